This design comes from an exercise in tuning for small area and a short achievable clock period on the open sky130 flow, not from production work.
At most, simulation tests tie the RTL to the original design; equivalence was not proved.
The runs stand in the order in which they began. Some may have run side by side, so a run need not build on the results above it, and the first need not be the original design.
The series may have gaps, and a smaller design here may also do less where the tests do not look.
Function not checked in run 2: the RTL went through the layout flow alone.
Power is estimated from default activity; no workload was simulated.

==> design/flow/design.v <==
`timescale 1ns / 1ps
module alu(
    input [2:0] funct3_in,    
    input [6:0] opcode_in, funct7_in,
    input [31:0] rs1_value_in, mux_result_in,    
    output reg [31:0] alu_result_out, raw_output
);
    localparam  reg_reg     = 7'b0110011,
                immediate   = 7'b0010011;
    always @(*) begin
        alu_result_out = 32'b0;
        case (opcode_in)
            immediate: begin
                case (funct3_in)
                    3'b000: alu_result_out = rs1_value_in + mux_result_in;
                    3'b001: alu_result_out = rs1_value_in << mux_result_in[4:0];
                    3'b010: alu_result_out = ($signed(rs1_value_in) < $signed(mux_result_in)) ? 1 : 0;
                    3'b011: alu_result_out = (rs1_value_in < mux_result_in) ? 1 : 0;
                    3'b100: alu_result_out = rs1_value_in ^ mux_result_in;
                    3'b101: begin
                        if (mux_result_in[11:5] == 0) alu_result_out = rs1_value_in >> mux_result_in[4:0];
                        else alu_result_out = $signed(rs1_value_in) >>> mux_result_in[4:0];
                    end
                    3'b110: alu_result_out = rs1_value_in | mux_result_in;
                    3'b111: alu_result_out = rs1_value_in & mux_result_in;          
                endcase
            end
            reg_reg: begin
                case (funct3_in)
                    3'b000: begin
                        if (funct7_in == 0) alu_result_out = rs1_value_in + mux_result_in;
                        else alu_result_out = rs1_value_in - mux_result_in;
                    end
                    3'b001: alu_result_out = rs1_value_in << mux_result_in[4:0];
                    3'b010: alu_result_out = ($signed(rs1_value_in) < $signed(mux_result_in)) ? 1 : 0;
                    3'b011: alu_result_out = (rs1_value_in < mux_result_in) ? 1 : 0;
                    3'b100: alu_result_out = rs1_value_in ^ mux_result_in;
                    3'b101: begin
                        if (funct7_in == 0) alu_result_out = rs1_value_in >> mux_result_in[4:0];
                        else alu_result_out = $signed(rs1_value_in) >>> mux_result_in[4:0];
                    end
                    3'b110: alu_result_out = rs1_value_in | mux_result_in;
                    3'b111: alu_result_out = rs1_value_in & mux_result_in;
                endcase             
            end
            default: begin
                alu_result_out = 32'b0;
            end
        endcase
        raw_output = alu_result_out;
    end        
endmodule
`timescale 1ns / 1ps
module decoder(
    input [31:0] instruction,
    output reg imm_sel_out, write_enable_out,
    output reg [2:0] funct3_out,
    output reg [4:0] rd_sel_out, rs1_sel_out, rs2_sel_out,
    output reg [6:0] funct7_out, opcode_out,
    output reg [11:0] imm_value_out
);
    localparam  reg_reg         = 7'b0110011,
                immediate       = 7'b0010011,
                upper_immediate = 7'b0110111,
                store           = 7'b0100011,
                branch          = 7'b1100011,
                jump            = 7'b1101111;
   always @(*) begin
        opcode_out = instruction[6:0];
        funct7_out = instruction[31:25];
        rs2_sel_out = instruction[24:20];
        rs1_sel_out = instruction[19:15];
        funct3_out = instruction[14:12];
        rd_sel_out = instruction[11:7];
        imm_value_out = instruction[31:20];
        imm_sel_out = 0;
        write_enable_out = 0;
        case (opcode_out)
            immediate: begin
                imm_sel_out = 1;
                write_enable_out = 1;             
            end
            reg_reg: begin
                imm_sel_out = 0;
                write_enable_out = 1;
            end
            default: begin
                imm_sel_out = 0;
                write_enable_out = 0;
            end
        endcase
   end
endmodule
`timescale 1ns / 1ps
module mux_alu(
    input imm_sel_in,
    input [11:0] imm_value_in,
    input [31:0] rs2_value_in,
    output [31:0] mux_result_out,
    output [11:0] trace_imm    
);
    assign mux_result_out = (imm_sel_in) ? {{20{imm_value_in[11]}}, imm_value_in} : rs2_value_in;
    assign trace_imm = imm_value_in;
endmodule
`timescale 1ns / 1ps
module raw_handler(
    input clk,
    input write_enable_in, write_enable_in_2,
    input [4:0] rs1_sel_in, rs2_sel_in, rd_write_back_in, rd_write_back_in_2,
    input [31:0] rs1_value_in, rs2_value_in, rd_value_in, rd_wb_value_2,
    output reg [4:0] get_rs1, get_rs2,
    output reg [31:0] rs1_value_out, rs2_value_out    
);
    always @(*) begin
        get_rs1 = rs1_sel_in;
        get_rs2 = rs2_sel_in;
        if (write_enable_in && rd_write_back_in != 5'b00000 && rs1_sel_in == rd_write_back_in) begin
            rs1_value_out = rd_value_in;
        end
        else if (write_enable_in_2 && rd_write_back_in_2 != 5'b00000 && rs1_sel_in == rd_write_back_in_2) begin
            rs1_value_out = rd_wb_value_2;
        end
        else begin
            rs1_value_out = rs1_value_in;
        end
        if (write_enable_in && rd_write_back_in != 5'b00000 && rs2_sel_in == rd_write_back_in) begin
            rs2_value_out = rd_value_in;
        end
        else if (write_enable_in_2 && rd_write_back_in_2 != 5'b00000 && rs2_sel_in == rd_write_back_in_2) begin
            rs2_value_out = rd_wb_value_2;
        end        
        else begin
            rs2_value_out = rs2_value_in;
        end
    end
endmodule
`timescale 1ns / 1ps
module register_file(
    input clk, write_enable_in,
    input [4:0] rd_sel_in, rs1_sel_in, rs2_sel_in,
    input [31:0] write_data_in,
    output reg [31:0] rs1_value_out, rs2_value_out,
    output reg [4:0] trace_rd, trace_rs1, trace_rs2,
    output reg [31:0] trace_write_in
);
    reg [31:0] registers [0:31];
    always @(*) begin
        rs1_value_out = (rs1_sel_in == 5'b00000) ? 32'b0 : registers[rs1_sel_in];
        rs2_value_out = (rs2_sel_in == 5'b00000) ? 32'b0 : registers[rs2_sel_in];
    end
    always @(posedge clk) begin
        if (write_enable_in && rd_sel_in != 5'b00000) begin
            registers[rd_sel_in] <= write_data_in;
        end   
        trace_rd <= rd_sel_in;
        trace_rs1 <= rs1_sel_in;
        trace_rs2 <= rs2_sel_in;
        trace_write_in <= write_data_in;   
    end
endmodule
`timescale 1ns / 1ps
module pipeline_reg_alu(
    input clk,
    input write_enable_in,
    input [4:0] rd_sel_in,
    input [31:0] alu_result_in,
    output reg write_enable_out,
    output reg [4:0] rd_sel_out, rd_write_back_2,
    output reg [31:0] alu_result_out, rd_wb_value_2
);
    always @(posedge clk) begin
        rd_sel_out <= rd_sel_in;
        alu_result_out <= alu_result_in;
        write_enable_out <= write_enable_in;
        rd_write_back_2 <= rd_sel_in;
        rd_wb_value_2 <= alu_result_in;                        
    end
endmodule
`timescale 1ns / 1ps
module pipeline_reg_decoder(
    input clk,
    input write_enable_in,
    input [31:0] mux_result_in, rs1_value_in,
    input [6:0] opcode_in, funct7_in,
    input [4:0] rd_sel_in,
    input [2:0] funct3_in,
    output reg write_enable_out,
    output reg [31:0] mux_result_out, rs1_value_out,
    output reg [6:0] opcode_out, funct7_out,
    output reg [4:0] rd_sel_out, raw_rd,
    output reg [2:0] funct3_out
);
    always @(posedge clk) begin
        write_enable_out <= write_enable_in;
        mux_result_out <= mux_result_in;
        rs1_value_out <= rs1_value_in;
        opcode_out <= opcode_in;
        funct7_out <= funct7_in;
        rd_sel_out <= rd_sel_in;
        funct3_out <= funct3_in;
        raw_rd <= rd_sel_in;  
    end
endmodule
`timescale 1ns / 1ps
module pipeline_reg_instruction(
    input clk,
    input [31:0] instruction_in,
    output reg [31:0] instruction_out,
    output reg [31:0] trace_instruction
);
    always @(posedge clk) begin
        instruction_out <= instruction_in;
        trace_instruction <= instruction_in;
    end
endmodule
`timescale 1ns / 1ps
module program_counter(
    input clk, rst_n,
    output reg [31:0] program_count
);
    always @(posedge clk) begin
        if (!rst_n) begin
            program_count <= 0;
        end
        else begin
            program_count <= program_count + 4;
        end
    end
endmodule
`timescale 1ns / 1ps
module cpu(
    input rst_n, clk,
    input [31:0] imem_insn,
    output [31:0] imem_addr,
    output [31:0] trace_instruction, trace_rd_value,
    output [11:0] trace_imm,
    output [4:0] trace_rd, trace_rs1, trace_rs2
);
    wire        imm_sel,
                write_enable,
                write_enable_reg,
                write_enable_alu;
    wire [31:0] instruction_reg,
                mux_result,
                mux_result_reg,
                rs1_value,
                rs1_value_reg,
                rs2_value,
                rs2_value_reg,
                alu_result,
                alu_result_reg,
                rd_wb_value,
                rd_wb_value_2,
                raw_rs1_value,
                raw_rs2_value;
    wire [11:0] imm_value;
    wire [6:0]  funct7,
                funct7_reg,
                opcode,
                opcode_reg;
    wire [4:0]  rd_sel,
                rd_sel_reg,
                rd_sel_wb,
                rd_write_back,
                rd_write_back_2,
                rs1_sel,
                rs1_sel_reg,
                rs2_sel,
                rs2_sel_reg,
                get_rs1,
                get_rs2;                
    wire [2:0]  funct3,
                funct3_reg;    
    pipeline_reg_instruction pri(
        .clk(clk),
        .instruction_in(imem_insn),
        .instruction_out(instruction_reg),
        .trace_instruction(trace_instruction)
    );
    pipeline_reg_decoder prd(
        .clk(clk),
        .write_enable_in(write_enable),
        .mux_result_in(mux_result),
        .rs1_value_in(raw_rs1_value),
        .opcode_in(opcode),
        .funct7_in(funct7),
        .rd_sel_in(rd_sel),
        .funct3_in(funct3),
        .write_enable_out(write_enable_reg),
        .mux_result_out(mux_result_reg),
        .rs1_value_out(rs1_value_reg),
        .opcode_out(opcode_reg),
        .funct7_out(funct7_reg),
        .rd_sel_out(rd_sel_reg),
        .funct3_out(funct3_reg),
        .raw_rd(rd_write_back)
    );
    pipeline_reg_alu pra(
        .clk(clk),
        .write_enable_in(write_enable_reg),
        .rd_sel_in(rd_sel_reg),
        .alu_result_in(alu_result),
        .write_enable_out(write_enable_alu),
        .rd_sel_out(rd_sel_wb),
        .alu_result_out(alu_result_reg),
        .rd_write_back_2(rd_write_back_2),
        .rd_wb_value_2(rd_wb_value_2)
    );
    program_counter pc(
        .clk(clk),
        .rst_n(rst_n),
        .program_count(imem_addr)
    );
    decoder dcr(
        .instruction(instruction_reg),
        .funct3_out(funct3),
        .funct7_out(funct7),
        .rd_sel_out(rd_sel),
        .rs1_sel_out(rs1_sel),
        .rs2_sel_out(rs2_sel),
        .imm_value_out(imm_value),
        .opcode_out(opcode),
        .imm_sel_out(imm_sel),
        .write_enable_out(write_enable)
    );
    mux_alu mux(
        .imm_sel_in(imm_sel),
        .imm_value_in(imm_value),
        .rs2_value_in(raw_rs2_value),
        .mux_result_out(mux_result),
        .trace_imm(trace_imm)
    );
    alu alu(
        .opcode_in(opcode_reg),
        .funct3_in(funct3_reg),
        .funct7_in(funct7_reg),
        .rs1_value_in(rs1_value_reg),
        .mux_result_in(mux_result_reg),
        .alu_result_out(alu_result),
        .raw_output(rd_wb_value)
    );
    raw_handler rwh(
        .clk(clk),
        .write_enable_in(write_enable_reg),
        .write_enable_in_2(write_enable_alu),
        .rs1_sel_in(rs1_sel),
        .rs2_sel_in(rs2_sel),
        .rd_write_back_in(rd_write_back),
        .rd_write_back_in_2(rd_write_back_2),
        .rs1_value_in(rs1_value),
        .rs2_value_in(rs2_value),
        .rd_value_in(rd_wb_value),
        .rd_wb_value_2(rd_wb_value_2),
        .get_rs1(get_rs1),
        .get_rs2(get_rs2),
        .rs1_value_out(raw_rs1_value),
        .rs2_value_out(raw_rs2_value)
    );
    register_file rgf(
        .clk(clk),
        .write_enable_in(write_enable_alu),
        .rd_sel_in(rd_sel_wb),
        .rs1_sel_in(get_rs1),
        .rs2_sel_in(get_rs2),
        .write_data_in(alu_result_reg),
        .rs1_value_out(rs1_value),
        .rs2_value_out(rs2_value),
        .trace_rd(trace_rd),
        .trace_rs1(trace_rs1),
        .trace_rs2(trace_rs2),
        .trace_write_in(trace_rd_value) 
    );
endmodule
==> design/flow/run.sh <==
#!/bin/bash
# synth_recipe.tcl (not shown) runs the flow's synth.tcl, then flattens the netlist and writes it again
# the make line also repeats each setting of config.mk as NAME=value (left out here)
make -C /OpenROAD-flow-scripts/flow DESIGN_CONFIG=/design/flow/config.mk WORK_HOME=/design/flow/orfs CLKGATE_MAP_FILE= SYNTH_SCRIPT=/design/flow/synth_recipe.tcl finish
==> design/flow/config.mk <==
export PLATFORM = sky130hd
export DESIGN_NAME = cpu
export DESIGN_NICKNAME = cpu
export VERILOG_FILES = /design/flow/design.v
export SDC_FILE = /design/flow/constraint.sdc
export NUM_CORES = 4
export LEC_CHECK = 0
export CAP_MARGIN = 20
export CORE_MARGIN = 2
export CORE_UTILIZATION = 50
export SLEW_MARGIN = 20
==> design/flow/constraint.sdc <==
create_clock -name core_clock -period 5.0 [get_ports {clk}]
set_input_delay 1.0000 -clock core_clock [delete_from_list [all_inputs] [get_ports {clk}]]
set_output_delay 1.0000 -clock core_clock [all_outputs]
set_load 0.01 [all_outputs]
==> results of run 1 <==
report_power, final:
| part | total (mW) | switching (mW) | internal (mW) |
|---|---|---|---|
| logic | 3.76 | 2.40 | 1.36 |
| clock network | 10.2 | 4.39 | 5.80 |
| registers | 11.6 | 0.257 | 11.3 |
cell type report:
cell class                      instances  area share, %
Inverter                              121         0.6272
Clock buffer                          187          5.123
Antenna cell                            3        0.01025
Sequential cell                      1258          48.47
Tap cell                             1662          2.840
Clock inverter                         65          1.019
Multi-Input combinational cell       3006          36.88
Timing Repair Buffer                  373          5.028
stage by stage:
| step | utilization (%) | cells | hold slack, ps | cell area [µm²] |
|---|---|---|---|---|
| global placement | 53.91 | 6419 | 349.0 | 68660 |
| detailed placement | 53.94 | 6420 | 336.7 | 68700 |
| finish | 57.49 | 6675 | 350.1 | 73210 |
| CTS | 57.47 | 6672 | 352.3 | 73200 |
| global route | 57.48 | 6672 | 360.9 | 73210 |
| floorplan | - | 4758 | 324.9 | 64230 |
cell usage in the layout (no fill, tap or decap), types with 99 or more instances in the layout:
cell type           n
a21oi_1           244
a221oi_1          171
a22oi_1            99
buf_4             180
clkbuf_16         141
clkdlybuf4s50_1   154
dfxtp_1           208
edfxtp_1         1024
inv_1             111
mux2i_1           431
mux4_2            376
nand2_1           233
nor2_1            294
o21ai_0           236
per-layer routing:
layer / routed length [µm] / track usage [%] / part of all wire [%]
met4: 10210 / 14.20 / 4.3
met5: 71 / 0 / 0.030
met3: 26560 / 8.229 / 11
met2: 106200 / 54.11 / 45
met1: 92110 / 49.64 / 39
kinds of logic (layout without fill, tap and decap cells):
logic type	after synthesis	in the layout
AO/OA/AOI/OAI	1104	1104
AND/OR/NAND/NOR	830	830
other	1	37
adder cells (fa/ha/maj)	100	100
flip-flops	1258	1258
buffers and inverters	494	746
multiplexers	876	876
XOR/XNOR	62	62
registers in the layout, summed over array words and instances (netlist names):
| register | cells |
|---|---|
| prd.rd_sel_out | 5 |
| pra.write_enable_out | 1 |
| rgf.trace_rs1 | 5 |
| rgf.trace_rs2 | 5 |
| prd.funct3_out | 3 |
| pri.instruction_out | 32 |
| prd.write_enable_out | 1 |
| pra.alu_result_out | 32 |
| prd.opcode_out | 7 |
| pc.program_count | 30 |
| prd.funct7_out | 7 |
| rgf.registers | 1024 |
| rgf.trace_write_in | 32 |
| rgf.trace_rd | 5 |
| pra.rd_write_back_2 | 5 |
| prd.rs1_value_out | 32 |
| prd.mux_result_out | 32 |
worst min path at each step:
stage / startpoint / depth (start not counted) / end
after global placement: pri.instruction_out[10] / 0 / prd.rd_sel_out[3]
after floorplan: prd.write_enable_out / 0 / pra.write_enable_out
final: pri.instruction_out[10] / 0 / prd.rd_sel_out[3]
after global routing: pri.instruction_out[10] / 0 / prd.rd_sel_out[3]
after detailed placement: pri.instruction_out[10] / 0 / prd.rd_sel_out[3]
after CTS: pri.instruction_out[10] / 0 / prd.rd_sel_out[3]
critical path: cells and delay by family (launching register included):
kind / cells / cell delay, ps
adders and majority gates: 1 / 440
buffers and inverters: 2 / 410
DFF: 1 / 640
and+or+nand+nor: 3 / 450
AOI/OAI and AO/OA: 7 / 2580
==> summary.txt, run 1 <==
total track usage -> 35.58%
CP required -> 5680 ps
PortBufs -> 154
WL per Instance -> 35.23 µm
Pwr per Cell Area -> 348.9 nW/µm²
Post-synth top cells -> edfxtp_1, mux2i_1, mux4_2
Setup crit start -> prd.mux_result_out[4]
drt drc -> 0
Worst Setup End Kind -> register
Final period util -> 92.59%
clock root cell -> clkbuf_16
total congestion overflow -> 0
clock skew -> 37.20 ps
Post-synth EDFFs -> 1024
Hold-fix buffers, CTS -> 0
crit-path max FO -> 9
post_cts resized -> 0
TNS Setup -> 0 ps
drt total wl -> 235200 µm
synthesis-stage register bit count -> 1258
Area contributors post-synth -> edfxtp_1, mux4_2, dfxtp_1, mux2i_1, a221oi_1
crit-path max cell delay -> 730 ps
crit path cell chain -> clkinv_1, ha_1, nor2_1, o21ai_0, a21oi_1, o21ai_1, a2111oi_0, buf_4, or3_1, a21oi_1, o31ai_1, nand2_1, a21o_1
Max Buffers Root-to-Sink -> 3
Netlist cell types -> 89
DR vias -> 46574
Synth Area in Simple Gates -> 5.818%
first-pass GRT wire length -> 332600 µm
count leader, synth -> edfxtp_1
postcts setup bufs -> 0
ANT nets after route -> 0
FP Rows -> 131
Syn Inst Count -> 4725
Pins Over Slew Limit -> 0
r2r setup slk -> 370 ps
worst vdd ir -> 292.4 µV
final net count -> 5033
clock latency (worst-skew pair) -> 790 ps
Tightest Hold Check Type -> reg -> reg
area of the die -> 131100 µm²
power consumption -> 25.55 mW
Final GP Congestion -> 1.060
Final Hold Vio Count -> 0
CTS clk-pin slew, worst paths -> 60 ps
Multi-input gate area -> 27000 µm²
sequential cell area -> 35490 µm²
area grow syn2layout -> 14.21%
Main synth FF type -> edfxtp_1
Post-Synth Adder-Cell Area -> 1.975%
Num CTS Buffers -> 139
minimum clock period -> 4630 ps
Worst EP arrival -> 5310 ps
filler instances -> 10155
Vias/cell -> 6.977
Leakage Power -> 26.28 nW
layout cells sized above 1 -> 18.98%
largest net degree at the start of global routing -> 94
Peak Freq -> 216.0 MHz
I/O pin count -> 157
Die Span X -> 362.1 µm
Initial Util -> 50.34%
Post-synth ARST share -> 0%
DP HPWL -> 154000 µm
CP max stage cell -> a2111oi_0
initial antenna violation count -> 7
post-synthesis mux area share -> 21.15%
H-tree depth -> 4
final worst setup slack -> 370.3 ps
RSZ-0062 raised after global routing -> false
DR pass1 iterations -> 8
Worst path most repeated cell -> a21oi_1
core area -> 127400 µm²
Synth Area per Inst -> 13.57 µm²
number of global-route vias before repair -> 44993
initial drt markers -> 6845
worst r2r path cells -> 13
critical path launch point type -> register
Yosys top cell by area -> edfxtp_1
complex-gate fraction of the synthesized area -> 11.62%
Post-Syn Area -> 64110 µm²
Place WS -> 506.0 ps
status -> complete, no violations
largest family of logic cells by synthesized area -> multiplexers
critical path type -> reg -> reg
Setup-failing EPs final -> 0
XOR/XNOR share of the synthesized area -> 0.8471%
reg-to-reg endpoint -> prd.mux_result_out[28]
Tightest Pin Transition -> 1227 ps
FF-to-FF Start -> prd.mux_result_out[4]
CTS tree -> yes
TritonCTS Sinks -> 1258
share of the synthesized area in the top cell type -> 47.97%
max-cap viol count -> 0
Synth Warn # -> 8
Critical Path Sink -> prd.mux_result_out[28]
Die H -> 362.1 µm
Rel. slew slack -> 17.19%
sequential element share of the synthesized area -> 55.27%
==> run 2: changes to the inputs <==
==> design/flow/design.v (replaced) <==
`timescale 1ns / 1ps
module cpu(
    input rst_n, clk,
    input [31:0] imem_insn,
    output [31:0] imem_addr,
    output [31:0] trace_instruction, trace_rd_value,
    output [11:0] trace_imm,
    output [4:0] trace_rd, trace_rs1, trace_rs2
);
    reg [31:2] pc;
    always @(posedge clk) begin
        if (!rst_n) pc <= 30'd0;
        else pc <= pc + 30'd1;
    end
    assign imem_addr = {pc, 2'b00};
    reg [31:0] ir;
    always @(posedge clk) ir <= imem_insn;
    assign trace_instruction = ir;
    assign trace_imm = ir[31:20];
    reg [31:0] a_q, b_q;         
    reg        we_e;             
    reg [4:0]  rd_e;
    reg        sub_q, sra_q;
    reg [7:0]  sel_q;            
    reg [31:0] res_q;            
    reg        we_r;
    reg [4:0]  rd_r;
    reg [31:0] rd_value_t;       
    reg [4:0]  rd_t, rs1_t, rs2_t;
    wire [31:0] alu_res;
    wire [4:0] rs1 = ir[19:15];
    wire [4:0] rs2 = ir[24:20];
    wire [4:0] rd  = ir[11:7];
    wire [2:0] f3  = ir[14:12];
    wire is_imm = (ir[6:0] == 7'b0010011);
    wire is_reg = (ir[6:0] == 7'b0110011);
    wire alt    = |ir[31:25];
    wire we_d   = (is_imm | is_reg) & (rd != 5'd0);
    wire [4:0] nrs1 = imem_insn[19:15];
    wire [4:0] nrs2 = imem_insn[24:20];
    reg  [31:1] dec1, dec2;
    reg  fe1, fe2, fr1, fr2;
    always @(posedge clk) begin
        dec1 <= 32'd1 << nrs1 >> 1;
        dec2 <= 32'd1 << nrs2 >> 1;
        fe1  <= we_d && (rd == nrs1);
        fe2  <= we_d && (rd == nrs2);
        fr1  <= we_e && (rd_e == nrs1);
        fr2  <= we_e && (rd_e == nrs2);
    end
    reg [31:0] regs [1:31];
    reg [31:0] rf1, rf2;
    integer ri;
    always @(*) begin
        rf1 = 32'd0;
        rf2 = 32'd0;
        for (ri = 1; ri < 32; ri = ri + 1) begin
            rf1 = rf1 | ({32{dec1[ri]}} & regs[ri]);
            rf2 = rf2 | ({32{dec2[ri]}} & regs[ri]);
        end
    end
    wire fe2b = fe2 && !is_imm;
    wire sub_d = (is_reg && f3 == 3'b000 && alt) || f3 == 3'b010 || f3 == 3'b011;
    wire [31:0] a_old = fr1 ? res_q : rf1;
    wire [31:0] b_old = is_imm ? {{20{ir[31]}}, ir[31:20]} : (fr2 ? res_q : rf2);
    always @(posedge clk) begin
        we_e  <= we_d;
        rd_e  <= rd;
        sub_q <= sub_d;
        sra_q <= alt;
        sel_q <= 8'd1 << f3;
        rs1_t <= rs1;
        rs2_t <= rs2;
    end
    wire [31:0] a  = a_q;
    wire [31:0] bx = b_q;        
    wire [32:0] g0 = {a & bx, sub_q};
    wire [32:0] p0 = {a ^ bx, 1'b0};
    wire [32:0] g1, p1, g2, p2, g3, p3, g4, p4, g5, p5, c;
    genvar gi;
    generate for (gi = 0; gi < 33; gi = gi + 1) begin : g_ks
        if (gi >= 1)  begin : l1 assign g1[gi] = g0[gi] | (p0[gi] & g0[gi-1]);  assign p1[gi] = p0[gi] & p0[gi-1];  end
        else          begin : k1 assign g1[gi] = g0[gi]; assign p1[gi] = p0[gi]; end
        if (gi >= 2)  begin : l2 assign g2[gi] = g1[gi] | (p1[gi] & g1[gi-2]);  assign p2[gi] = p1[gi] & p1[gi-2];  end
        else          begin : k2 assign g2[gi] = g1[gi]; assign p2[gi] = p1[gi]; end
        if (gi >= 4)  begin : l3 assign g3[gi] = g2[gi] | (p2[gi] & g2[gi-4]);  assign p3[gi] = p2[gi] & p2[gi-4];  end
        else          begin : k3 assign g3[gi] = g2[gi]; assign p3[gi] = p2[gi]; end
        if (gi >= 8)  begin : l4 assign g4[gi] = g3[gi] | (p3[gi] & g3[gi-8]);  assign p4[gi] = p3[gi] & p3[gi-8];  end
        else          begin : k4 assign g4[gi] = g3[gi]; assign p4[gi] = p3[gi]; end
        if (gi >= 16) begin : l5 assign g5[gi] = g4[gi] | (p4[gi] & g4[gi-16]); assign p5[gi] = p4[gi] & p4[gi-16]; end
        else          begin : k5 assign g5[gi] = g4[gi]; assign p5[gi] = p4[gi]; end
        if (gi >= 32) begin : l6 assign c[gi] = g5[gi] | (p5[gi] & g5[gi-32]); end
        else          begin : k6 assign c[gi] = g5[gi]; end
    end endgenerate
    wire [31:0] p = p0[32:1];
    wire ltu = ~c[32];
    wire lts = p[31] ? ~c[31] : a[31];
    wire        left = sel_q[1];
    wire [31:0] a_rev;
    generate for (gi = 0; gi < 32; gi = gi + 1) begin : g_rev
        assign a_rev[gi] = a[31 - gi];
    end endgenerate
    wire [31:0] sh_in = left ? a_rev : a;
    wire        fill  = sra_q & ~left & a[31];
    wire [31:0] shr   = $signed({fill, sh_in}) >>> bx[4:0];
    wire [31:0] shl;
    generate for (gi = 0; gi < 32; gi = gi + 1) begin : g_rev2
        assign shl[gi] = shr[31 - gi];
    end endgenerate
    wire [31:0] other =
          ({32{sel_q[1]}} & shl)
        | ({32{sel_q[2]}} & {31'd0, lts})
        | ({32{sel_q[3]}} & {31'd0, ltu})
        | ({32{sel_q[4]}} & (a ^ bx))
        | ({32{sel_q[5]}} & shr)
        | ({32{sel_q[6]}} & (a | bx))
        | ({32{sel_q[7]}} & (a & bx));
    wire [31:0] r0 = other | ({32{sel_q[0]}} &  p);
    wire [31:0] r1 = other | ({32{sel_q[0]}} & ~p);
    assign alu_res = (c[31:0] & r1) | (~c[31:0] & r0);
    wire [31:0] a0 = fe1 ? r0 : a_old;
    wire [31:0] a1 = fe1 ? r1 : a_old;
    wire [31:0] b0 = (fe2b ? r0 : b_old) ^ {32{sub_d}};
    wire [31:0] b1 = (fe2b ? r1 : b_old) ^ {32{sub_d}};
    always @(posedge clk) begin
        a_q <= (c[31:0] & a1) | (~c[31:0] & a0);
        b_q <= (c[31:0] & b1) | (~c[31:0] & b0);
    end
    always @(posedge clk) begin
        res_q <= alu_res;
        rd_r  <= rd_e;
        we_r  <= we_e;
    end
    always @(posedge clk) begin
        if (we_r) regs[rd_r] <= res_q;
        rd_t       <= rd_r;
        rd_value_t <= res_q;
    end
    assign trace_rd_value = rd_value_t;
    assign trace_rd  = rd_t;
    assign trace_rs1 = rs1_t;
    assign trace_rs2 = rs2_t;
endmodule
--- a/design/flow/config.mk
+++ b/design/flow/config.mk
@@ -8,4 +8,5 @@
 export CAP_MARGIN = 20
 export CORE_MARGIN = 2
 export CORE_UTILIZATION = 50
+export SETUP_SLACK_MARGIN = 1.8
 export SLEW_MARGIN = 20
==> run 2 against run 1 <==
Clock power about the same. Via count up 3.7%. Maximum frequency rose by 37%. Synthesized cell count decreased by 11%. Critical path type unchanged. Highest routed layer unchanged.
==> summary.txt, run 2 <==
GRT busiest layer -> met2
Tightest Pin Transition -> 1297 ps
Vias/cell -> 7.992
Num CTS Buffers -> 136
total track usage -> 46.60%
Die Span X -> 338.5 µm
final cell count without fillers -> 6040
CTS clk-pin slew, worst paths -> 60 ps
total congestion overflow -> 0
Pins Over Slew Limit -> 0
Main synth FF type -> edfxtp_1
post-synthesis mux area share -> 3.495%
CTS tree -> yes
area of the die -> 114600 µm²
I/O pin count -> 157
Multi-input gate area -> 19400 µm²
Pwr per Cell Area -> 432.9 nW/µm²
TNS Setup -> 0 ps
final worst setup slack -> 1616 ps
complex-gate fraction of the synthesized area -> 20.15%
internal power -> 20.33 mW
power consumption -> 28.52 mW
clock root cell -> clkbuf_16
Final period util -> 67.69%
Post-synth EDFFs -> 992
share of the synthesized area in the top cell type -> 53.23%
largest family of logic cells by synthesized area -> compound AO/OA/AOI/OAI gates
Die H -> 338.5 µm
PortBufs -> 154
Post-synth ARST share -> 0%
Comb pwr share -> 17.5%
core area -> 110800 µm²
met3 Use GR -> 22.77%
clock latency (worst-skew pair) -> 790 ps
Netlist cell types -> 78
critical path launch point type -> register
WL per Instance -> 45.51 µm
worst vdd ir -> 287.3 µV
fin util -> 59.43%
critical path type -> reg -> reg
count leader, synth -> edfxtp_1
Tightest Hold Check Type -> reg -> reg
drt drc -> 0
clock skew -> 35.92 ps
number of global-route vias before repair -> 44739
Max Buffers Root-to-Sink -> 3
RSZ-0062 raised after global routing -> true
area grow syn2layout -> 17.70%
Syn Inst Count -> 4216
Yosys top cell by area -> edfxtp_1
CP required -> 5630 ps
Reg with most FFs -> regs
max reg flops -> 992
Synth Area in Simple Gates -> 6.659%
layout cells sized above 1 -> 17.19%
commonest non-fill, non-tap cell in the layout -> edfxtp_1
share of power burned in registers -> 45.7%
crit-path max cell delay -> 1120 ps
Design Area, Final -> 65870 µm²
Post-Syn Area -> 55960 µm²
first-pass GRT wire length -> 369100 µm
synthesis-stage register bit count -> 1285
final hold slack -> 350.8 ps
Final Hold Vio Count -> 0
Sw Ratio -> 28.69%
GRT met2 Usage -> 65.16%
Final GP Congestion -> 0.9880
filler instances -> 8836
drt total wl -> 274900 µm
met1 Track Usage GR -> 56.35%
status -> complete, no violations
DR pass1 iterations -> 10
Place WS -> 1039 ps
Cell Area, Placed -> 60430 µm²
Worst Setup End Kind -> register
sequential cell area -> 35800 µm²
CP max stage cell -> dfxtp_2
Synth Warn # -> 1
Setup-failing EPs final -> 0
TritonCTS Sinks -> 1285
initial drt markers -> 11391
Rel. slew slack -> 13.36%
initial antenna violation count -> 19
sequential element share of the synthesized area -> 63.72%
FP Rows -> 122
crit-path max FO -> 17
minimum clock period -> 3384 ps
placed cell count -> 5756
crit path cell chain -> buf_4, a22oi_1, nand4_1, nor4_1, buf_2, o21ai_0, o31ai_1, xnor2_1
Post-synth top cells -> edfxtp_1, a22oi_1, dfxtp_1
Worst EP arrival -> 4020 ps
XOR/XNOR share of the synthesized area -> 1.550%
Area contributors post-synth -> edfxtp_1, dfxtp_1, a22oi_1, a221oi_1, a22o_1
DP HPWL -> 164300 µm
Clock Power Share -> 36.8%
Initial Util -> 50.49%
final net count -> 4535
Hold-fix buffers, CTS -> 0
Leakage Power -> 22.14 nW
largest net degree at the start of global routing -> 65
Peak Freq -> 295.5 MHz
Post-Synth Adder-Cell Area -> 1.453%
H-tree depth -> 4
Synth Area per Inst -> 13.27 µm²
P_sw -> 8.181 mW
ANT nets after route -> 0
max-cap viol count -> 0
commonest non-fill, non-tap cells in the layout -> edfxtp_1, a22oi_1, a221oi_1, a22o_1, buf_4
DR vias -> 48274
run 2: changes by cell type after synthesis, sizes merged, moves of 67 or more:
cell,previous run,this run
o21ai,243,173
nand4,17,141
mux4,376,62
nor2,328,154
a22oi,99,419
a221oi,173,284
nand2,233,166
buf,171,70
a22o,7,275
mux2i,431,30
a21oi,248,153
run 2: repair_timing:
action / 4_1_cts / 5_1_grt
pin swaps: 8 / 14
cloned: 2 / 0
gates resized for setup: 72 / 68
buffers inserted: 16 / 10
endpoints found under the setup margin: 94 / 40
run 2: area by class of cell:
| type | count | area share, % |
|---|---|---|
| Antenna cell | 9 | 0.03419 |
| Clock buffer | 172 | 5.760 |
| Clock inverter | 73 | 1.185 |
| Inverter | 88 | 0.5243 |
| Multi-Input combinational cell | 2516 | 29.45 |
| Sequential cell | 1285 | 54.35 |
| Tap cell | 1488 | 2.827 |
| Timing Repair Buffer | 408 | 5.857 |
| Timing Repair inverter | 1 | 0.007598 |
run 2: cell families after synthesis:
logic type               count (synthesis)
multiplexers                           115
other                                    1
adder cells (fa/ha/maj)                 65
AND/OR/NAND/NOR                        738
flip-flops                            1285
AO/OA/AOI/OAI                         1497
XOR/XNOR                                99
buffers and inverters                  416
run 2: critical path, delay by kind of cell (launching register included):
family	cells	cell delay (ps)
XOR/XNOR	1	160
buffers and inverters	2	760
AO/OA/AOI/OAI	3	930
flip-flops	1	1120
AND/OR/NAND/NOR	2	260
run 2: power groups by stage:
stage               Clock [mW]  Sequential (mW)  Combinational [mW]
floorplan                    0             13.3                2.25
global placement             0             13.2                4.49
detailed placement           0             13.2                4.47
CTS                       10.5             13.0                4.66
global route              10.9             13.0                5.18
finish                    10.5             13.0                5.00
run 2: path summary, 6_finish.rpt:
check	startpoint	end	slack, ps	cells after the start
setup / recovery	dec2[14]	b_q[27]	1620	8
hold / removal	ir[15]	rs1_t[0]	350	0
setup reg to reg	dec2[14]	b_q[27]	1620	8
hold reg to reg	ir[15]	rs1_t[0]	350	0
run 2: layer usage:
layer | wire [µm] | part of all wire (%) | vias to the layer above
li1 | - | - | 17717
met1 | 89060 | 32 | 23144
met2 | 110500 | 40 | 5700
met3 | 49860 | 18 | 1685
met4 | 24860 | 9.0 | 28
met5 | 600 | 0.22 | -
==> run 3: changes to the inputs <==
--- a/design/flow/design.v
+++ b/design/flow/design.v
@@ -18,6 +18,8 @@
     assign trace_instruction = ir;
     assign trace_imm = ir[31:20];
     reg [31:0] a_q, b_q;         
+    reg [6:0]  s1_q, s2_q;
+    reg [2:0]  s3_q;
     reg        we_e;             
     reg [4:0]  rd_e;
     reg        sub_q, sra_q;
@@ -75,7 +77,7 @@
     wire [31:0] a  = a_q;
     wire [31:0] bx = b_q;        
     wire [32:0] g0 = {a & bx, sub_q};
-    wire [32:0] p0 = {a ^ bx, 1'b0};
+    wire [32:0] p0 = {a | bx, 1'b0};      
     wire [32:0] g1, p1, g2, p2, g3, p3, g4, p4, g5, p5, c;
     genvar gi;
     generate for (gi = 0; gi < 33; gi = gi + 1) begin : g_ks
@@ -92,27 +94,32 @@
         if (gi >= 32) begin : l6 assign c[gi] = g5[gi] | (p5[gi] & g5[gi-32]); end
         else          begin : k6 assign c[gi] = g5[gi]; end
     end endgenerate
-    wire [31:0] p = p0[32:1];
+    wire [31:0] p = a ^ bx;
     wire ltu = ~c[32];
     wire lts = p[31] ? ~c[31] : a[31];
-    wire        left = sel_q[1];
-    wire [31:0] a_rev;
-    generate for (gi = 0; gi < 32; gi = gi + 1) begin : g_rev
-        assign a_rev[gi] = a[31 - gi];
+    wire        fill = sra_q & a[31];
+    wire [37:0] x0 = {{3{fill}}, a, 3'b000};           
+    wire [31:0] l1, l2, shv;
+    generate for (gi = 0; gi < 32; gi = gi + 1) begin : g_sh1
+        assign l1[gi] = (s1_q[0] & x0[gi+3])
+                      | (s1_q[1] & x0[gi+4]) | (s1_q[2] & x0[gi+5]) | (s1_q[3] & x0[gi+6])
+                      | (s1_q[4] & x0[gi+2]) | (s1_q[5] & x0[gi+1]) | (s1_q[6] & x0[gi]);
     end endgenerate
-    wire [31:0] sh_in = left ? a_rev : a;
-    wire        fill  = sra_q & ~left & a[31];
-    wire [31:0] shr   = $signed({fill, sh_in}) >>> bx[4:0];
-    wire [31:0] shl;
-    generate for (gi = 0; gi < 32; gi = gi + 1) begin : g_rev2
-        assign shl[gi] = shr[31 - gi];
+    wire [55:0] x1 = {{12{fill}}, l1, 12'd0};          
+    generate for (gi = 0; gi < 32; gi = gi + 1) begin : g_sh2
+        assign l2[gi] = (s2_q[0] & x1[gi+12])
+                      | (s2_q[1] & x1[gi+16]) | (s2_q[2] & x1[gi+20]) | (s2_q[3] & x1[gi+24])
+                      | (s2_q[4] & x1[gi+8])  | (s2_q[5] & x1[gi+4])  | (s2_q[6] & x1[gi]);
+    end endgenerate
+    wire [63:0] x2 = {{16{fill}}, l2, 16'd0};          
+    generate for (gi = 0; gi < 32; gi = gi + 1) begin : g_sh3
+        assign shv[gi] = (s3_q[0] & x2[gi+16]) | (s3_q[1] & x2[gi+32]) | (s3_q[2] & x2[gi]);
     end endgenerate
     wire [31:0] other =
-          ({32{sel_q[1]}} & shl)
+          ({32{sel_q[1] | sel_q[5]}} & shv)
         | ({32{sel_q[2]}} & {31'd0, lts})
         | ({32{sel_q[3]}} & {31'd0, ltu})
         | ({32{sel_q[4]}} & (a ^ bx))
-        | ({32{sel_q[5]}} & shr)
         | ({32{sel_q[6]}} & (a | bx))
         | ({32{sel_q[7]}} & (a & bx));
     wire [31:0] r0 = other | ({32{sel_q[0]}} &  p);
@@ -120,11 +127,22 @@
     assign alu_res = (c[31:0] & r1) | (~c[31:0] & r0);
     wire [31:0] a0 = fe1 ? r0 : a_old;
     wire [31:0] a1 = fe1 ? r1 : a_old;
-    wire [31:0] b0 = (fe2b ? r0 : b_old) ^ {32{sub_d}};
-    wire [31:0] b1 = (fe2b ? r1 : b_old) ^ {32{sub_d}};
+    wire [31:0] bt0 = fe2b ? r0 : b_old;
+    wire [31:0] bt1 = fe2b ? r1 : b_old;
+    wire [31:0] b0 = bt0 ^ {32{sub_d}};
+    wire [31:0] b1 = bt1 ^ {32{sub_d}};
+    wire [4:0] sh = (c[4:0] & bt1[4:0]) | (~c[4:0] & bt0[4:0]);
+    wire       left_d = (f3 == 3'b001);
+    wire [2:0] sh_dec1 = {sh[1:0] == 2'd3, sh[1:0] == 2'd2, sh[1:0] == 2'd1};
+    wire       sh_n1   = (sh[1:0] == 2'd0);
+    wire [2:0] sh_dec2 = {sh[3:2] == 2'd3, sh[3:2] == 2'd2, sh[3:2] == 2'd1};
+    wire       sh_n2   = (sh[3:2] == 2'd0);
     always @(posedge clk) begin
         a_q <= (c[31:0] & a1) | (~c[31:0] & a0);
         b_q <= (c[31:0] & b1) | (~c[31:0] & b0);
+        s1_q <= {left_d ? sh_dec1 : 3'd0, left_d ? 3'd0 : sh_dec1, sh_n1};
+        s2_q <= {left_d ? sh_dec2 : 3'd0, left_d ? 3'd0 : sh_dec2, sh_n2};
+        s3_q <= {left_d & sh[4], ~left_d & sh[4], ~sh[4]};
     end
     always @(posedge clk) begin
         res_q <= alu_res;
--- a/design/flow/config.mk
+++ b/design/flow/config.mk
@@ -8,5 +8,7 @@
 export CAP_MARGIN = 20
 export CORE_MARGIN = 2
 export CORE_UTILIZATION = 50
-export SETUP_SLACK_MARGIN = 1.8
+export CTS_CLUSTER_DIAMETER = 80
+export CTS_CLUSTER_SIZE = 25
+export SETUP_SLACK_MARGIN = 2.3
 export SLEW_MARGIN = 20
==> run 3 against run 2 <==
Via count increased by 4.2%. Power decreased by 11%. Combinational power increased by 11%. Cell count increased by 2.2%. Hold slack improved by 4.1 ps. Die area increased by 0.34%. Final area increased by 1.4%. Clock skew increased by 4.4 ps. Maximum frequency increased by 8.0%. Highest routed layer unchanged.
==> summary.txt, run 3 <==
status -> complete, no violations
Reg with most FFs -> regs
Final period util -> 62.67%
final net count -> 4735
hold depth -> 0
Worst Setup End Kind -> register
Setup-failing EPs final -> 0
crit-path max cell delay -> 790 ps
Max Buffers Root-to-Sink -> 3
Num CTS Buffers -> 67
critical path type -> reg -> reg
commonest non-fill, non-tap cells in the layout -> edfxtp_1, a22oi_1, buf_4, a221oi_1, a22o_1
Yosys top cell by area -> edfxtp_1
clock root cell -> clkbuf_16
Netlist cell types -> 89
Peak Freq -> 319.1 MHz
minimum clock period -> 3133 ps
Leakage Power -> 22.47 nW
critical path launch point type -> register
CTS tree -> yes
Post-synth EDFFs -> 992
filler instances -> 8844
FF-to-FF Start -> dec2[2]
Die H -> 339.1 µm
core area -> 111000 µm²
Final GP Congestion -> 1.010
total track usage -> 47.27%
crit-path max FO -> 15
Syn Inst Count -> 4314
TritonCTS Sinks -> 1302
drt drc -> 0
DR vias -> 50308
drt total wl -> 282800 µm
max-cap viol count -> 0
end of the worst hold path -> rs1_t[2]
Post-synth ARST share -> 0%
Area contributors post-synth -> edfxtp_1, dfxtp_1, a22oi_1, a221oi_1, a22o_1
worst vdd ir -> 306.2 µV
min-delay src -> ir[17]
Pins Over Slew Limit -> 0
Synth Area per Inst -> 13.02 µm²
FP Rows -> 122
CTS clk-pin slew, worst paths -> 100 ps
worst r2r path cells -> 8
Tightest Pin Transition -> 1249 ps
clock skew -> 40.29 ps
Tightest Hold Check Type -> reg -> reg
Post-Syn Area -> 56150 µm²
RSZ-0062 raised after global routing -> true
Hold-fix buffers, CTS -> 0
crit path cell chain -> buf_4, a22o_1, a221oi_1, nand3_1, nor4_4, o21ai_0, o21a_1, xnor2_1
H-tree depth -> 3
Worst EP arrival -> 3710 ps
Pwr per Cell Area -> 380.7 nW/µm²
PortBufs -> 154
max reg flops -> 992
placed cell count -> 5850
Vias/cell -> 8.147
TNS Setup -> 0 ps
final cell count without fillers -> 6175
WL per Instance -> 45.79 µm
Main synth FF type -> edfxtp_1
CP max stage cell -> nor4_4
initial antenna violation count -> 22
Final Hold Vio Count -> 0
r2r setup slk -> 1870 ps
Post-synth top cells -> edfxtp_1, a22oi_1, dfxtp_1
largest net degree at the start of global routing -> 38
sequential element share of the synthesized area -> 64.10%
CP required -> 5580 ps
initial drt markers -> 12785
synthesis-stage register bit count -> 1302
clock latency (worst-skew pair) -> 720 ps
commonest non-fill, non-tap cell in the layout -> edfxtp_1
Initial Util -> 50.60%
reg-to-reg endpoint -> b_q[26]
area grow syn2layout -> 18.94%
DP HPWL -> 170800 µm
DR pass1 iterations -> 15
area of the die -> 115000 µm²
I/O pin count -> 157
Synth Warn # -> 1
total congestion overflow -> 0
count leader, synth -> edfxtp_1
ANT nets after route -> 0
first-pass GRT wire length -> 377100 µm
Rel. slew slack -> 16.74%
share of the synthesized area in the top cell type -> 53.05%
layout cells sized above 1 -> 21.21%
Die Span X -> 339.1 µm
number of global-route vias before repair -> 45752
-- run 3: changes by cell type in the layout (fill, tap and decap cells not counted), moves of 28 or more --
cell,change
dfxtp_1,-28
clkbuf_16,-69
a22oi_1,+75
dfxtp_4,+45
clkinv_2,-29
nand2_1,-76
o21ai_0,-81
nand3_2,+32
buf_4,+138
a222oi_1,+55
buf_6,+36
mux4_2,-62
-- run 3: critical path: cells and delay by family, from the launching register on --
family	cells	cell delay (ps)
simple gates	2	980
compound gates	4	820
flops	1	690
buf+inv	1	380
xor+xnor	1	110
-- run 3: routing by layer --
layer,up-vias,global-route usage [%],routed length [µm]
li1,18462,-,-
met1,24169,57.84,92000
met2,5909,66.35,113000
met3,1740,22.02,50630
met4,28,31.81,26910
met5,-,1.511,221
-- run 3: cells by family after synthesis --
logic type,after synthesis,synth area share (%)
other,1,0.006679
multiplexers,10,0.1827
AO/OA/AOI/OAI,1622,22.61
adder cells (fa/ha/maj),65,1.448
AND/OR/NAND/NOR,790,7.369
XOR/XNOR,74,1.154
buffers and inverters,450,3.126
flip-flops,1302,64.10
-- run 3: power by group --
| part | switching, mW | leakage [nW] | total, mW | internal, mW |
|---|---|---|---|---|
| sequential | 0.652 | 11.7 | 13.4 | 12.7 |
| clock | 3.75 | 1.00 | 6.48 | 2.72 |
| combinational | 3.46 | 9.80 | 5.57 | 2.11 |
-- run 3: layout make-up --
| type | instances | area, µm² | share of cell area, % |
|---|---|---|---|
| sequential | 1302 | 36310 | 54.37 |
| multi-input combinational | 2563 | 20550 | 30.77 |
| timing repair buffer | 596 | 5582 | 8.358 |
| tap | 1488 | 1862 | 2.788 |
| clock buffer | 93 | 1858 | 2.782 |
| inverter | 106 | 404.1 | 0.6051 |
| clock inverter | 18 | 195.2 | 0.2923 |
| antenna | 9 | 22.52 | 0.03372 |
-- run 3: through the flow --
| stage | utilization [%] | area (µm²) | hold slack, ps | setup WS [ps] | power (mW) |
|---|---|---|---|---|---|
| 6_report | 60.18 | 66780 | 354.9 | 1867 | 25.42 |
| 3_5_place_dp | 54.68 | 60680 | 336.2 | 1419 | 17.60 |
| 3_3_place_gp | 54.65 | 60650 | 335.0 | 1425 | 17.60 |
| 2_1_floorplan | - | 56230 | 335.9 | 2257 | 15.55 |
| 4_1_cts | 59.10 | 65580 | 355.6 | 2160 | 24.64 |
| 5_1_grt | 60.17 | 66770 | 358.4 | 1958 | 25.88 |
-- run 3: repair_timing --
| action | CTS | global route |
|---|---|---|
| pin swaps | 166 | 128 |
| buffers inserted | 133 | 66 |
| endpoints found under the hold margin | 0 | 0 |
| setup endpoints to repair | 659 | 178 |
| gates cloned | 5 | 1 |
| gates resized for setup | 417 | 150 |
-- run 3: worst max-delay path by stage --
stage | end | start | slack (ps)
after floorplan | regs[28][0] | we_r | 2260
after global placement | b_q[12] | s1_q[3] | 1420
after detailed placement | b_q[23] | a_q[10] | 1420
after CTS | b_q[26] | a_q[11] | 2160
after global routing | b_q[26] | dec2[2] | 1960
final | b_q[26] | dec2[2] | 1870
==> run 4: changes to the inputs <==
==> design/flow/design.v (replaced) <==
`timescale 1ns / 1ps
module cm_a22oi(input a1, a2, b1, b2, output y);
    assign y = ~((a1 & a2) | (b1 & b2));
endmodule
module cm_a222oi(input a1, a2, b1, b2, c1, c2, output y);
    assign y = ~((a1 & a2) | (b1 & b2) | (c1 & c2));
endmodule
module cm_nand4(input a, b, c, d, output y);
    assign y = ~(a & b & c & d);
endmodule
module cm_nand3(input a, b, c, output y);
    assign y = ~(a & b & c);
endmodule
module cm_nor3(input a, b, c, output y);
    assign y = ~(a | b | c);
endmodule
module cm_xor2(input a, b, output y);
    assign y = a ^ b;
endmodule
module cm_nand2(input a, b, output y);
    assign y = ~(a & b);
endmodule
module cm_nor2(input a, b, output y);
    assign y = ~(a | b);
endmodule
module cm_mux2i(input a0, a1, s, output y);
    assign y = ~(s ? a1 : a0);
endmodule
module cm_inv(input a, output y);
    assign y = ~a;
endmodule
module cm_a21oi(input a1, a2, b1, output y);
    assign y = ~((a1 & a2) | b1);
endmodule
module cm_o21ai(input a1, a2, b1, output y);
    assign y = ~((a1 | a2) & b1);
endmodule
`timescale 1ns / 1ps
module ks_carry(input [31:0] gn, input [31:0] tn, input cin, output [31:0] c);
    wire [31:0] g0, t0;      
    wire [31:0] g1, t1;      
    wire [31:0] g2, t2;      
    wire [31:0] g3, t3;      
    wire [31:0] g4, t4;      
    wire [31:0] g5;          
    assign g0 = {gn[30:0], ~cin};
    assign t0 = {tn[30:0], 1'b1};
    genvar i;
    generate for (i = 0; i < 32; i = i + 1) begin : g_ks
        if (i >= 1) begin : l1
            cm_o21ai ug(.a1(t0[i]), .a2(g0[i-1]), .b1(g0[i]), .y(g1[i]));
            cm_nor2  ut(.a(t0[i]), .b(t0[i-1]), .y(t1[i]));
        end else begin : k1
            cm_inv   ug(.a(g0[i]), .y(g1[i]));
            assign t1[i] = 1'b0;
        end
        if (i >= 2) begin : l2
            cm_a21oi ug(.a1(t1[i]), .a2(g1[i-2]), .b1(g1[i]), .y(g2[i]));
            cm_nand2 ut(.a(t1[i]), .b(t1[i-2]), .y(t2[i]));
        end else begin : k2
            cm_inv   ug(.a(g1[i]), .y(g2[i]));
            assign t2[i] = 1'b1;
        end
        if (i >= 4) begin : l3
            cm_o21ai ug(.a1(t2[i]), .a2(g2[i-4]), .b1(g2[i]), .y(g3[i]));
            cm_nor2  ut(.a(t2[i]), .b(t2[i-4]), .y(t3[i]));
        end else begin : k3
            cm_inv   ug(.a(g2[i]), .y(g3[i]));
            assign t3[i] = 1'b0;
        end
        if (i >= 8) begin : l4
            cm_a21oi ug(.a1(t3[i]), .a2(g3[i-8]), .b1(g3[i]), .y(g4[i]));
            cm_nand2 ut(.a(t3[i]), .b(t3[i-8]), .y(t4[i]));
        end else begin : k4
            cm_inv   ug(.a(g3[i]), .y(g4[i]));
            assign t4[i] = 1'b1;
        end
        if (i >= 16) begin : l5
            cm_o21ai ug(.a1(t4[i]), .a2(g4[i-16]), .b1(g4[i]), .y(g5[i]));
        end else begin : k5
            cm_inv   ug(.a(g4[i]), .y(g5[i]));
        end
    end endgenerate
    assign c = g5;
endmodule
`timescale 1ns / 1ps
module rf_or33(input [32:0] s, input [32:0] d, output [2:0] o);
    wire [10:0] l1;
    genvar i;
    generate for (i = 0; i < 11; i = i + 1) begin : g_l1
        cm_a222oi u(.a1(s[3*i]), .a2(d[3*i]), .b1(s[3*i+1]), .b2(d[3*i+1]),
                    .c1(s[3*i+2]), .c2(d[3*i+2]), .y(l1[i]));
    end endgenerate
    cm_nand4 u_o0(.a(l1[0]), .b(l1[1]), .c(l1[2]),  .d(l1[3]), .y(o[0]));
    cm_nand4 u_o1(.a(l1[4]), .b(l1[5]), .c(l1[6]),  .d(l1[7]), .y(o[1]));
    cm_nand3 u_o2(.a(l1[8]), .b(l1[9]), .c(l1[10]),            .y(o[2]));
endmodule
module rf_or32(input [31:0] s, input [31:0] d, output [2:0] o);
    wire [10:0] l1;
    genvar i;
    generate for (i = 0; i < 10; i = i + 1) begin : g_l1
        cm_a222oi u(.a1(s[3*i]), .a2(d[3*i]), .b1(s[3*i+1]), .b2(d[3*i+1]),
                    .c1(s[3*i+2]), .c2(d[3*i+2]), .y(l1[i]));
    end endgenerate
    cm_a22oi u_l1x(.a1(s[30]), .a2(d[30]), .b1(s[31]), .b2(d[31]), .y(l1[10]));
    cm_nand4 u_o0(.a(l1[0]), .b(l1[1]), .c(l1[2]),  .d(l1[3]), .y(o[0]));
    cm_nand4 u_o1(.a(l1[4]), .b(l1[5]), .c(l1[6]),  .d(l1[7]), .y(o[1]));
    cm_nand3 u_o2(.a(l1[8]), .b(l1[9]), .c(l1[10]),            .y(o[2]));
endmodule
`timescale 1ns / 1ps
module cpu(
    input rst_n, clk,
    input [31:0] imem_insn,
    output [31:0] imem_addr,
    output [31:0] trace_instruction, trace_rd_value,
    output [11:0] trace_imm,
    output [4:0] trace_rd, trace_rs1, trace_rs2
);
    reg [31:2] pc;
    always @(posedge clk) begin
        if (!rst_n) pc <= 30'd0;
        else pc <= pc + 30'd1;
    end
    assign imem_addr = {pc, 2'b00};
    reg [31:0] ir;
    always @(posedge clk) ir <= imem_insn;
    assign trace_instruction = ir;
    assign trace_imm = ir[31:20];
    reg [31:0] a_q, b_q;         
    reg [4:0]  sh_q;             
    reg        we_e;             
    reg [4:0]  rd_e;
    reg        sub_q, sra_q;
    reg [7:0]  sel_q;            
    reg [31:0] res_q;            
    reg        we_r;
    reg [4:0]  rd_r;
    reg [31:0] rd_value_t;       
    reg [4:0]  rd_t, rs1_t, rs2_t;
    wire [31:0] alu_res;
    wire [4:0] rs1 = ir[19:15];
    wire [4:0] rs2 = ir[24:20];
    wire [4:0] rd  = ir[11:7];
    wire [2:0] f3  = ir[14:12];
    wire is_imm = (ir[6:0] == 7'b0010011);
    wire is_reg = (ir[6:0] == 7'b0110011);
    wire alt    = |ir[31:25];
    wire we_d   = (is_imm | is_reg) & (rd != 5'd0);
    wire [4:0] nrs1 = imem_insn[19:15];
    wire [4:0] nrs2 = imem_insn[24:20];
    wire nis_imm = (imem_insn[6:0] == 7'b0010011);
    wire fe1_n = we_d && (rd == nrs1);
    wire fr1_n = we_e && (rd_e == nrs1);
    wire fe2_n = we_d && (rd == nrs2) && !nis_imm;
    wire fr2_n = we_e && (rd_e == nrs2) && !nis_imm;
    reg  [31:1] dec1, dec2;
    reg  fe1, fe2, fr1, fr2, imm_q;
    always @(posedge clk) begin
        dec1  <= (fe1_n | fr1_n) ? 31'd0 : (32'd1 << nrs1 >> 1);
        dec2  <= (fe2_n | fr2_n | nis_imm) ? 31'd0 : (32'd1 << nrs2 >> 1);
        fe1   <= fe1_n;
        fe2   <= fe2_n;
        fr1   <= fr1_n & !fe1_n;
        fr2   <= fr2_n & !fe2_n;
        imm_q <= nis_imm;
    end
    reg [31:0] regs [1:31];
    wire [31:0] imm = {{20{ir[31]}}, ir[31:20]};
    wire [31:0] a_old_n, b_old_n;    
    genvar gi;
    generate for (gi = 0; gi < 32; gi = gi + 1) begin : g_rd
        wire [31:0] col;
        wire [2:0]  na, nb;
        assign col[0] = res_q[gi];
        genvar r;
        for (r = 1; r < 32; r = r + 1) begin : g_col
            assign col[r] = regs[r][gi];
        end
        rf_or32 u_a(.s({dec1, fr1}), .d(col), .o(na));
        rf_or33 u_b(.s({imm_q, dec2, fr2}), .d({imm[gi], col}), .o(nb));
        cm_nor3 u_an(.a(na[0]), .b(na[1]), .c(na[2]), .y(a_old_n[gi]));
        cm_nor3 u_bn(.a(nb[0]), .b(nb[1]), .c(nb[2]), .y(b_old_n[gi]));
    end endgenerate
    wire sub_d = (is_reg && f3 == 3'b000 && alt) || f3 == 3'b010 || f3 == 3'b011;
    always @(posedge clk) begin
        we_e  <= we_d;
        rd_e  <= rd;
        sub_q <= sub_d;
        sra_q <= alt;
        sel_q <= 8'd1 << f3;
        rs1_t <= rs1;
        rs2_t <= rs2;
    end
    wire [31:0] a  = a_q;
    wire [31:0] bx = b_q;        
    wire [31:0] c;
    wire [31:0] gn, tn;
    generate for (gi = 0; gi < 32; gi = gi + 1) begin : g_gt
        cm_nand2 u_g(.a(a[gi]), .b(bx[gi]), .y(gn[gi]));
        cm_nor2  u_t(.a(a[gi]), .b(bx[gi]), .y(tn[gi]));
    end endgenerate
    ks_carry u_ks(.gn(gn), .tn(tn), .cin(sub_q), .c(c));
    wire c32 = (a[31] & bx[31]) | ((a[31] | bx[31]) & c[31]);
    wire [31:0] p = a ^ bx;
    wire ltu = ~c32;
    wire lts = p[31] ? ~c[31] : a[31];
    wire        left = sel_q[1];
    wire        fill = sra_q & ~left & a[31];
    wire [31:0] x0, y0, y1, y2, y3, shv, shl;    
    generate for (gi = 0; gi < 32; gi = gi + 1) begin : g_sh
        cm_mux2i u_r(.a0(a[gi]), .a1(a[31-gi]), .s(left), .y(x0[gi]));
    end endgenerate
    wire [32:0] x0e = {~fill, x0};
    wire [33:0] y0e = {{2{fill}}, y0};
    wire [35:0] y1e = {{4{~fill}}, y1};
    wire [39:0] y2e = {{8{fill}}, y2};
    wire [47:0] y3e = {{16{~fill}}, y3};
    generate for (gi = 0; gi < 32; gi = gi + 1) begin : g_shl
        cm_mux2i u_0(.a0(x0e[gi]), .a1(x0e[gi+1]),  .s(sh_q[0]), .y(y0[gi]));
        cm_mux2i u_1(.a0(y0e[gi]), .a1(y0e[gi+2]),  .s(sh_q[1]), .y(y1[gi]));
        cm_mux2i u_2(.a0(y1e[gi]), .a1(y1e[gi+4]),  .s(sh_q[2]), .y(y2[gi]));
        cm_mux2i u_3(.a0(y2e[gi]), .a1(y2e[gi+8]),  .s(sh_q[3]), .y(y3[gi]));
        cm_mux2i u_4(.a0(y3e[gi]), .a1(y3e[gi+16]), .s(sh_q[4]), .y(shv[gi]));
        assign shl[gi] = shv[31-gi];
    end endgenerate
    wire [31:0] lg = ({32{sel_q[4]}} & (a ^ bx)) | ({32{sel_q[6]}} & (a | bx))
                   | ({32{sel_q[7]}} & (a & bx));
    wire [31:0] e0 = lg | ({32{sel_q[0]}} &  p);
    wire [31:0] e1 = lg | ({32{sel_q[0]}} & ~p);
    wire [31:0] m_n, s_n, res, fa_n, fb_n, a_d, bt;
    generate for (gi = 0; gi < 32; gi = gi + 1) begin : g_tail
        cm_mux2i u_m(.a0(e0[gi]), .a1(e1[gi]), .s(c[gi]), .y(m_n[gi]));
        cm_a22oi u_s(.a1(sel_q[5]), .a2(shv[gi]), .b1(sel_q[1]), .b2(shl[gi]), .y(s_n[gi]));
        if (gi == 0) begin : b0
            assign res[gi] = ~(m_n[gi] & s_n[gi]) | (sel_q[2] & lts) | (sel_q[3] & ltu);
        end else begin : bn
            cm_nand2 u_r(.a(m_n[gi]), .b(s_n[gi]), .y(res[gi]));
        end
        cm_nand2 u_fa(.a(fe1), .b(res[gi]), .y(fa_n[gi]));
        cm_nand2 u_fb(.a(fe2), .b(res[gi]), .y(fb_n[gi]));
        cm_nand2 u_a(.a(a_old_n[gi]), .b(fa_n[gi]), .y(a_d[gi]));
        cm_nand2 u_b(.a(b_old_n[gi]), .b(fb_n[gi]), .y(bt[gi]));
    end endgenerate
    assign alu_res = res;
    wire [31:0] b_d = bt ^ {32{sub_d}};
    wire [4:0] sh = bt[4:0];
    always @(posedge clk) begin
        a_q <= a_d;
        b_q <= b_d;
        sh_q <= sh;
    end
    always @(posedge clk) begin
        res_q <= alu_res;
        rd_r  <= rd_e;
        we_r  <= we_e;
    end
    always @(posedge clk) begin
        if (we_r) regs[rd_r] <= res_q;
        rd_t       <= rd_r;
        rd_value_t <= res_q;
    end
    assign trace_rd_value = rd_value_t;
    assign trace_rd  = rd_t;
    assign trace_rs1 = rs1_t;
    assign trace_rs2 = rs2_t;
endmodule
--- a/design/flow/config.mk
+++ b/design/flow/config.mk
@@ -12,3 +12,5 @@
 export CTS_CLUSTER_SIZE = 25
 export SETUP_SLACK_MARGIN = 2.3
 export SLEW_MARGIN = 20
+export SYNTH_HIERARCHICAL = 1
+export SYNTH_MINIMUM_KEEP_SIZE = 0
==> run 4 against run 3 <==
Still clean on timing, DRC and antenna. First-iteration DRC count is 33% lower. Register-to-register slack improved by 210 ps. Hold slack better by 10 ps. Highest routed layer unchanged.
==> summary.txt, run 4 <==
Post-Syn Area -> 54150 µm²
crit-path max cell delay -> 860 ps
power consumption -> 24.07 mW
commonest non-fill, non-tap cell in the layout -> edfxtp_1
layout cells sized above 1 -> 15.96%
Final GP Congestion -> 0.9766
Leakage Power -> 20.34 nW
critical path type -> reg -> reg
Synth Area per Inst -> 14.46 µm²
area of the die -> 110900 µm²
Pins Over Slew Limit -> 0
final net count -> 4189
critical path depth -> 6
crit path cell chain -> buf_4, a222oi_1, nand4_1, nor3_2, nand2_1, xnor2_1
total congestion overflow -> 0
Final Hold Vio Count -> 0
reg-to-reg endpoint -> b_q[11]
Final period util -> 58.38%
clock skew -> 59.39 ps
CP max stage cell -> nor3_2
TNS Setup -> 0 ps
P_sw -> 7.409 mW
placed cell count -> 5381
CTS clk-pin slew, worst paths -> 100 ps
minimum clock period -> 2919 ps
WL per Instance -> 37.25 µm
DP HPWL -> 127400 µm
FP Rows -> 120
number of global-route vias before repair -> 38802
DR pass1 iterations -> 15
Sw Ratio -> 30.78%
first-pass GRT wire length -> 285400 µm
Setup crit start -> dec2[21]
Pwr per Cell Area -> 392.7 nW/µm²
Synth Warn # -> 7
Syn Inst Count -> 3746
TritonCTS Sinks -> 1291
worst vdd ir -> 267.5 µV
initial antenna violation count -> 7
Rel. slew slack -> 20.48%
Peak Freq -> 342.6 MHz
Initial Util -> 50.51%
internal power -> 16.66 mW
H-tree depth -> 2
cell class contributing the biggest share of worst-path delay -> simple AND/OR/NAND/NOR gates
Die Span X -> 333.1 µm
max reg flops -> 992
core area -> 107200 µm²
RSZ-0062 raised after global routing -> true
drt total wl -> 206600 µm
PortBufs -> 154
Design Area, Final -> 61290 µm²
commonest non-fill, non-tap cells in the layout -> edfxtp_1, a222oi_1, nand2_1, dfxtp_1, mux2i_1
area grow syn2layout -> 13.17%
Max Buffers Root-to-Sink -> 3
status -> complete, no violations
Hold-fix buffers, CTS -> 0
clock root cell -> clkbuf_16
crit-path max FO -> 32
Critical Path Sink -> b_q[11]
DR vias -> 40845
CP bufs+invs -> 1
I/O pin count -> 157
Reg with most FFs -> regs
Comb pwr share -> 19.5%
drt drc -> 0
Tightest Pin Transition -> 1193 ps
Die H -> 333.1 µm
Vias/cell -> 7.365
r2r setup slk -> 2080 ps
initial drt markers -> 8514
Num CTS Buffers -> 60
Tightest Hold Check Type -> reg -> reg
worst r2r path cells -> 6
critical path launch point type -> register
CTS tree -> yes
ANT nets after route -> 0
CP required -> 5560 ps
clock latency (worst-skew pair) -> 740 ps
max-cap viol count -> 0
Clock Power Share -> 24.2%
largest net degree at the start of global routing -> 35
Setup-failing EPs final -> 0
Cell Area, Placed -> 58510 µm²
Worst EP arrival -> 3470 ps
final cell count without fillers -> 5546
Worst Setup End Kind -> register
FF-to-FF Start -> dec2[21]
share of power burned in registers -> 56.3%
total track usage -> 36.04%
==> run 4: worst min path at each step <==
stage,start,to,cells after the start
after CTS,ir[16],rs1_t[1],0
after global routing,ir[16],rs1_t[1],0
final,ir[16],rs1_t[1],0
after global placement,ir[16],rs1_t[1],0
after detailed placement,ir[16],rs1_t[1],0
after floorplan,we_e,we_r,0
==> run 4: final cells by class <==
| type | count | area (µm²) |
|---|---|---|
| diodes | 1 | 2.502 |
| clock buffers | 102 | 1680 |
| clock inverters | 12 | 141.4 |
| fillers | 8709 | 45920 |
| inverters | 119 | 449.2 |
| multi-input cells | 2270 | 18180 |
| flip-flops and latches | 1291 | 35930 |
| well taps | 1403 | 1755 |
| repair buffers | 348 | 3152 |
==> run 4: stage by stage <==
step,hold WS (ps),util (%),worst slack (ps)
CTS,360.6,56.69,2248
global route,368.3,57.17,2146
global placement,360.5,54.58,1608
detailed placement,342.8,54.58,1640
floorplan,343.3,-,2022
finish,365.2,57.17,2081
==> run 4: timing repair <==
action	CTS	global route
cloned	3	2
buffers inserted	23	22
endpoints found under the setup margin	371	117
pin swaps	14	26
hold endpoints to repair	0	0
resized for setup	127	84
==> run 4: power by group through the flow <==
stage / Clock (mW) / Sequential (mW) / Combinational, mW
floorplan: 0 / 13.9 / 1.90
global placement: 0 / 13.8 / 4.32
detailed placement: 0 / 13.8 / 4.36
CTS: 5.87 / 13.5 / 4.44
global route: 6.23 / 13.6 / 4.93
finish: 5.82 / 13.6 / 4.69
==> run 4: worst reg2reg max path, stage by stage, from the launching register on <==
cell	delay (ps)
dfxtp_1	320
buf_4	330
a222oi_1	490
nand4_1	410
nor3_2	860
nand2_1	170
xnor2_1	170
==> run 4: metal layers <==
metal | part of all wire (%) | vias to the layer above | track usage (%)
met5 | 0.011 | - | 0
met4 | 7.1 | 4 | 21.46
met3 | 13 | 562 | 8.489
met2 | 44 | 3208 | 54.70
met1 | 35 | 20117 | 47.32
li1 | - | 16954 | -
==> run 5: changes to the inputs <==
--- a/design/flow/design.v
+++ b/design/flow/design.v
@@ -16,6 +16,12 @@
 endmodule
 module cm_xor2(input a, b, output y);
     assign y = a ^ b;
+endmodule
+module cm_o22ai(input a1, a2, b1, b2, output y);
+    assign y = ~((a1 | a2) & (b1 | b2));
+endmodule
+module cm_nand2b(input a_n, b, output y);
+    assign y = ~(~a_n & b);
 endmodule
 module cm_nand2(input a, b, output y);
     assign y = ~(a & b);
@@ -84,28 +90,36 @@
     assign c = g5;
 endmodule
 `timescale 1ns / 1ps
-module rf_or33(input [32:0] s, input [32:0] d, output [2:0] o);
+module rf_or33(input [32:0] s, input [32:0] d, output [1:0] n);
     wire [10:0] l1;
+    wire [3:0]  l2;
     genvar i;
     generate for (i = 0; i < 11; i = i + 1) begin : g_l1
         cm_a222oi u(.a1(s[3*i]), .a2(d[3*i]), .b1(s[3*i+1]), .b2(d[3*i+1]),
                     .c1(s[3*i+2]), .c2(d[3*i+2]), .y(l1[i]));
     end endgenerate
-    cm_nand4 u_o0(.a(l1[0]), .b(l1[1]), .c(l1[2]),  .d(l1[3]), .y(o[0]));
-    cm_nand4 u_o1(.a(l1[4]), .b(l1[5]), .c(l1[6]),  .d(l1[7]), .y(o[1]));
-    cm_nand3 u_o2(.a(l1[8]), .b(l1[9]), .c(l1[10]),            .y(o[2]));
-endmodule
-module rf_or32(input [31:0] s, input [31:0] d, output [2:0] o);
+    cm_nand3 u_o0(.a(l1[0]), .b(l1[1]),  .c(l1[2]), .y(l2[0]));
+    cm_nand3 u_o1(.a(l1[3]), .b(l1[4]),  .c(l1[5]), .y(l2[1]));
+    cm_nand3 u_o2(.a(l1[6]), .b(l1[7]),  .c(l1[8]), .y(l2[2]));
+    cm_nand2 u_o3(.a(l1[9]), .b(l1[10]),            .y(l2[3]));
+    cm_nor2  u_n0(.a(l2[0]), .b(l2[1]), .y(n[0]));
+    cm_nor2  u_n1(.a(l2[2]), .b(l2[3]), .y(n[1]));
+endmodule
+module rf_or32(input [31:0] s, input [31:0] d, output [1:0] n);
     wire [10:0] l1;
+    wire [3:0]  l2;
     genvar i;
     generate for (i = 0; i < 10; i = i + 1) begin : g_l1
         cm_a222oi u(.a1(s[3*i]), .a2(d[3*i]), .b1(s[3*i+1]), .b2(d[3*i+1]),
                     .c1(s[3*i+2]), .c2(d[3*i+2]), .y(l1[i]));
     end endgenerate
     cm_a22oi u_l1x(.a1(s[30]), .a2(d[30]), .b1(s[31]), .b2(d[31]), .y(l1[10]));
-    cm_nand4 u_o0(.a(l1[0]), .b(l1[1]), .c(l1[2]),  .d(l1[3]), .y(o[0]));
-    cm_nand4 u_o1(.a(l1[4]), .b(l1[5]), .c(l1[6]),  .d(l1[7]), .y(o[1]));
-    cm_nand3 u_o2(.a(l1[8]), .b(l1[9]), .c(l1[10]),            .y(o[2]));
+    cm_nand3 u_o0(.a(l1[0]), .b(l1[1]),  .c(l1[2]), .y(l2[0]));
+    cm_nand3 u_o1(.a(l1[3]), .b(l1[4]),  .c(l1[5]), .y(l2[1]));
+    cm_nand3 u_o2(.a(l1[6]), .b(l1[7]),  .c(l1[8]), .y(l2[2]));
+    cm_nand2 u_o3(.a(l1[9]), .b(l1[10]),            .y(l2[3]));
+    cm_nor2  u_n0(.a(l2[0]), .b(l2[1]), .y(n[0]));
+    cm_nor2  u_n1(.a(l2[2]), .b(l2[3]), .y(n[1]));
 endmodule
 `timescale 1ns / 1ps
 module cpu(
@@ -133,7 +147,6 @@
     reg        sub_q, sra_q;
     reg [7:0]  sel_q;            
     reg [31:0] res_q;            
-    reg        we_r;
     reg [4:0]  rd_r;
     reg [31:0] rd_value_t;       
     reg [4:0]  rd_t, rs1_t, rs2_t;
@@ -166,20 +179,22 @@
     end
     reg [31:0] regs [1:31];
     wire [31:0] imm = {{20{ir[31]}}, ir[31:20]};
-    wire [31:0] a_old_n, b_old_n;    
+    wire [31:0] a_n0, a_n1, b_n0, b_n1;
     genvar gi;
     generate for (gi = 0; gi < 32; gi = gi + 1) begin : g_rd
         wire [31:0] col;
-        wire [2:0]  na, nb;
+        wire [1:0]  na, nb;
         assign col[0] = res_q[gi];
         genvar r;
         for (r = 1; r < 32; r = r + 1) begin : g_col
             assign col[r] = regs[r][gi];
         end
-        rf_or32 u_a(.s({dec1, fr1}), .d(col), .o(na));
-        rf_or33 u_b(.s({imm_q, dec2, fr2}), .d({imm[gi], col}), .o(nb));
-        cm_nor3 u_an(.a(na[0]), .b(na[1]), .c(na[2]), .y(a_old_n[gi]));
-        cm_nor3 u_bn(.a(nb[0]), .b(nb[1]), .c(nb[2]), .y(b_old_n[gi]));
+        rf_or32 u_a(.s({dec1, fr1}), .d(col), .n(na));
+        rf_or33 u_b(.s({imm_q, dec2, fr2}), .d({imm[gi], col}), .n(nb));
+        assign a_n0[gi] = na[0];
+        assign a_n1[gi] = na[1];
+        assign b_n0[gi] = nb[0];
+        assign b_n1[gi] = nb[1];
     end endgenerate
     wire sub_d = (is_reg && f3 == 3'b000 && alt) || f3 == 3'b010 || f3 == 3'b011;
     always @(posedge clk) begin
@@ -200,46 +215,62 @@
         cm_nor2  u_t(.a(a[gi]), .b(bx[gi]), .y(tn[gi]));
     end endgenerate
     ks_carry u_ks(.gn(gn), .tn(tn), .cin(sub_q), .c(c));
-    wire c32 = (a[31] & bx[31]) | ((a[31] | bx[31]) & c[31]);
     wire [31:0] p = a ^ bx;
-    wire ltu = ~c32;
-    wire lts = p[31] ? ~c[31] : a[31];
-    wire        left = sel_q[1];
-    wire        fill = sra_q & ~left & a[31];
-    wire [31:0] x0, y0, y1, y2, y3, shv, shl;    
+    wire        fill = sra_q & a[31];
+    wire [31:0] r0, r1, r2, r3, r4;      
+    wire [31:0] q0, q1, q2, q3, q4;      
+    wire [31:0] shv_n = r4, shl_n = q4;
     generate for (gi = 0; gi < 32; gi = gi + 1) begin : g_sh
-        cm_mux2i u_r(.a0(a[gi]), .a1(a[31-gi]), .s(left), .y(x0[gi]));
-    end endgenerate
-    wire [32:0] x0e = {~fill, x0};
-    wire [33:0] y0e = {{2{fill}}, y0};
-    wire [35:0] y1e = {{4{~fill}}, y1};
-    wire [39:0] y2e = {{8{fill}}, y2};
-    wire [47:0] y3e = {{16{~fill}}, y3};
-    generate for (gi = 0; gi < 32; gi = gi + 1) begin : g_shl
-        cm_mux2i u_0(.a0(x0e[gi]), .a1(x0e[gi+1]),  .s(sh_q[0]), .y(y0[gi]));
-        cm_mux2i u_1(.a0(y0e[gi]), .a1(y0e[gi+2]),  .s(sh_q[1]), .y(y1[gi]));
-        cm_mux2i u_2(.a0(y1e[gi]), .a1(y1e[gi+4]),  .s(sh_q[2]), .y(y2[gi]));
-        cm_mux2i u_3(.a0(y2e[gi]), .a1(y2e[gi+8]),  .s(sh_q[3]), .y(y3[gi]));
-        cm_mux2i u_4(.a0(y3e[gi]), .a1(y3e[gi+16]), .s(sh_q[4]), .y(shv[gi]));
-        assign shl[gi] = shv[31-gi];
-    end endgenerate
+        if (gi + 1 < 32) begin : r0m cm_mux2i u(.a0(a[gi]), .a1(a[gi+1]), .s(sh_q[0]), .y(r0[gi])); end
+        else begin : r0f cm_mux2i u(.a0(a[gi]), .a1(fill), .s(sh_q[0]), .y(r0[gi])); end
+        if (gi >= 1) begin : q0m cm_mux2i u(.a0(a[gi]), .a1(a[gi-1]), .s(sh_q[0]), .y(q0[gi])); end
+        else begin : q0f assign q0[gi] = ~(~sh_q[0] & a[gi]); end
+        if (gi + 2 < 32) begin : r1m cm_mux2i u(.a0(r0[gi]), .a1(r0[gi+2]), .s(sh_q[1]), .y(r1[gi])); end
+        else begin : r1f cm_mux2i u(.a0(r0[gi]), .a1(fill_n), .s(sh_q[1]), .y(r1[gi])); end
+        if (gi >= 2) begin : q1m cm_mux2i u(.a0(q0[gi]), .a1(q0[gi-2]), .s(sh_q[1]), .y(q1[gi])); end
+        else begin : q1f assign q1[gi] = ~(sh_q[1] | q0[gi]); end
+        if (gi + 4 < 32) begin : r2m cm_mux2i u(.a0(r1[gi]), .a1(r1[gi+4]), .s(sh_q[2]), .y(r2[gi])); end
+        else begin : r2f cm_mux2i u(.a0(r1[gi]), .a1(fill), .s(sh_q[2]), .y(r2[gi])); end
+        if (gi >= 4) begin : q2m cm_mux2i u(.a0(q1[gi]), .a1(q1[gi-4]), .s(sh_q[2]), .y(q2[gi])); end
+        else begin : q2f assign q2[gi] = ~(~sh_q[2] & q1[gi]); end
+        if (gi + 8 < 32) begin : r3m cm_mux2i u(.a0(r2[gi]), .a1(r2[gi+8]), .s(sh_q[3]), .y(r3[gi])); end
+        else begin : r3f cm_mux2i u(.a0(r2[gi]), .a1(fill_n), .s(sh_q[3]), .y(r3[gi])); end
+        if (gi >= 8) begin : q3m cm_mux2i u(.a0(q2[gi]), .a1(q2[gi-8]), .s(sh_q[3]), .y(q3[gi])); end
+        else begin : q3f assign q3[gi] = ~(sh_q[3] | q2[gi]); end
+        if (gi + 16 < 32) begin : r4m cm_mux2i u(.a0(r3[gi]), .a1(r3[gi+16]), .s(sh_q[4]), .y(r4[gi])); end
+        else begin : r4f cm_mux2i u(.a0(r3[gi]), .a1(fill), .s(sh_q[4]), .y(r4[gi])); end
+        if (gi >= 16) begin : q4m cm_mux2i u(.a0(q3[gi]), .a1(q3[gi-16]), .s(sh_q[4]), .y(q4[gi])); end
+        else begin : q4f assign q4[gi] = ~(~sh_q[4] & q3[gi]); end
+    end endgenerate
+    wire fill_n = ~fill;
     wire [31:0] lg = ({32{sel_q[4]}} & (a ^ bx)) | ({32{sel_q[6]}} & (a | bx))
                    | ({32{sel_q[7]}} & (a & bx));
-    wire [31:0] e0 = lg | ({32{sel_q[0]}} &  p);
-    wire [31:0] e1 = lg | ({32{sel_q[0]}} & ~p);
-    wire [31:0] m_n, s_n, res, fa_n, fb_n, a_d, bt;
+    wire [31:0] e0_n = ~(lg | ({32{sel_q[0]}} &  p));
+    wire [31:0] e1_n = ~(lg | ({32{sel_q[0]}} & ~p));
+    wire srl_n = ~sel_q[5];
+    wire sll_n = ~sel_q[1];
+    wire [31:0] m, s, res_n, res, fa_n, fb_n, a_d, bt;
+    wire g31 = a[31] & bx[31];
+    wire t31 = a[31] | bx[31];
+    wire lt0 = (sel_q[2] & (p[31] | a[31]))  | (sel_q[3] & ~g31);
+    wire lt1 = (sel_q[2] & (~p[31] & a[31])) | (sel_q[3] & ~t31);
+    wire z0_n = ~(m[0] | lt0);
+    wire z1_n = ~(m[0] | lt1);
     generate for (gi = 0; gi < 32; gi = gi + 1) begin : g_tail
-        cm_mux2i u_m(.a0(e0[gi]), .a1(e1[gi]), .s(c[gi]), .y(m_n[gi]));
-        cm_a22oi u_s(.a1(sel_q[5]), .a2(shv[gi]), .b1(sel_q[1]), .b2(shl[gi]), .y(s_n[gi]));
+        cm_mux2i u_m(.a0(e0_n[gi]), .a1(e1_n[gi]), .s(c[gi]), .y(m[gi]));
+        cm_o22ai u_s(.a1(srl_n), .a2(shv_n[gi]), .b1(sll_n), .b2(shl_n[gi]), .y(s[gi]));
         if (gi == 0) begin : b0
-            assign res[gi] = ~(m_n[gi] & s_n[gi]) | (sel_q[2] & lts) | (sel_q[3] & ltu);
+            wire mc;
+            cm_mux2i u_c(.a0(z0_n), .a1(z1_n), .s(c[31]), .y(mc));
+            cm_nor2  u_r(.a(mc), .b(s[gi]), .y(res_n[gi]));
         end else begin : bn
-            cm_nand2 u_r(.a(m_n[gi]), .b(s_n[gi]), .y(res[gi]));
-        end
-        cm_nand2 u_fa(.a(fe1), .b(res[gi]), .y(fa_n[gi]));
-        cm_nand2 u_fb(.a(fe2), .b(res[gi]), .y(fb_n[gi]));
-        cm_nand2 u_a(.a(a_old_n[gi]), .b(fa_n[gi]), .y(a_d[gi]));
-        cm_nand2 u_b(.a(b_old_n[gi]), .b(fb_n[gi]), .y(bt[gi]));
+            cm_nor2  u_r(.a(m[gi]), .b(s[gi]), .y(res_n[gi]));
+        end
+        assign res[gi] = ~res_n[gi];
+        cm_nand2b u_fa(.a_n(res_n[gi]), .b(fe1), .y(fa_n[gi]));
+        cm_nand2b u_fb(.a_n(res_n[gi]), .b(fe2), .y(fb_n[gi]));
+        cm_nand3 u_a(.a(a_n0[gi]), .b(a_n1[gi]), .c(fa_n[gi]), .y(a_d[gi]));
+        cm_nand3 u_b(.a(b_n0[gi]), .b(b_n1[gi]), .c(fb_n[gi]), .y(bt[gi]));
     end endgenerate
     assign alu_res = res;
     wire [31:0] b_d = bt ^ {32{sub_d}};
@@ -249,13 +280,16 @@
         b_q <= b_d;
         sh_q <= sh;
     end
+    reg [31:1] wen;
+    integer ri;
     always @(posedge clk) begin
         res_q <= alu_res;
         rd_r  <= rd_e;
-        we_r  <= we_e;
-    end
-    always @(posedge clk) begin
-        if (we_r) regs[rd_r] <= res_q;
+        wen   <= we_e ? (32'd1 << rd_e >> 1) : 31'd0;
+    end
+    always @(posedge clk) begin
+        for (ri = 1; ri < 32; ri = ri + 1)
+            if (wen[ri]) regs[ri] <= res_q;
         rd_t       <= rd_r;
         rd_value_t <= res_q;
     end
--- a/design/flow/config.mk
+++ b/design/flow/config.mk
@@ -7,10 +7,10 @@
 export LEC_CHECK = 0
 export CAP_MARGIN = 20
 export CORE_MARGIN = 2
-export CORE_UTILIZATION = 50
+export CORE_UTILIZATION = 60
 export CTS_CLUSTER_DIAMETER = 80
-export CTS_CLUSTER_SIZE = 25
-export SETUP_SLACK_MARGIN = 2.3
+export CTS_CLUSTER_SIZE = 20
+export SETUP_SLACK_MARGIN = 2.6
 export SLEW_MARGIN = 20
 export SYNTH_HIERARCHICAL = 1
 export SYNTH_MINIMUM_KEEP_SIZE = 0
==> run 5 against run 4 <==
Clock skew shrank 27 ps. Still clean on timing, DRC and antenna. Maximum frequency grew 8.2%. Synthesized cell count increased by 8.4%. Cell count grew 3.6%. Critical endpoint is now b_q[2]. Die area shrank 14%. Critical path type unchanged. Utilization increased by 13 points. Sequential power about the same.
==> summary.txt, run 5 <==
status -> complete, no violations
drt total wl -> 204100 µm
PortBufs -> 154
fin util -> 70.01%
crit-path max FO -> 8
Setup-failing EPs final -> 0
largest net degree at the start of global routing -> 63
total congestion overflow -> 0
ANT nets after route -> 0
Initial Util -> 60.81%
clock skew -> 32.61 ps
final net count -> 4539
max reg flops -> 992
Tightest Pin Transition -> 1223 ps
Reg with most FFs -> regs
CP required -> 5580 ps
clock root cell -> clkbuf_16
WL per Instance -> 35.51 µm
final worst setup slack -> 2303 ps
commonest non-fill, non-tap cell in the layout -> edfxtp_1
Tightest Hold Check Type -> reg -> reg
Max Buffers Root-to-Sink -> 3
CTS tree -> yes
Hold-fix buffers, CTS -> 0
Pwr per Cell Area -> 403.0 nW/µm²
CP bufs+invs -> 2
Synth Warn # -> 8
H-tree depth -> 3
TNS Setup -> 0 ps
Peak Freq -> 370.7 MHz
RSZ-0062 raised after global routing -> true
FP Rows -> 111
CP max stage cell -> dfxtp_4
Leakage Power -> 22.59 nW
Cell Area, Placed -> 59800 µm²
Design Area, Final -> 64370 µm²
first-pass GRT wire length -> 285800 µm
number of global-route vias before repair -> 41727
Worst EP arrival -> 3280 ps
DR pass1 iterations -> 12
Die Span X -> 309.3 µm
Post-Syn Area -> 55910 µm²
layout cells sized above 1 -> 16.88%
initial drt markers -> 9699
area grow syn2layout -> 15.12%
Worst path most repeated cell -> mux2i_1
DR vias -> 43641
total track usage -> 42.01%
cell class contributing the biggest share of worst-path delay -> multiplexers
critical path type -> reg -> reg
minimum clock period -> 2697 ps
Final GP Congestion -> 1.038
Vias/cell -> 7.594
area of the die -> 95640 µm²
Worst Setup End Kind -> register
clock latency (worst-skew pair) -> 700 ps
power consumption -> 25.94 mW
Place WS -> 1702 ps
TritonCTS Sinks -> 1321
DP HPWL -> 119800 µm
placed cell count -> 5521
crit path cell chain -> buf_6, buf_16, mux2i_4, mux2i_1, mux2i_1, mux2i_1, mux2i_1, o22ai_2, nor2_2, nand2b_4, nand3_4, xnor2_2
I/O pin count -> 157
CTS clk-pin slew, worst paths -> 90 ps
crit-path max cell delay -> 470 ps
max-cap viol count -> 0
Final Hold Vio Count -> 0
initial antenna violation count -> 3
drt drc -> 0
Pins Over Slew Limit -> 0
Final period util -> 53.95%
Die H -> 309.3 µm
worst vdd ir -> 333.7 µV
critical path launch point type -> register
commonest non-fill, non-tap cells in the layout -> edfxtp_1, a222oi_1, nor2_1, mux2i_1, nand3_1
Rel. slew slack -> 18.48%
Syn Inst Count -> 4062
final hold slack -> 332.4 ps
Num CTS Buffers -> 78
Synth Area per Inst -> 13.76 µm²
core area -> 91940 µm²
final cell count without fillers -> 5747
==> run 5: report_power, final <==
group	internal [mW]	switching (mW)
sequential	13.1	0.719
clock	3.06	3.60
combinational	1.98	3.53
==> run 5: final timing paths <==
path         slack (ps)       to  cells past startpoint    start
max reg2reg        2300   b_q[2]                     12  sh_q[0]
min reg2reg         330  rd_t[0]                      0  rd_r[0]
min                 330  rd_t[0]                      0  rd_r[0]
max                2300   b_q[2]                     12  sh_q[0]
==> run 5: repair_timing <==
| item | in CTS | in global routing |
|---|---|---|
| buffers inserted | 64 | 12 |
| endpoints found under the setup margin | 279 | 119 |
| gates cloned | 5 | 0 |
| resized for setup | 429 | 143 |
| pin swaps | 55 | 50 |
==> run 5: final cells by class <==
cell class	instances	area (µm²)
diodes	1	2.502
clock buffers	134	2205
inverters	169	638.1
repair buffers	369	3348
fillers	6483	27580
well taps	1243	1555
repair inverters	1	5.005
flip-flops and latches	1321	36620
multi-input cells	2499	19880
clock inverters	10	113.9
==> run 5: per-layer routing <==
metal	GRT usage [%]	vias to the layer above	routed length [µm]
li1	-	17918	-
met1	55.29	21133	69860
met2	61.25	3868	86550
met4	27.14	5	15430
met5	0.4550	-	75
met3	12.14	717	32190
==> run 6: changes to the inputs <==
--- a/design/flow/config.mk
+++ b/design/flow/config.mk
@@ -10,7 +10,7 @@
 export CORE_UTILIZATION = 60
 export CTS_CLUSTER_DIAMETER = 80
 export CTS_CLUSTER_SIZE = 20
-export SETUP_SLACK_MARGIN = 2.6
+export SETUP_SLACK_MARGIN = 2.3
 export SLEW_MARGIN = 20
 export SYNTH_HIERARCHICAL = 1
 export SYNTH_MINIMUM_KEEP_SIZE = 0
==> run 6 against run 5 <==
Global-route usage decreased by 1.1 points. Highest routed layer is now met4. Register-to-register slack improved by 60 ps. Maximum frequency is 0.80% higher. Still clean. Critical path type is now reg -> out.
==> summary.txt, run 6 <==
ANT nets after route -> 0
Syn Inst Count -> 4062
Die Span X -> 309.3 µm
total track usage -> 40.87%
crit-path max FO -> 4
Place WS -> 1546 ps
DR vias -> 43058
crit path cell chain -> clkdlybuf4s50_1
DP HPWL -> 117800 µm
CP bufs+invs -> 1
initial antenna violation count -> 0
largest net degree at the start of global routing -> 39
min-delay src -> rd_r[4]
Worst EP arrival -> 1680 ps
I/O pin count -> 157
Final period util -> 53.52%
crit-path max cell delay -> 580 ps
max reg flops -> 992
number of global-route vias before repair -> 41353
area of the die -> 95640 µm²
PortBufs -> 154
Leakage Power -> 21.88 nW
CP max stage cell -> clkdlybuf4s50_1
DR pass1 iterations -> 13
FF-to-FF Start -> sh_q[1]
Final GP Congestion -> 1.011
filler instances -> 6694
Post-Syn Area -> 55910 µm²
RSZ-0062 raised after global routing -> true
CTS clk-pin slew, worst paths -> 80 ps
Reg with most FFs -> regs
Pwr per Cell Area -> 401.1 nW/µm²
drt drc -> 0
critical path type -> reg -> out
FP Rows -> 111
total congestion overflow -> 0
first-pass GRT wire length -> 279100 µm
r2r setup slk -> 2360 ps
TNS Setup -> 0 ps
Worst Setup End Kind -> primary output
Tightest Hold Check Type -> reg -> reg
n_diodes -> 0
max-cap viol count -> 0
clock root cell -> clkbuf_16
CTS tree -> yes
minimum clock period -> 2676 ps
status -> complete, no violations
Synth Area per Inst -> 13.76 µm²
drt total wl -> 199500 µm
Final Hold Vio Count -> 0
Synth Warn # -> 8
WL per Instance -> 35.08 µm
TritonCTS Sinks -> 1321
Hold-fix buffers, CTS -> 0
Max Buffers Root-to-Sink -> 3
layout cells sized above 1 -> 11.00%
Num CTS Buffers -> 77
core area -> 91940 µm²
Rel. slew slack -> 18.12%
critical path launch point type -> register
final hold slack -> 332.2 ps
cell class contributing the biggest share of worst-path delay -> buffers and inverters
initial drt markers -> 9136
Initial Util -> 60.81%
commonest non-fill, non-tap cell in the layout -> edfxtp_1
Setup crit start -> ir[25]
area grow syn2layout -> 12.08%
final worst setup slack -> 2324 ps
worst vdd ir -> 323.6 µV
CP required -> 4000 ps
commonest non-fill, non-tap cells in the layout -> edfxtp_1, a222oi_1, mux2i_1, nor2_1, nand3_1
Die H -> 309.3 µm
clock latency (worst-skew pair) -> 700 ps
Peak Freq -> 373.7 MHz
Pins Over Slew Limit -> 0
Tightest Pin Transition -> 1228 ps
power consumption -> 25.13 mW
Setup-failing EPs final -> 0
H-tree depth -> 3
clock skew -> 33.31 ps
final net count -> 4481
Vias/cell -> 7.571
-- run 6: final timing paths --
| path | end | cells after the start |
|---|---|---|
| setup / recovery | trace_imm[5] | 1 |
| setup reg to reg | b_q[26] | 10 |
| hold / removal | rd_t[4] | 0 |
| hold reg to reg | rd_t[4] | 0 |
-- run 6: stage by stage --
stage | std cells | instance area (µm²) | util [%]
final | 5687 | 62670 | 68.16
after CTS | 5677 | 62390 | 67.86
after floorplan | 4063 | 55920 | -
after detailed placement | 5527 | 59840 | 65.08
after global placement | 5527 | 59830 | 65.08
after global routing | 5687 | 62670 | 68.16
-- run 6: area by class of cell --
type / instances / area (µm²) / share of cell area, %
clock inverters: 9 / 93.84 / 0.1497
inverters: 169 / 634.4 / 1.012
clock buffers: 133 / 2180 / 3.478
well taps: 1243 / 1555 / 2.482
multi-input cells: 2499 / 18740 / 29.91
repair buffers: 313 / 2904 / 4.634
flip-flops and latches: 1321 / 36560 / 58.34
-- run 6: repair_timing --
| action | CTS | global route |
|---|---|---|
| gates cloned | 1 | 0 |
| gates resized for setup | 76 | 67 |
| setup buffers | 7 | 10 |
| endpoints found under the setup margin | 149 | 55 |
| pin swaps | 0 | 9 |
-- run 6: routing by layer --
layer / global-route usage [%] / up-vias / wire length [µm]
met1: 52.74 / 20821 / 68890
li1: - / 17765 / -
met5: 0.4550 / - / 0
met3: 12.67 / 703 / 30320
met4: 26.45 / 0 / 14950
met2: 60.07 / 3769 / 85330
-- run 6: report_power, final --
group | leakage [nW] | internal [mW] | switching, mW
logic | 9.01 | 1.65 | 3.24
clock network | 1.08 | 3.02 | 3.55
registers | 11.8 | 13.0 | 0.632
total | 21.9 | 17.7 | 7.42
==> run 7: changes to the inputs <==
--- a/design/flow/design.v
+++ b/design/flow/design.v
@@ -223,26 +223,28 @@
     generate for (gi = 0; gi < 32; gi = gi + 1) begin : g_sh
         if (gi + 1 < 32) begin : r0m cm_mux2i u(.a0(a[gi]), .a1(a[gi+1]), .s(sh_q[0]), .y(r0[gi])); end
         else begin : r0f cm_mux2i u(.a0(a[gi]), .a1(fill), .s(sh_q[0]), .y(r0[gi])); end
-        if (gi >= 1) begin : q0m cm_mux2i u(.a0(a[gi]), .a1(a[gi-1]), .s(sh_q[0]), .y(q0[gi])); end
-        else begin : q0f assign q0[gi] = ~(~sh_q[0] & a[gi]); end
         if (gi + 2 < 32) begin : r1m cm_mux2i u(.a0(r0[gi]), .a1(r0[gi+2]), .s(sh_q[1]), .y(r1[gi])); end
         else begin : r1f cm_mux2i u(.a0(r0[gi]), .a1(fill_n), .s(sh_q[1]), .y(r1[gi])); end
-        if (gi >= 2) begin : q1m cm_mux2i u(.a0(q0[gi]), .a1(q0[gi-2]), .s(sh_q[1]), .y(q1[gi])); end
-        else begin : q1f assign q1[gi] = ~(sh_q[1] | q0[gi]); end
         if (gi + 4 < 32) begin : r2m cm_mux2i u(.a0(r1[gi]), .a1(r1[gi+4]), .s(sh_q[2]), .y(r2[gi])); end
         else begin : r2f cm_mux2i u(.a0(r1[gi]), .a1(fill), .s(sh_q[2]), .y(r2[gi])); end
-        if (gi >= 4) begin : q2m cm_mux2i u(.a0(q1[gi]), .a1(q1[gi-4]), .s(sh_q[2]), .y(q2[gi])); end
-        else begin : q2f assign q2[gi] = ~(~sh_q[2] & q1[gi]); end
         if (gi + 8 < 32) begin : r3m cm_mux2i u(.a0(r2[gi]), .a1(r2[gi+8]), .s(sh_q[3]), .y(r3[gi])); end
         else begin : r3f cm_mux2i u(.a0(r2[gi]), .a1(fill_n), .s(sh_q[3]), .y(r3[gi])); end
-        if (gi >= 8) begin : q3m cm_mux2i u(.a0(q2[gi]), .a1(q2[gi-8]), .s(sh_q[3]), .y(q3[gi])); end
-        else begin : q3f assign q3[gi] = ~(sh_q[3] | q2[gi]); end
         if (gi + 16 < 32) begin : r4m cm_mux2i u(.a0(r3[gi]), .a1(r3[gi+16]), .s(sh_q[4]), .y(r4[gi])); end
         else begin : r4f cm_mux2i u(.a0(r3[gi]), .a1(fill), .s(sh_q[4]), .y(r4[gi])); end
-        if (gi >= 16) begin : q4m cm_mux2i u(.a0(q3[gi]), .a1(q3[gi-16]), .s(sh_q[4]), .y(q4[gi])); end
-        else begin : q4f assign q4[gi] = ~(~sh_q[4] & q3[gi]); end
     end endgenerate
     wire fill_n = ~fill;
+    generate for (gi = 0; gi < 32; gi = gi + 1) begin : g_shl
+        if (gi >= 16) begin : q0m cm_mux2i u(.a0(a[gi]), .a1(a[gi-16]), .s(sh_q[4]), .y(q0[gi])); end
+        else begin : q0f assign q0[gi] = ~(~sh_q[4] & a[gi]); end
+        if (gi >= 8) begin : q1m cm_mux2i u(.a0(q0[gi]), .a1(q0[gi-8]), .s(sh_q[3]), .y(q1[gi])); end
+        else begin : q1f assign q1[gi] = ~(sh_q[3] | q0[gi]); end
+        if (gi >= 4) begin : q2m cm_mux2i u(.a0(q1[gi]), .a1(q1[gi-4]), .s(sh_q[2]), .y(q2[gi])); end
+        else begin : q2f assign q2[gi] = ~(~sh_q[2] & q1[gi]); end
+        if (gi >= 2) begin : q3m cm_mux2i u(.a0(q2[gi]), .a1(q2[gi-2]), .s(sh_q[1]), .y(q3[gi])); end
+        else begin : q3f assign q3[gi] = ~(sh_q[1] | q2[gi]); end
+        if (gi >= 1) begin : q4m cm_mux2i u(.a0(q3[gi]), .a1(q3[gi-1]), .s(sh_q[0]), .y(q4[gi])); end
+        else begin : q4f assign q4[gi] = ~(~sh_q[0] & q3[gi]); end
+    end endgenerate
     wire [31:0] lg = ({32{sel_q[4]}} & (a ^ bx)) | ({32{sel_q[6]}} & (a | bx))
                    | ({32{sel_q[7]}} & (a & bx));
     wire [31:0] e0_n = ~(lg | ({32{sel_q[0]}} &  p));
==> run 7 against run 6 <==
Still clean. Sequential cell count did not move. Sequential power about the same. Final area increased by 0.56%. Area after synthesis barely moved. Routed wire length rose by 5.0%. Cell count increased by 0.28%. Utilization up 0.38 points. Critical path type is now reg -> reg.
==> summary.txt, run 7 <==
total congestion overflow -> 0
minimum clock period -> 2808 ps
layout cells sized above 1 -> 12.54%
Worst Setup End Kind -> register
CP required -> 5570 ps
placed cell count -> 5521
FP Rows -> 111
Worst EP arrival -> 3380 ps
initial antenna violation count -> 3
Synth Warn # -> 8
worst vdd ir -> 295.0 µV
Final period util -> 56.17%
CP bufs+invs -> 1
max-cap viol count -> 0
WL per Instance -> 36.73 µm
H-tree depth -> 3
first-pass GRT wire length -> 290300 µm
drt total wl -> 209500 µm
Max Buffers Root-to-Sink -> 3
final worst setup slack -> 2192 ps
number of global-route vias before repair -> 41787
Hold-fix buffers, CTS -> 0
drt drc -> 0
Synth Area per Inst -> 13.77 µm²
Pins Over Slew Limit -> 0
filler instances -> 6730
Worst path most repeated cell -> mux2i_1
clock skew -> 42.46 ps
Peak Freq -> 356.1 MHz
TNS Setup -> 0 ps
Pwr per Cell Area -> 407.4 nW/µm²
Setup-failing EPs final -> 0
Vias/cell -> 7.686
core area -> 91940 µm²
Initial Util -> 60.78%
fin util -> 68.54%
DP HPWL -> 123100 µm
TritonCTS Sinks -> 1321
commonest non-fill, non-tap cell in the layout -> edfxtp_1
Design Area, Final -> 63020 µm²
ANT nets after route -> 0
total track usage -> 42.88%
RSZ-0062 raised after global routing -> true
crit-path max cell delay -> 430 ps
CP max stage cell -> dfxtp_4
critical path launch point type -> register
Post-Syn Area -> 55880 µm²
Reg with most FFs -> regs
largest net degree at the start of global routing -> 37
Leakage Power -> 21.97 nW
PortBufs -> 154
cell class contributing the biggest share of worst-path delay -> multiplexers
CTS clk-pin slew, worst paths -> 90 ps
final cell count without fillers -> 5703
Place WS -> 1556 ps
initial drt markers -> 9893
Tightest Hold Check Type -> reg -> reg
commonest non-fill, non-tap cells in the layout -> edfxtp_1, a222oi_1, mux2i_1, nor2_1, nand3_1
DR vias -> 43836
Cell Area, Placed -> 59790 µm²
clock root cell -> clkbuf_16
Syn Inst Count -> 4059
Die H -> 309.2 µm
Final GP Congestion -> 1.005
critical path type -> reg -> reg
CTS tree -> yes
crit path cell chain -> buf_4, mux2i_1, mux2i_1, mux2i_1, mux2i_1, mux2i_2, o22ai_1, nor2_2, nand2b_1, nand3_1, xnor2_1
final net count -> 4497
area of the die -> 95600 µm²
max reg flops -> 992
clock latency (worst-skew pair) -> 710 ps
Die Span X -> 309.2 µm
crit-path max FO -> 6
DR pass1 iterations -> 14
status -> complete, no violations
I/O pin count -> 157
Final Hold Vio Count -> 0
Rel. slew slack -> 14.87%
Tightest Pin Transition -> 1277 ps
area grow syn2layout -> 12.76%
Num CTS Buffers -> 77
## run 7: final timing paths
kind / start / end / slack, ps / cells past startpoint
setup / recovery: sh_q[4] / b_q[21] / 2190 / 11
hold / removal: rd_r[4] / rd_t[4] / 330 / 0
setup reg to reg: sh_q[4] / b_q[21] / 2190 / 11
hold reg to reg: rd_r[4] / rd_t[4] / 330 / 0
## run 7: area by class of cell
| class | instances | area (µm²) | share of cell area (%) |
|---|---|---|---|
| antenna | 1 | 2.502 | 0.003971 |
| clock buffer | 130 | 2147 | 3.407 |
| clock inverter | 11 | 182.7 | 0.2899 |
| inverter | 171 | 641.9 | 1.019 |
| multi-input combinational | 2493 | 18830 | 29.88 |
| sequential | 1321 | 36590 | 58.07 |
| tap | 1243 | 1555 | 2.468 |
| timing repair buffer | 333 | 3060 | 4.857 |
## run 7: power breakdown
part           internal [mW]  switching, mW  total, mW
sequential              13.1          0.532       13.6
combinational           1.71           3.71       5.42
clock                   3.01           3.65       6.66
total                   17.8           7.89       25.7
## run 7: what timing repair did
item / in CTS / in global routing
endpoints found under the setup margin: 143 / 69
gates resized for setup: 112 / 92
setup buffers: 15 / 25
gates cloned: 0 / 0
hold endpoints to repair: 0 / 0
pin swaps: 0 / 9
## run 7: metrics by stage
step                hold slack [ps]  total power, mW
floorplan                     309.6            16.37
global placement              311.9            18.64
detailed placement            315.7            18.73
CTS                           333.1            25.28
global route                  334.4            26.29
finish                        327.6            25.67
## run 7: layer usage
layer / global-route usage (%) / vias up / wire (µm)
met3: 14.34 / 796 / 34240
met4: 28.40 / 4 / 16820
met5: 0 / - / 28
met2: 61.23 / 4053 / 86610
met1: 55.95 / 21147 / 71800
li1: - / 17836 / -
==> run 8: changes to the inputs <==
==> design/flow/design.v: back to that of run 5 <==
--- a/design/flow/config.mk
+++ b/design/flow/config.mk
@@ -10,7 +10,7 @@
 export CORE_UTILIZATION = 60
 export CTS_CLUSTER_DIAMETER = 80
 export CTS_CLUSTER_SIZE = 20
-export SETUP_SLACK_MARGIN = 2.3
+export SETUP_SLACK_MARGIN = 2.45
 export SLEW_MARGIN = 20
 export SYNTH_HIERARCHICAL = 1
 export SYNTH_MINIMUM_KEEP_SIZE = 0
==> run 8 against run 7 <==
Still clean. Register-to-register slack improved by 140 ps. Maximum frequency increased by 5.1%. Critical path depth increased by 1. Non-clock buffer count increased by 7. Hold slack improved by 6.8 ps.
==> summary.txt, run 8 <==
RSZ-0062 raised after global routing -> true
initial antenna violation count -> 3
Die Span X -> 309.3 µm
Design Area, Final -> 63560 µm²
initial drt markers -> 9392
Pwr per Cell Area -> 400.0 nW/µm²
Place WS -> 1702 ps
crit-path max FO -> 6
crit-path max cell delay -> 390 ps
status -> complete, no violations
Die H -> 309.3 µm
worst r2r path cells -> 12
Peak Freq -> 374.1 MHz
CP max stage cell -> dfxtp_4
Synth Warn # -> 8
CTS clk-pin slew, worst paths -> 80 ps
Setup-failing EPs final -> 0
Initial Util -> 60.81%
Reg with most FFs -> regs
Synth Area per Inst -> 13.76 µm²
Max Buffers Root-to-Sink -> 3
CP required -> 5550 ps
fin util -> 69.13%
Post-Syn Area -> 55910 µm²
Leakage Power -> 22.25 nW
Rel. slew slack -> 16.71%
clock skew -> 37.03 ps
drt total wl -> 202200 µm
first-pass GRT wire length -> 280900 µm
Worst path most repeated cell -> mux2i_1
Final period util -> 53.46%
Tightest Pin Transition -> 1249 ps
DR vias -> 43679
crit path cell chain -> buf_8, buf_12, mux2i_2, mux2i_1, mux2i_1, mux2i_1, mux2i_1, o22ai_2, nor2_2, nand2b_4, nand3_4, xnor2_2
I/O pin count -> 157
critical path type -> reg -> reg
largest net degree at the start of global routing -> 41
clock root cell -> clkbuf_16
Worst EP arrival -> 3220 ps
core area -> 91940 µm²
critical path launch point type -> register
final net count -> 4508
Final Hold Vio Count -> 0
CTS tree -> yes
WL per Instance -> 35.39 µm
PortBufs -> 154
total congestion overflow -> 0
DR pass1 iterations -> 13
total track usage -> 41.31%
clock latency (worst-skew pair) -> 710 ps
area of the die -> 95640 µm²
max-cap viol count -> 0
commonest non-fill, non-tap cell in the layout -> edfxtp_1
layout cells sized above 1 -> 13.74%
H-tree depth -> 3
Pins Over Slew Limit -> 0
Final GP Congestion -> 1.022
commonest non-fill, non-tap cells in the layout -> edfxtp_1, a222oi_1, nor2_1, mux2i_1, nand3_1
drt drc -> 0
ANT nets after route -> 0
Tightest Hold Check Type -> reg -> reg
FP Rows -> 111
TNS Setup -> 0 ps
hold depth -> 0
number of global-route vias before repair -> 41646
worst vdd ir -> 317.2 µV
Cell Area, Placed -> 59820 µm²
Worst Setup End Kind -> register
Num CTS Buffers -> 76
TritonCTS Sinks -> 1321
DP HPWL -> 118000 µm
final worst setup slack -> 2327 ps
Syn Inst Count -> 4062
Hold-fix buffers, CTS -> 0
Vias/cell -> 7.646
max reg flops -> 992
area grow syn2layout -> 13.68%
minimum clock period -> 2673 ps
run 8: cell count changes in the layout (fill, tap and decap cells not counted), moves of 9 or more:
cell             previous run  this run
dlygate4sd2_1              10       116
clkdlybuf4s50_1           131        34
dfxtp_2                   106        68
mux2i_1                   302       267
dfxtp_4                    23        52
mux2i_4                     1        28
o22ai_1                    28        16
o22ai_2                     4        16
mux2i_2                    19        29
dfxtp_1                   200       209
dlymetal6s2s_1             13         4
nor2_1                    275       284
run 8: final timing paths:
path | start | to | slack (ps)
worst max-delay path | sh_q[0] | b_q[24] | 2330
worst min-delay path | rd_r[3] | rd_t[3] | 330
worst max register to register | sh_q[0] | b_q[24] | 2330
worst min register to register | rd_r[3] | rd_t[3] | 330
run 8: timing repair:
item,in CTS,in global routing
buffers inserted,17,26
pin swaps,1,59
resized for setup,224,181
setup endpoints to repair,214,57
cloned,1,5
run 8: stage by stage:
step                      hold WS, ps  std cells  power [mW]
after CTS                       335.2       5681       24.83
after global routing            349.6       5712       26.14
after detailed placement        315.0       5524       18.50
after floorplan                 309.6       4063       16.39
after global placement          312.8       5523       18.44
final                           334.4       5713       25.42
run 8: final cells by class:
| cell class | instances | area [µm²] |
|---|---|---|
| timing repair buffer | 340 | 3095 |
| tap | 1243 | 1555 |
| antenna | 1 | 2.502 |
| timing repair inverter | 1 | 5.005 |
| inverter | 169 | 641.9 |
| clock inverter | 6 | 67.56 |
| fill | 6553 | 28380 |
| sequential | 1321 | 36660 |
| clock buffer | 133 | 2190 |
| multi-input combinational | 2499 | 19350 |
run 8: worst max-delay path: cells and delay by family, from the launching register on:
kind,cells,cell delay (ps)
XOR/XNOR,1,140
buffers and inverters,2,290
AO/OA/AOI/OAI,1,170
AND/OR/NAND/NOR,3,470
multiplexers,5,1040
flip-flops,1,390
run 8: layer usage:
| layer | vias to the layer above | global-route usage (%) | wire length (µm) |
|---|---|---|---|
| met3 | 800 | 12.19 | 31560 |
| met4 | 6 | 27.65 | 15540 |
| li1 | 17858 | - | - |
| met2 | 3906 | 60.34 | 86420 |
| met5 | - | 1.668 | 191 |
| met1 | 21109 | 53.58 | 68460 |
run 8: power breakdown:
| part | internal [mW] | switching, mW | total, mW |
|---|---|---|---|
| combinational | 1.80 | 3.34 | 5.14 |
| clock | 3.01 | 3.51 | 6.52 |
| sequential | 13.1 | 0.712 | 13.8 |
| total | 17.9 | 7.56 | 25.4 |

port drivers added, routing unchanged:
How much do the figures lean on ideal ports? The routed layouts below were timed once more, with nothing changed but the port constraints. Step 1: set_driving_cell puts a clkbuf_16 on clk and a buf_2 on each other input, an assumption about the parent block. Step 2 moves the port delays by t, midway between the first and last clock arrival at a register: inputs arrive t later, outputs are due t later. That takes back most of the time a late clock gives input paths. a / b / c = ideal ports / drivers / drivers and shift; a / b = the first two.
run	t (ns)	setup slack, ns	worst setup path after step 2
run 1	0.845	0.370 / 0.370 / 0.370	register to register
run 2	0.842	1.616 / 1.616 / 1.616	register to register
run 3	0.774	1.867 / 1.867 / 1.867	register to register
run 4	0.793	2.081 / 2.081 / 1.790	input to register
run 5	0.753	2.303 / 2.303 / 1.999	input to register
run 6	0.762	2.324 / 2.246 / 1.866	input to register
run 7	0.768	2.192 / 2.192 / 1.956	input to register
run 8	0.764	2.327 / 2.327 / 1.944	input to register
After both steps every run listed still meets setup and hold. The setup slack of run 6, which loses most, moves by -0.078 ns with the drivers and by -0.458 ns with both steps.
